Context: an optimization exercise on an open-source flow, tuned for small area. The choices shown serve that exercise and are no tape-out recipe. RTL that was checked went through simulation tests only; none was proved equivalent to the original. The runs stand in the order in which they began. Some may have run side by side, so a run need not build on the results above it, and the first need not be the original design. The series may have gaps, and a smaller design here may also do less where the tests do not look. Only the layout flow was run in runs 4 to 6; the RTL was not checked for function there. Power and IR drop assume default switching activity.

[flow/config.mk]
export PLATFORM = sky130hd
export DESIGN_NAME = top
export DESIGN_NICKNAME = top
export VERILOG_FILES = /design/flow/design.v
export SDC_FILE = /design/flow/constraint.sdc
export NUM_CORES = 4
export LEC_CHECK = 0
export CAP_MARGIN = 20
export CORE_MARGIN = 2
export CORE_UTILIZATION = 40
export SLEW_MARGIN = 20
[flow/constraint.sdc]
create_clock -name core_clock -period 40.0 [get_ports {clk}]
set_input_delay 8.0000 -clock core_clock [delete_from_list [all_inputs] [get_ports {clk}]]
set_output_delay 8.0000 -clock core_clock [all_outputs]
set_load 0.01 [all_outputs]
[flow/design.v]
`timescale 1ns / 1ps
module baudgen_rx #(
		    parameter BAUD_DIV = 1250
		    )(
		      input wire  rst,
		      input wire  clk,
		      input wire  baud_clk_en,
		      output wire baud_clk
		      );
   localparam N = $clog2(BAUD_DIV);
   localparam M = $clog2(BAUD_DIV >> 1);
   reg [N-1:0] 			  divide_cnt;
   assign baud_clk = (divide_cnt == M) ? baud_clk_en : 0;
   always @(posedge clk) begin
      if (rst) divide_cnt <= 0;
      else begin
	 if (baud_clk_en) divide_cnt <= (divide_cnt == BAUD_DIV - 1) ? 0 : divide_cnt + 1;
	 else divide_cnt <= BAUD_DIV - 1;
      end
   end
endmodule
`timescale 1ns / 1ps
module baudgen_tx #(
		    parameter BAUD_DIV = 1250
		    )(
		      input wire  rst,
		      input wire  clk,
		      input wire  baud_clk_en,
		      output wire baud_clk
		      );
   localparam N = $clog2(BAUD_DIV);
   reg [N-1:0] 			  divide_cnt;
   assign baud_clk = (divide_cnt == 0) ? baud_clk_en : 0;
   always @(posedge clk) begin
      if (rst) divide_cnt <= 0;
      else begin
	 if (baud_clk_en) divide_cnt <= (divide_cnt == BAUD_DIV - 1) ? 0 : divide_cnt + 1;
	 else divide_cnt <= BAUD_DIV - 1;
      end
   end
endmodule
`timescale 1ns / 1ps
module uart_rx(
	input wire clk,
	input wire rst,
	input wire rx,
	output reg rx_done,
	output reg [7:0] rx_data
    );
	wire baud_clk;
	reg baud_clk_en, bit_counter_rst, load, rx_temp;
	reg [1:0] state, next_state;
	reg [3:0] bit_counter;
	reg [9:0] raw_rx_data;
	localparam IDLE = 2'b00;
	localparam RECEIVE = 2'b01;
	localparam LOAD = 2'b10;
	localparam DONE = 2'b11;
	baudgen_rx
	baudgen_rx_inst (
		.rst(rst),
		.clk(clk),
		.baud_clk_en(baud_clk_en),
		.baud_clk(baud_clk));
	always @(posedge clk) begin
		if (rst) begin
			state <= IDLE;
			bit_counter <= 4'd0;
			rx_data <= 8'd0;
			rx_temp <= 1'b1;
			raw_rx_data <= 10'd0;
			end 
		else begin
			rx_temp <= rx;
			state <= next_state;
			if (bit_counter_rst) bit_counter <= 4'd0;
			else if (baud_clk) bit_counter <= bit_counter + 4'd1;
			if (baud_clk) raw_rx_data <= {rx_temp, raw_rx_data[9:1]};
			if (load) rx_data <= raw_rx_data[8:1];
		end
	end
	always @(*) begin
		next_state = state;
		case (state)
			IDLE : begin
				baud_clk_en = 1'b0;
				bit_counter_rst = 1'b1;
				load = 1'b0;
				rx_done = 1'b0;
				if (rx_temp == 1'b0) next_state = RECEIVE;
			end
			RECEIVE : begin
				baud_clk_en = 1'b1;
				bit_counter_rst = 1'b0;
				load = 1'b0;
				rx_done = 1'b0;
				if (bit_counter == 4'd10) next_state = LOAD;
			end
			LOAD : begin
				baud_clk_en = 1'b0;
				bit_counter_rst = 1'b0;
				load = 1'b1;
				rx_done = 1'b0;
				next_state = DONE;
			end
			DONE : begin
				baud_clk_en = 1'b0;
				bit_counter_rst = 1'b0;
				load = 1'b0;
				rx_done = 1'b1;
				next_state = IDLE;
			end
			default : begin
				baud_clk_en = 1'b0;
				bit_counter_rst = 1'b0;
				load = 1'b0;
				rx_done = 1'b0;
			end
		endcase
	end
endmodule
`timescale 1ns / 1ps
module uart_tx(
	       input wire 	clk,
	       input wire 	rst,
	       input wire 	tx_start,
	       input wire [7:0] tx_data,
	       output reg 	tx,
	       output reg 	tx_ready
	       );
   wire 			baud_clk;
   reg [9:0] 			shifter;
   reg [3:0] 			bit_counter;
   reg [7:0] 			tx_data_reg;
   reg 				shifter_rst;
   reg 				baud_clk_en;
   reg [1:0] 			state, next_state;
   localparam IDLE = 2'b00;
   localparam START = 2'b01;
   localparam TRANS = 2'b10;
   baudgen_tx
     baudgen_tx_inst (
		      .rst(rst),
		      .clk(clk),
		      .baud_clk_en(baud_clk_en),
		      .baud_clk(baud_clk));
   always @(posedge clk) begin
      if (rst) tx_data_reg <= 8'd0;
      else begin
	 if (tx_start == 1'b1 && state == IDLE) tx_data_reg <= tx_data;
      end
   end
   always @(posedge clk) begin
      if (rst) begin
	 shifter <= 10'b11_1111_1111;
	 tx <= 1'b1;
	 bit_counter <= 4'd0;
      end
      else begin
	 if (shifter_rst == 1'b1) begin
	    shifter <= {tx_data_reg, 2'b01};
	    bit_counter <= 4'd0;
	 end
	 else if (shifter_rst == 1'b0 && baud_clk == 1'b1) begin
	    shifter <= {1'b1, shifter[9:1]};
	    bit_counter <= bit_counter + 4'd1;
	 end
	 tx <= shifter[0];
      end
   end
   always @(posedge clk) begin
      if (rst) state <= IDLE;
      else state <= next_state;
   end
   always @(*) begin
      next_state = state;
      baud_clk_en = 1'b0;
      case (state) 
	IDLE : begin
	   shifter_rst = 1'b0;
	   tx_ready = 1'b1;
	   if (tx_start == 1'b1) next_state = START;
	end
	START : begin
	   shifter_rst = 1'b1;
	   baud_clk_en = 1'b1;
	   tx_ready = 1'b0;
	   next_state = TRANS;
	end
	TRANS : begin
	   shifter_rst = 1'b0;
	   baud_clk_en = 1'b1;
	   tx_ready = 1'b0;
	   if (bit_counter == 4'd11) next_state = IDLE;
	end
	default : begin
	   shifter_rst = 1'b0;
	   tx_ready = 1'b0;
	end
      endcase
   end
endmodule
`timescale 1ns / 1ps
module bluetooth_parser(
    input  wire        clk,
    input  wire        rst,
    input  wire        rx_bluetooth,
    input  wire        req_husky_done,
    output reg         req_husky_arrow_en,
    output reg  [2:0]  man_motor_state,
    output reg  [3:0]  led
);
    localparam 
        MAN_STOP     = 3'b000,
        MAN_FORWARD  = 3'b001,
        MAN_BACKWARD = 3'b010,
        MAN_LEFT     = 3'b011,
        MAN_RIGHT    = 3'b100,
        AUTO         = 3'b110;
    localparam [22:0] TIMER_MAX = 23'd1_499_999;
    wire        rx_bluetooth_done;
    wire [7:0]  rx_bluetooth_data;
    reg  [7:0]  prev_rx_bluetooth_data;
    reg         periodic_mode;
    reg [22:0]  timer_cnt;
    uart_rx uart_rx_bluetooth_inst (
        .clk      (clk),
        .rst      (rst),
        .rx       (rx_bluetooth),
        .rx_done  (rx_bluetooth_done),
        .rx_data  (rx_bluetooth_data)
    );
    always @(posedge clk) begin
        if (rst) begin
            periodic_mode          <= 1'b0;
            man_motor_state        <= MAN_STOP;
            prev_rx_bluetooth_data <= 8'd0;
        end else begin
             if (rx_bluetooth_done) begin
                case (rx_bluetooth_data)
                    8'h46: man_motor_state <= MAN_FORWARD;
                    8'h52: man_motor_state <= MAN_RIGHT;
                    8'h42: man_motor_state <= MAN_BACKWARD;
                    8'h4C: man_motor_state <= MAN_LEFT;
                    8'h53: man_motor_state <= MAN_STOP;
                    8'h56: man_motor_state <= man_motor_state;
                    8'h41: 
                        if (!periodic_mode) begin
                            periodic_mode <= 1'b1;
                            man_motor_state <= AUTO;
                        end else begin
                            periodic_mode <= 1'b0;
                            man_motor_state <= MAN_STOP;
                        end 
                    default: if (!periodic_mode)
                                 man_motor_state <= MAN_STOP;
                endcase
                prev_rx_bluetooth_data <= rx_bluetooth_data;
            end
        end
    end
    always @(posedge clk) begin
        if (rst)
            timer_cnt <= 23'd0;
        else if (!periodic_mode)
            timer_cnt <= 23'd0;
        else if (timer_cnt == TIMER_MAX)
            timer_cnt <= 23'd0;
        else
            timer_cnt <= timer_cnt + 1;
    end
    always @(posedge clk) begin
        if (rst)
            req_husky_arrow_en <= 1'b0;
        else begin
            req_husky_arrow_en <= 1'b0;
            if (periodic_mode && (timer_cnt == TIMER_MAX))
                req_husky_arrow_en <= 1'b1;
            if (rx_bluetooth_done && rx_bluetooth_data == 8'h56 && prev_rx_bluetooth_data != 8'h56)
                req_husky_arrow_en <= 1'b1;
        end
    end
    always @(posedge clk) begin
        if (rst)
            led <= 4'd0;
        else begin
            if (periodic_mode)
                led <= 4'b0111;
            else 
                led <= 4'b0000;
            if (rx_bluetooth_done) begin
                case (rx_bluetooth_data)
                    8'h46: led <= 4'b1000;
                    8'h52: led <= 4'b0001;
                    8'h42: led <= 4'b0100;
                    8'h4C: led <= 4'b0010;
                    8'h53: led <= 4'b0000;
                    8'h56: led <= 4'b0011;
                    default: led <= 4'b0000;
                endcase
            end
        end
    end
endmodule
`timescale 1ns / 1ps
module bluetooth_request(
			 input wire 	  clk,
			 input wire 	  rst,
			 input wire 	  req_bluetooth_start,
			 input wire [7:0] req_bluetooth_data,
			 output reg 	  req_bluetooth_done,
			 output wire 	  tx_bluetooth
			 );
   localparam PACKET_LEN = 4'd10;
   wire 				  tx_bluetooth_ready;
   reg [3:0] 				  byte_index;
   wire [7:0] 				  tx_bluetooth_data;
   reg 					  tx_bluetooth_start;
   uart_tx
     uart_tx_bluetooth_inst (
			     .clk(clk),
			     .rst(rst),
			     .tx_start(tx_bluetooth_start),
			     .tx_data(tx_bluetooth_data),
			     .tx(tx_bluetooth),
			     .tx_ready(tx_bluetooth_ready));
   assign tx_bluetooth_data = req_bluetooth_data;
   localparam IDLE = 3'b000;
   localparam BUILD = 3'b001;
   localparam LOAD = 3'b010;
   localparam SEND = 3'b011;
   localparam WAIT = 3'b100;
   localparam DONE = 3'b101;
   reg [2:0] 				  state, next_state;
   always @(posedge clk) begin
      if (rst) begin
	 state <= IDLE;
      end
      else begin
	 state <= next_state;
      end
   end
   always @(*) begin
      next_state = state;
      tx_bluetooth_start = 1'b0;
      req_bluetooth_done = 1'b0;
      case (state)
	IDLE : begin
	   if (req_bluetooth_start) next_state = BUILD;
	end
	BUILD : begin
	   next_state = LOAD;
	end
	LOAD : begin
	   tx_bluetooth_start = 1'b1;
	   next_state = SEND;
	end
	SEND : begin
	   next_state = WAIT;
	end
	WAIT : begin
	   if (tx_bluetooth_ready) next_state = DONE;
	end
	DONE : begin
	   req_bluetooth_done = 1'b1;
	   next_state = IDLE;
	end
      endcase
   end
endmodule
`timescale 1ns / 1ps
module buzzer(
	      input wire 	clk,  
	      input wire 	rst,  
	      input wire [15:0] distance,  
	      input wire 	valid,  
	      output reg 	buzzer           
	      );
   reg [31:0] 			tone_cnt;
   localparam [31:0] tone_period = 15000;  
   reg [31:0] 			beep_cnt;
   reg [31:0] 			beep_period;
   reg 				tone_en;
   always @(posedge clk) begin
      if (rst) begin
         beep_period <= 0;
      end else if (valid) begin
         if (distance < 10)
           beep_period <= 100000;    
         else if (distance < 15)
           beep_period <= 300000;    
         else if (distance < 20)
           beep_period <= 600000;    
         else if (distance < 25)
           beep_period <= 1200000;   
         else if (distance < 30)
           beep_period <= 2400000;   
         else
           beep_period <= 32'hFFFFFFFF;  
      end
   end
   always @(posedge clk) begin
      if (rst) begin
         beep_cnt <= 0;
         tone_en <= 0;
      end else if (beep_period == 32'hFFFFFFFF) begin
         tone_en <= 0;                
         beep_cnt <= 0;
      end else begin
         beep_cnt <= beep_cnt + 1;
         if (beep_cnt >= beep_period) begin
            beep_cnt <= 0;
            tone_en <= ~tone_en;     
         end
      end
   end
   always @(posedge clk) begin
      if (rst) begin
         tone_cnt <= 0;
         buzzer <= 0;
      end else if (!tone_en) begin
         tone_cnt <= 0;
         buzzer <= 0;
      end else begin
         tone_cnt <= tone_cnt + 1;
         if (tone_cnt < tone_period / 2)
           buzzer <= 1;
         else if (tone_cnt < tone_period)
           buzzer <= 0;
         else
           tone_cnt <= 0;
      end
   end
endmodule
`timescale 1ns / 1ps
module driving_algorithm(
			 input wire 	   clk,
			 input wire 	   rst,
			 input wire [15:0] origin_x,
			 input wire [15:0] target_x,
			 input wire [15:0] origin_y,
			 input wire [15:0] target_y,
			 output reg [2:0]  auto_motor_state
			 );
   localparam [2:0]
     AUTO_STOP     = 3'b000,
     AUTO_FORWARD  = 3'b001,
     AUTO_BACKWARD = 3'b010,
     AUTO_LEFT     = 3'b011,
     AUTO_RIGHT    = 3'b100;
   localparam [22:0] TURN_CYCLES  = 23'd499_999;
   localparam [22:0] PAUSE_CYCLES = 23'd899_999;
   localparam [22:0] BACK_CYCLES  = 23'd1_999_999;
   wire signed [16:0] 			   dx = $signed(target_x) - $signed(origin_x);
   wire signed [16:0] 			   dy = $signed(target_y) - $signed(origin_y);
   wire 				   forward_enable  = (target_x > 16'd100 && target_x < 16'd200 && target_y <= 16'd130);
   wire 				   backward_enable = (target_x > 16'd100 && target_x < 16'd200 && target_y > 16'd130 && target_y < 16'd200);
   wire 				   left_enable     = (target_x < 16'd101);
   wire 				   right_enable    = (target_x > 16'd199 || suspicious_corner);
   wire 				   suspicious_corner = ((target_y > 16'd200 && target_y < 16'd240) || (dx > -30 && dx < 0 && dy > -30 && dy < 0));
   reg 					   turn_phase;
   reg [22:0] 				   cnt;
   always @(posedge clk) begin
      if (rst) begin
         turn_phase       <= 1'b1;
         cnt              <= 23'd0;
         auto_motor_state <= AUTO_STOP;
      end
      else if (forward_enable) begin
         turn_phase       <= 1'b1;
         cnt              <= 23'd0;
         auto_motor_state <= AUTO_FORWARD;
      end
      else if (backward_enable) begin
         if (cnt < BACK_CYCLES) begin
            cnt              <= cnt + 1;
            auto_motor_state <= AUTO_BACKWARD;
         end else begin
            cnt              <= 23'd0;
            auto_motor_state <= AUTO_STOP;
         end
      end
      else if (left_enable || right_enable) begin
         if (turn_phase) begin
            if (cnt < TURN_CYCLES) begin
               cnt              <= cnt + 1;
               auto_motor_state <= left_enable ? AUTO_LEFT : AUTO_RIGHT;
            end else begin
               turn_phase       <= 1'b0;
               cnt              <= 23'd0;
               auto_motor_state <= AUTO_STOP;
            end
         end else begin
            if (cnt < PAUSE_CYCLES) begin
               cnt              <= cnt + 1;
               auto_motor_state <= AUTO_STOP;
            end else begin
               turn_phase       <= 1'b1;
               cnt              <= 23'd0;
               auto_motor_state <= left_enable ? AUTO_LEFT : AUTO_RIGHT;
            end
         end
      end
      else begin
         turn_phase       <= 1'b1;
         cnt              <= 23'd0;
         auto_motor_state <= AUTO_STOP;
      end
   end
endmodule
`timescale 1ns / 1ps
module husky_cmd_set(
		     input wire       clk,
		     input wire       rst,
		     input wire       btn0,
		     input wire       req_husky_done,
		     input wire       req_husky_arrow_en,
		     output reg       req_husky_start,
		     output reg [7:0] req_husky_cmd,
		     output reg [7:0] req_husky_data_len
		     );
   reg 				      btn0_sync0, btn0_sync1, btn0_prev;
   always @(posedge clk) begin
      if (rst) begin
	 btn0_sync0 <= 1'b0;
	 btn0_sync1 <= 1'b0;
	 btn0_prev <= 1'b0;
      end
      else begin
	 btn0_sync0 <= btn0;
	 btn0_sync1 <= btn0_sync0;
	 btn0_prev <= btn0_sync1;
      end
   end
   wire 				      btn0_rise;
   assign btn0_rise = ~btn0_prev & btn0_sync1;
   localparam CMD_NONE = 8'h00;
   localparam CMD_REQUEST_KNOCK = 8'h2C;
   localparam CMD_REQUEST_ARROW_LEARNED = 8'h25;
   always @(posedge clk) begin
		if (rst) begin
			req_husky_start <= 1'b0;
			req_husky_cmd <= CMD_NONE;
			req_husky_data_len <= 8'h00;
      end
      else begin
            if (btn0_rise) begin
                req_husky_start <= 1'b1;
				req_husky_cmd <= CMD_REQUEST_KNOCK;
				req_husky_data_len <= 8'h00;
            end
			if (req_husky_arrow_en) begin  
				req_husky_start <= 1'b1;
				req_husky_cmd <= CMD_REQUEST_ARROW_LEARNED;
				req_husky_data_len <= 8'h00;
			end
			else if (req_husky_done) begin
				req_husky_start <= 1'b0;
				req_husky_cmd <= CMD_NONE;
				req_husky_data_len <= 8'h00;
			end
      end
	end
endmodule
`timescale 1ns / 1ps
module husky_parser(
		    input wire 	     clk,
		    input wire 	     rst,
		    input wire 	     rx_husky,
		    input wire 	     req_bluetooth_done,
		    output reg 	     req_bluetooth_start,
		    output reg [7:0] req_bluetooth_data,
		    output reg [15:0] origin_x,
            output reg [15:0] target_x,
            output reg [15:0] origin_y,
            output reg [15:0] target_y
		    );
   wire 			     rx_husky_done;
   wire [7:0] 			     rx_husky_data;
   uart_rx
     uart_rx_husky_inst (
			 .clk(clk),
			 .rst(rst),
			 .rx(rx_husky),
			 .rx_done(rx_husky_done),
			 .rx_data(rx_husky_data));
   localparam IDLE = 4'b0000;
   localparam HEADER1 = 4'b0001;
   localparam HEADER2 = 4'b0010;
   localparam ADDR = 4'b0011;
   localparam LEN = 4'b0100;
   localparam CMD = 4'b0101;
   localparam DATA_LOAD = 4'b0111;
   localparam DATA_WAIT = 4'b1000;
   localparam SEND = 4'b1001;
   localparam SEND_WAIT = 4'b1010;
   reg [3:0] 			     state, next_state;
   reg [3:0] 			     byte_count;
   reg [7:0] 			     buffer [0:9];
   reg [3:0] 			     send_index;
   always @(posedge clk) begin
      if (rst) begin
	 state <= IDLE;
	 next_state <= IDLE;
	 origin_x <= 16'd0;
	 origin_y <= 16'd0;
	 target_x <= 16'd0;
	 target_y <= 16'd0;
	 byte_count <= 4'd0;
	 send_index <= 4'd1;
	 req_bluetooth_start <= 1'b0;
	 req_bluetooth_data <= 8'd0;
      end 
      else begin
	 state <= next_state;
	 req_bluetooth_start <= 1'b0;
	 case (state)
	   IDLE : begin
	      if (rx_husky_done && rx_husky_data == 8'h55) next_state <= HEADER1;
	   end
	   HEADER1 : begin
              if (rx_husky_done && rx_husky_data == 8'hAA) next_state <= HEADER2;
	   end
	   HEADER2 : begin
              if (rx_husky_done && rx_husky_data == 8'h11) next_state <= ADDR;
	   end
	   ADDR : begin
              if (rx_husky_done) next_state <= LEN;
	   end
	   LEN : begin
              if (rx_husky_done) next_state <= CMD;
	   end
	   CMD : begin
              if (rx_husky_done && rx_husky_data == 8'h2B) begin
		 next_state <= DATA_LOAD;
		 byte_count <= 4'd0;
              end
	   end
	   DATA_LOAD : begin
	      buffer[byte_count] <= rx_husky_data;
	      next_state <= DATA_WAIT;
	   end
	   DATA_WAIT : begin
	      if (rx_husky_done) begin
		 if (byte_count == 4'd9) begin
		    next_state <= SEND;
		    byte_count <= 4'd0;
		    send_index <= 4'd1;
		 end
		 else begin
		    byte_count <= byte_count + 4'd1;
		    next_state <= DATA_LOAD;
		 end
	      end
	   end
	   SEND : begin
	      req_bluetooth_data <= buffer[send_index];
	      req_bluetooth_start <= 1'b1;
	      next_state <= SEND_WAIT;
	   end
	   SEND_WAIT : begin
	    if (req_bluetooth_done) begin
		 if (send_index == 4'd8) begin
		    origin_x <= {buffer[2], buffer[1]};
		    origin_y <= {buffer[4], buffer[3]};
		    target_x <= {buffer[6], buffer[5]};
		    target_y <= {buffer[8], buffer[7]};
		    send_index <= 4'd1;
		    next_state <= IDLE;
		 end
		 else begin
		    send_index <= send_index + 4'd1;
		    next_state <= SEND;
		 end
	    end
	   end
	 endcase
      end
   end
endmodule
`timescale 1ns / 1ps
module husky_request(
		     input wire       clk,
		     input wire       rst,
		     input wire       req_husky_start,
		     input wire [7:0] req_husky_cmd,
		     input wire [7:0] req_husky_data_len,
		     output reg       req_husky_done,
		     output wire      tx_husky
		     );
   localparam PACKET_LEN = 3'd6;
   wire 			      tx_husky_ready;
   reg [7:0] 			      tx_husky_packet [0:5];
   reg [2:0] 			      byte_index;
   reg [2:0] 			      state, next_state;
   wire [7:0] 			      tx_husky_data;
   reg 				      tx_husky_start;
   uart_tx
     uart_tx_husky_inst (
			 .clk(clk),
			 .rst(rst),
			 .tx_start(tx_husky_start),
			 .tx_data(tx_husky_data),
			 .tx(tx_husky),
			 .tx_ready(tx_husky_ready));
   always @(*) begin
      tx_husky_packet[0] = 8'h55;
      tx_husky_packet[1] = 8'hAA;
      tx_husky_packet[2] = 8'h11;
      tx_husky_packet[3] = req_husky_data_len;
      tx_husky_packet[4] = req_husky_cmd;
      tx_husky_packet[5] = tx_husky_packet[0] + tx_husky_packet[1] + tx_husky_packet[2] + tx_husky_packet[3] + tx_husky_packet[4];
   end
   assign tx_husky_data = tx_husky_packet[byte_index];
   localparam IDLE = 3'b000;
   localparam BUILD = 3'b001;
   localparam LOAD = 3'b010;
   localparam SEND = 3'b011;
   localparam WAIT = 3'b100;
   localparam DONE = 3'b101;
   always @(posedge clk) begin
      if (rst) begin
	 state <= IDLE;
	 byte_index <= 3'd0;
      end
      else begin
	 state <= next_state;
	 if (state == WAIT && tx_husky_ready && byte_index < PACKET_LEN - 3'd1) byte_index <= byte_index + 3'd1;
	 if (state == DONE) byte_index <= 3'd0;
      end
   end
   always @(*) begin
      next_state = state;
      tx_husky_start = 1'b0;
      req_husky_done = 1'b0;
      case (state)
	IDLE : begin
	   if (req_husky_start) next_state = BUILD;
	end
	BUILD : begin
	   next_state = LOAD;
	end
	LOAD : begin
	   tx_husky_start = 1'b1;
	   next_state = SEND;
	end
	SEND : begin
	   next_state = WAIT;
	end
	WAIT : begin
	   if (tx_husky_ready) next_state = (byte_index == PACKET_LEN - 3'd1) ? DONE : LOAD;
	end
	DONE : begin
	   req_husky_done = 1'b1;
	   next_state = IDLE;
	end
      endcase
   end
endmodule
`timescale 1ns / 1ps
module motor_controller(
			input wire 	 clk,
			input wire 	 rst,
			input wire [2:0] man_motor_state,
			input wire [2:0] auto_motor_state,
			input wire 	 obstacle_stop,
			output reg 	 A_1A,
			output reg 	 A_1B,
			output reg 	 B_1A,
			output reg 	 B_1B
			);
   localparam MAN_STOP    = 3'b000;
   localparam MAN_FORWARD = 3'b001;
   localparam MAN_BACKWARD= 3'b010;
   localparam MAN_LEFT    = 3'b011;
   localparam MAN_RIGHT   = 3'b100;
   localparam AUTO        = 3'b110;
   localparam AUTO_STOP    = 3'b000;
   localparam AUTO_FORWARD = 3'b001;
   localparam AUTO_BACKWARD= 3'b010;
   localparam AUTO_LEFT    = 3'b011;
   localparam AUTO_RIGHT   = 3'b100;
   reg [7:0] 				 counter;
   always @(posedge clk) begin
      if (rst)
        counter <= 8'd0;
      else
        counter <= (counter == 8'd255) ? 8'd0 : counter + 8'd1;
   end
   always @(*) begin
      case (man_motor_state)
        MAN_STOP : begin
           A_1A = 1'b0;
           A_1B = 1'b0;
           B_1A = 1'b0;
           B_1B = 1'b0;
        end
        MAN_FORWARD : begin
           A_1A = 1'b1;
           A_1B = 1'b0;
           B_1A = 1'b1;
           B_1B = 1'b0;
        end
        MAN_BACKWARD : begin
           A_1A = 1'b0;
           A_1B = 1'b1;
           B_1A = 1'b0;
           B_1B = 1'b1;
        end
        MAN_LEFT : begin
           A_1A = 1'b0;
           A_1B = 1'b1;
           B_1A = 1'b1;
           B_1B = 1'b0;
        end
        MAN_RIGHT : begin
           A_1A = 1'b1;
           A_1B = 1'b0;
           B_1A = 1'b0;
           B_1B = 1'b1;
        end
        AUTO : begin
	   if (obstacle_stop) begin
	      A_1A = 1'b0;
	      A_1B = 1'b0;
	      B_1A = 1'b0;
	      B_1B = 1'b0;
	   end
	   else begin
              case (auto_motor_state)
		AUTO_STOP : begin
                   A_1A = 1'b0;
                   A_1B = 1'b0;
                   B_1A = 1'b0;
                   B_1B = 1'b0;
		end
		AUTO_FORWARD : begin
                   A_1A = (counter < 8'd185) ? 1'b1 : 1'b0;
                   A_1B = 1'b0;
                   B_1A = (counter < 8'd185) ? 1'b1 : 1'b0;
                   B_1B = 1'b0;
		end
		AUTO_BACKWARD : begin
                   A_1A = 1'b0;
                   A_1B = (counter < 8'd180) ? 1'b1 : 1'b0;
                   B_1A = 1'b0;
                   B_1B = (counter < 8'd180) ? 1'b1 : 1'b0;
		end
		AUTO_LEFT : begin
                   A_1A = 1'b0;
                   A_1B = (counter < 8'd200) ? 1'b1 : 1'b0;
                   B_1A = (counter < 8'd200) ? 1'b1 : 1'b0;
                   B_1B = 1'b0;
		end
		AUTO_RIGHT : begin
                   A_1A = (counter < 8'd200) ? 1'b1 : 1'b0;
                   A_1B = 1'b0;
                   B_1A = 1'b0;
                   B_1B = (counter < 8'd200) ? 1'b1 : 1'b0;
		end
		default : begin
                   A_1A = 1'b0;
                   A_1B = 1'b0;
                   B_1A = 1'b0;
                   B_1B = 1'b0;
		end
              endcase
	   end
        end
        default : begin
           A_1A = 1'b0;
           A_1B = 1'b0;
           B_1A = 1'b0;
           B_1B = 1'b0;
        end
      endcase
   end
endmodule
`timescale 1ns / 1ps
module ultrasonic (
		   input wire 	     clk,  
		   input wire 	     rst,  
		   output reg 	     trig,  
		   input wire 	     echo,  
		   output reg [15:0] distance,  
		   output reg 	     valid,  
		   output reg 	     obstacle_stop  
		   );
   localparam CLK_FREQ = 12000000;
   localparam TRIG_PERIOD = CLK_FREQ / 10;   
   localparam TRIG_PULSE = 1200;             
   localparam STOP_THRESHOLD = 20;  
   reg [31:0] 			     trig_cnt;
   reg 				     echo_d, echo_start;
   reg [31:0] 			     echo_timer;
   always @(posedge clk) begin
      if (rst) begin
         trig_cnt <= 0;
         trig <= 0;
      end else begin
         trig_cnt <= trig_cnt + 1;
         if (trig_cnt < TRIG_PULSE)
           trig <= 1;
         else
           trig <= 0;
         if (trig_cnt >= TRIG_PERIOD)
           trig_cnt <= 0;
      end
   end
   always @(posedge clk) begin
      if (rst) begin
         echo_d <= 0;
         echo_start <= 0;
         echo_timer <= 0;
         distance <= 0;
         valid <= 0;
	 obstacle_stop <= 0;
      end else begin
         echo_d <= echo;
         echo_start <= echo & ~echo_d;   
         if (echo_start)
           echo_timer <= 0;
         else if (echo)
           echo_timer <= echo_timer + 1;
         else if (~echo & echo_d) begin  
            distance <= echo_timer / 696;  
            valid <= 1;
	    if ((echo_timer / 696) < STOP_THRESHOLD)
              obstacle_stop <= 1;
            else
              obstacle_stop <= 0;
         end else
           valid <= 0;
      end
   end
endmodule
`timescale 1ns / 1ps
module xadc_parser (
		    input wire clk,  
		    input wire rst,  
		    input wire [15:0] adc_data,  
		    input wire drdy,  
		    output reg den,  
		    output reg pwm_r,  
		    output reg pwm_g,  
		    output reg pwm_b              
		    );
   reg [15:0] 		       counter;
   always @(posedge clk) begin
      if (rst) begin
         den <= 1'd0;
         counter <= 16'd0;
      end else begin
         if (counter == 16'd0) begin
            den <= 1'd1;
            counter <= counter + 16'd1;
         end else if (counter == 16'd1) begin
            den <= 1'd0;
            counter <= counter + 16'd1;
         end else if (counter == 16'd60000) begin
            counter <= 16'd0;
         end else begin
            counter <= counter + 16'd1;
         end
      end
   end
   reg [7:0] duty;             
   wire [17:0] scaled_wire;
   assign scaled_wire = (adc_data[15:4] - 12'd880) * 12'd271;
   always @(posedge clk) begin
      if (rst)
        duty <= 8'd0;
      else if (drdy) begin
         if (adc_data[15:4] <= 12'd880)
           duty <= 8'd0;
         else if (adc_data[15:4] >= 12'd1360)
           duty <= 8'd255;
         else begin
	    duty <= scaled_wire >> 9;
         end
      end
   end
   reg [7:0] pwm_counter;
   always @(posedge clk) begin
      if (rst)
        pwm_counter <= 8'd0;
      else
        pwm_counter <= pwm_counter + 8'd1;
   end
   always @(posedge clk) begin
      if (rst) begin
         pwm_r <= 1'd0;
         pwm_g <= 1'd0;
         pwm_b <= 1'd0;
      end else begin
         pwm_r <= (pwm_counter < duty) ? 1'd1 : 1'd0;
         pwm_g <= (pwm_counter < duty) ? 1'd1 : 1'd0;
         pwm_b <= (pwm_counter < duty) ? 1'd1 : 1'd0;
      end
   end
endmodule
`timescale 1ns / 1ps
module top(
	   input wire 	     clk,
	   input wire 	     rst,
	   input wire 	     btn0,
	   input wire 	     rx_bluetooth,
	   input wire 	     rx_husky,
	   input wire [15:0] adc_data,
	   input wire 	     adc_drdy,
	   input wire 	     echo,
	   output wire 	     tx_bluetooth,
	   output wire 	     tx_husky,
	   output wire 	     tx_pc,
	   output wire 	     A_1A,
	   output wire 	     A_1B,
	   output wire 	     B_1A,
	   output wire 	     B_1B,
	   output wire [3:0] led,
	   output wire 	     right_pwm_r,
	   output wire 	     right_pwm_g,
	   output wire 	     right_pwm_b,
	   output wire 	     left_pwm_r,
	   output wire 	     left_pwm_g,
	   output wire 	     left_pwm_b,
	   output wire 	     trig,
	   output wire 	     buzzer,
	   output wire 	     adc_den
	   );
   wire 		     pwm_r, pwm_g, pwm_b;
   assign tx_pc = rx_husky;
   assign right_pwm_r = pwm_r;
   assign right_pwm_g = pwm_g;
   assign right_pwm_b = pwm_b;
   assign left_pwm_r = pwm_r;
   assign left_pwm_g = pwm_g;
   assign left_pwm_b = pwm_b;
   wire 		     req_husky_start;
   wire 		     req_husky_done;
   wire 		     req_husky_arrow_en;
   wire [7:0] 		     req_husky_cmd;
   wire [7:0] 		     req_husky_data_len;
   wire 		     req_bluetooth_done;
   wire 		     req_bluetooth_start;
   wire [7:0] 		     req_bluetooth_data;
   wire [2:0] 		     man_motor_state;
   wire [2:0] 		     auto_motor_state;
   wire [15:0] 		     origin_x;
   wire [15:0] 		     target_x;
   wire [15:0] 		     origin_y;
   wire [15:0] 		     target_y;
   wire [15:0] 		     distance;
   wire 		     valid;
   wire 		     obstacle_stop;
   husky_cmd_set 
     husky_cmd_set_inst (
			 .clk(clk),
			 .rst(rst),
			 .btn0(btn0),
			 .req_husky_done(req_husky_done),
			 .req_husky_arrow_en(req_husky_arrow_en),
			 .req_husky_start(req_husky_start),
			 .req_husky_cmd(req_husky_cmd),
			 .req_husky_data_len(req_husky_data_len));
   husky_request
     husky_request_inst (
			 .clk(clk),
			 .rst(rst),
			 .req_husky_start(req_husky_start),
			 .req_husky_cmd(req_husky_cmd),
			 .req_husky_data_len(req_husky_data_len),
			 .req_husky_done(req_husky_done),
			 .tx_husky(tx_husky));
   husky_parser
     husky_parser_inst (
			.clk(clk),
			.rst(rst),
			.rx_husky(rx_husky),
			.req_bluetooth_done(req_bluetooth_done),
			.req_bluetooth_start(req_bluetooth_start),
			.req_bluetooth_data(req_bluetooth_data),
			.origin_x(origin_x),
			.target_x(target_x),
			.origin_y(origin_y),
			.target_y(target_y));
   driving_algorithm
     driving_algo_inst (
			.clk(clk),
			.rst(rst),
			.origin_x(origin_x),
			.target_x(target_x),
			.origin_y(origin_y),
			.target_y(target_y),
			.auto_motor_state(auto_motor_state));
   bluetooth_request
     bluetooth_request_inst (
			     .clk(clk),
			     .rst(rst),
			     .req_bluetooth_start(req_bluetooth_start),
			     .req_bluetooth_data(req_bluetooth_data),
			     .req_bluetooth_done(req_bluetooth_done),
			     .tx_bluetooth(tx_bluetooth));
   bluetooth_parser
     bluetooth_parser_inst (
			    .clk(clk),
			    .rst(rst),
			    .rx_bluetooth(rx_bluetooth),
			    .req_husky_done(req_husky_done),
			    .req_husky_arrow_en(req_husky_arrow_en),
			    .man_motor_state(man_motor_state),
			    .led(led));
   motor_controller
     motor_controller_inst (
			    .clk(clk),
			    .rst(rst),
			    .man_motor_state(man_motor_state),
			    .auto_motor_state(auto_motor_state),
				 .obstacle_stop(obstacle_stop),
			    .A_1A(A_1A),
			    .A_1B(A_1B),
			    .B_1A(B_1A),
			    .B_1B(B_1B));
   buzzer
     buzzer_inst (
		  .clk(clk),
		  .rst(rst),
		  .distance(distance),
		  .valid(valid),
		  .buzzer(buzzer));
   ultrasonic
     ultrasonic_inst (
		      .clk(clk),
		      .rst(rst),
		      .trig(trig),
		      .echo(echo),
		      .distance(distance),
		      .valid(valid),
		      .obstacle_stop(obstacle_stop));
   xadc_parser
     xadc_parser (
		  .clk(clk),
		  .rst(rst),
		  .adc_data(adc_data),
		  .drdy(adc_drdy),
		  .den(adc_den),
		  .pwm_r(pwm_r),
		  .pwm_g(pwm_g),
		  .pwm_b(pwm_b));
endmodule
[flow/run.sh]
#!/bin/bash
# synth_recipe.tcl (not shown) runs the flow's synth.tcl, then flattens the netlist and writes it again
# the make line also repeats each setting of config.mk as NAME=value (left out here)
make -C /OpenROAD-flow-scripts/flow DESIGN_CONFIG=/design/flow/config.mk WORK_HOME=/design/flow/orfs CLKGATE_MAP_FILE= SYNTH_SCRIPT=/design/flow/synth_recipe.tcl finish
==> out/qor.yml, run 1 <==
outcome: "complete, no violations"
drtPass1Iterations: 4
largest-register: "husky_parser_inst.buffer"
critPathLaunchType: "register"
yosysMostFrequentCell: "dfxtp_1"
grt_pass1_wl_mm: 135.6
maxSlewViolCount: 0
p_switching_uw: 431.4
crit_fanout: 31
grt_use_met3_pct: 2.473
largest_register_ffs: 128
cts_tree: "built"
cts_buffers: 75
combinationalPowerShare_pct: 14.4
drtIter0Drc: 1831
synth_area_leaders: "dfxtp_1 (28%), edfxtp_1 (10%), ha_1 (5.8%), nor2_1 (5.1%), nand2_1 (4.2%)"
syn-cell-area_sq_um: 37640
design.core.area_sq_um: 93330
hpwlAfterDp_mm: 56.76
p_int_uw: 1233
post_cts_buffers: 0
max_cap_viol_count: 0
route.detailed.drc: 0
nets: 4464
synth_commonest_cells: "dfxtp_1 (520), nor2_1 (514), nand2_1 (421)"
synth.top_cell.area_share_pct: 27.66
routed_via_density: 5.302
htree_levels: 3
cts-resized-gates: 0
routed_wl_mm: 81.42
slowest_stage: "dfxtp_1"
cp.required_ns: 40.48
yosys.area.top_type: "dfxtp_1"
power_uw: 1664
synthCells: 4267
max_freq_mhz: 47.42
ios: 43
hp-class: "reg -> reg"
avgSynthCellArea_sq_um: 8.821
synth_cell_type_count: 139
synth_edf_count: 128
period_needed_ns: 21.09
use_met1_pct: 23.34
fin_crit_sh_pct: 52.72
tightestPinTransition_ns: 0.9668
critPathArrivalTime_ns: 21.57
rsz0062_at_grt: "false"
fillCellCount: 9101
post_drt_wl_per_cell_microns: 14.67
hold_viol: 0
syn_to_final_growth_pct: 10.60
yosys_warnings: 15
first_global_vias: 26920
grt_use_met2_pct: 26.03
slew_headroom_pct: 35.08
chipWidth_microns: 310.8
drive_gt1_share_pct: 7.800
vdd_drop_max_mv: 0.03471
cpPeakStageDelay_ns: 0.95
clock_skew_ns: 0.02212
rows: 112
power_density_nw_per_um2: 39.98
path_class: "reg -> reg"
antenna_found_initial: 0
n_antenna_cell: 0
start_util_pct: 40.33
dieArea_sq_um: 96570
yosysSeqAreaShare_pct: 37.87
switching_share_pct: 25.92
track_usage_pct: 16.43
clk_pin_slew_ns: 0.06
grt_max_degree: 171
p_leak_uw: 0.01459
port_buffers: 38
ctsHoldBuffers: 0
ys.flop_type: "dfxtp_1"
dr_total_vias: 29420
ys_seq_elements: 648
clock_sinks: 648
cts_buffer_depth: 3
die_h_microns: 310.8
place.gp.congestion: 0.8241
antenna_left: 0
overflow: 0
synthArstFlopShare_pct: 0
cp-end-kind: "register"
clock-root-buffer: "clkbuf_16"
finalSetupViolCount: 0
seq_power_share_pct: 42.9
grt-busiest-layer: "met2"
clkPwrFrac_pct: 42.7
clk_latency_ns: 0.64
finalSetupTns_ns: 0
## per-stage QoR
stage / setup WS [ns] / utilization [%] / cell area, sq um / instances / hold slack (ns)
finish: 18.91 / 44.61 / 41630 / 5549 / 0.4307
global route: 16.90 / 44.61 / 41630 / 5549 / 0.4363
CTS: 19.15 / 44.59 / 41620 / 5549 / 0.4282
detailed placement: 19.18 / 41.82 / 39030 / 5414 / 0.4289
global placement: 19.22 / 41.82 / 39030 / 5414 / 0.4124
floorplan: 23.88 / - / 37750 / 4297 / 0.3998
## cell type report
type	count	area, sq um	area share (%)
Tap cell	1254	1569	3.769
Inverter	223	837.1	2.011
Multi-Input combinational cell	3240	21900	52.60
Clock inverter	37	525.5	1.262
Timing Repair Buffer	49	480.5	1.154
Sequential cell	648	14250	34.24
Clock buffer	98	2066	4.962
## placed cells by master, fill, tap and decap left out, drive strengths merged, types with 19 or more instances in the layout
cell type / count
clkbuf: 98
nand3: 162
mux4: 40
mux2: 26
nor4: 47
nand2b: 50
o21a: 33
clkdlybuf4s50: 37
or3: 28
o211ai: 29
conb: 32
xnor2: 153
a21o: 28
and3: 58
ha: 175
xor2: 137
and2: 37
a21oi: 295
o21bai: 24
nand2: 422
inv: 223
dfxtp: 520
clkinv: 25
nor3: 132
mux2i: 93
o21ai: 149
nor2b: 53
nand4: 56
o31ai: 22
or2: 25
fa: 29
a211o: 19
a211oi: 43
edfxtp: 128
a31oi: 33
nor2: 518
## power by group through the flow
stage	Combinational, uW	Clock (uW)	Sequential [uW]
finish	240	711	713
global route	278	757	718
CTS	245	731	714
detailed placement	243	0	728
global placement	239	0	727
floorplan	199	0	719
## worst paths after layout
path	depth (start not counted)	to	slack [ns]	from
min reg2reg	1	ultrasonic_inst.echo_start	0.43	ultrasonic_inst.echo_d
max	64	ultrasonic_inst.distance[0]	18.91	ultrasonic_inst.echo_timer[31]
min	1	ultrasonic_inst.echo_start	0.43	ultrasonic_inst.echo_d
max reg2reg	64	ultrasonic_inst.distance[0]	18.91	ultrasonic_inst.echo_timer[31]
## cell families (layout without fill, tap and decap cells)
| group | Yosys count | in the layout | synth area share (%) |
|---|---|---|---|
| flops | 648 | 648 | 37.87 |
| compound gates | 883 | 883 | 16.42 |
| other cells | 2 | 32 | 0.01995 |
| buf+inv | 409 | 407 | 4.318 |
| simple gates | 1661 | 1661 | 21.11 |
| fa+ha+maj | 215 | 215 | 7.662 |
| xor+xnor | 290 | 290 | 6.898 |
| mux | 159 | 159 | 5.698 |
## routing by layer
layer  routed length, microns  part of all wire [%]
met5                        0                     0
met4                     1434                   1.8
met3                     2874                   3.5
met2                    36640                    45
met1                    40470                    50
## critical path: cells and delay by family (launching register included)
family          cells  cell delay, ns
mux                 4            1.62
buf+inv             1            0.09
compound gates     39           11.16
xor+xnor            2            1.37
flops               1            0.95
simple gates       18            5.73
==> inputs of run 2 (changes only) <==
==> flow/design.v (replaced) <==
module uart_rx(
    input  wire       clk,
    input  wire       rst,
    input  wire       rx,
    output wire       rx_done,
    output wire [7:0] rx_data
);
    reg        rx_temp;
    reg        active;     
    reg [3:0]  bc;
    reg [10:0] div;
    reg [7:0]  sh;
    wire baud = active && div == 11'd11;
    assign rx_done = active && bc == 4'd12;
    assign rx_data = sh;
    always @(posedge clk) begin
        rx_temp <= rst | rx;
        if (rst)
            active <= 1'b0;
        else if (!active)
            active <= !rx_temp;
        else if (bc == 4'd12)
            active <= 1'b0;
        if (!active)
            bc <= 4'd0;
        else if (bc >= 4'd10 || baud)
            bc <= bc + 4'd1;
        div <= (!active || div == 11'd1249) ? 11'd0 : div + 11'd1;
        if (baud && bc != 4'd9)
            sh <= {rx_temp, sh[7:1]};
    end
endmodule
module uart_tx(
    input  wire       clk,
    input  wire       rst,
    input  wire       start,    
    input  wire       last,     
    input  wire [7:0] data,     
    output wire       load,     
    output wire       next,     
    output wire       done,     
    output wire       tx
);
    localparam S_IDLE = 3'd0, S_BUILD = 3'd1, S_LOAD = 3'd2, S_SEND = 3'd3,
               S_TRANS = 3'd4, S_WAIT = 3'd5, S_DONE = 3'd6;
    reg [2:0]  state;
    reg [10:0] div;
    reg [3:0]  bc;
    wire trans = state == S_TRANS;
    wire tick  = div == 11'd1;
    assign load = state == S_LOAD;
    assign next = state == S_WAIT && !last;
    assign done = state == S_DONE;
    reg bit_out;
    always @(*) begin
        case (bc)
            4'd1: bit_out = 1'b0;
            4'd2: bit_out = data[0];
            4'd3: bit_out = data[1];
            4'd4: bit_out = data[2];
            4'd5: bit_out = data[3];
            4'd6: bit_out = data[4];
            4'd7: bit_out = data[5];
            4'd8: bit_out = data[6];
            4'd9: bit_out = data[7];
            default: bit_out = 1'b1;
        endcase
    end
    assign tx = !trans || bit_out;
    always @(posedge clk) begin
        if (rst)
            state <= S_IDLE;
        else case (state)
            S_IDLE:  if (start) state <= S_BUILD;
            S_BUILD: state <= S_LOAD;
            S_LOAD:  state <= S_SEND;
            S_SEND:  state <= S_TRANS;
            S_TRANS: if (bc == 4'd10 && tick) state <= S_WAIT;
            S_WAIT:  state <= last ? S_DONE : S_LOAD;
            default: state <= S_IDLE;
        endcase
        div <= (!trans || div == 11'd1249) ? 11'd0 : div + 11'd1;
        bc  <= !trans ? 4'd0 : bc + {3'd0, tick};
    end
endmodule
`timescale 1ns / 1ps
module top(
	   input wire 	     clk,
	   input wire 	     rst,
	   input wire 	     btn0,
	   input wire 	     rx_bluetooth,
	   input wire 	     rx_husky,
	   input wire [15:0] adc_data,
	   input wire 	     adc_drdy,
	   input wire 	     echo,
	   output wire 	     tx_bluetooth,
	   output wire 	     tx_husky,
	   output wire 	     tx_pc,
	   output wire 	     A_1A,
	   output wire 	     A_1B,
	   output wire 	     B_1A,
	   output wire 	     B_1B,
	   output wire [3:0] led,
	   output wire 	     right_pwm_r,
	   output wire 	     right_pwm_g,
	   output wire 	     right_pwm_b,
	   output wire 	     left_pwm_r,
	   output wire 	     left_pwm_g,
	   output wire 	     left_pwm_b,
	   output wire 	     trig,
	   output wire 	     buzzer,
	   output wire 	     adc_den
	   );
   assign tx_pc = rx_husky;
   reg [7:0] pwm_cnt;
   always @(posedge clk) pwm_cnt <= rst ? 8'd0 : pwm_cnt + 8'd1;
   wire       bt_done;
   wire [7:0] bt_data;
   uart_rx bt_rx(.clk(clk), .rst(rst), .rx(rx_bluetooth), .rx_done(bt_done), .rx_data(bt_data));
   localparam [2:0] MAN_STOP = 3'b000, MAN_AUTO = 3'b001, MAN_F = 3'b111,
                    MAN_B = 3'b100, MAN_L = 3'b101, MAN_R = 3'b110;
   reg        periodic;
   reg [2:0]  man;
   reg        prev_v;
   reg        arrow_en;
   reg        bt_pd;       
   reg [20:0] timer;
   wire timer_max = timer == 21'd1_499_999;
   always @(posedge clk) begin
      if (rst) begin
         periodic <= 1'b0;
         man      <= MAN_STOP;
         prev_v   <= 1'b0;
      end else if (bt_done) begin
         case (bt_data)
           8'h46: man <= MAN_F;
           8'h52: man <= MAN_R;
           8'h42: man <= MAN_B;
           8'h4C: man <= MAN_L;
           8'h53: man <= MAN_STOP;
           8'h56: ;
           8'h41: begin
              periodic <= !periodic;
              man      <= periodic ? MAN_STOP : MAN_AUTO;
           end
           default: if (!periodic) man <= MAN_STOP;
         endcase
         prev_v <= bt_data == 8'h56;
      end
      timer    <= (!periodic || timer_max) ? 21'd0 : timer + 21'd1;
      arrow_en <= !rst && ((periodic && timer_max) || (bt_done && bt_data == 8'h56 && !prev_v));
      bt_pd    <= !rst && bt_done;
   end
   reg [3:0] led_byte;
   always @(*) begin
      case (bt_data)
        8'h46: led_byte = 4'b1000;
        8'h52: led_byte = 4'b0001;
        8'h42: led_byte = 4'b0100;
        8'h4C: led_byte = 4'b0010;
        8'h56: led_byte = 4'b0011;
        default: led_byte = 4'b0000;
      endcase
   end
   assign led = bt_pd ? led_byte : {1'b0, periodic, periodic, periodic};
   reg btn_s0, btn_s1, btn_prev;
   reg [1:0] hcmd;       
   wire h_done;
   always @(posedge clk) begin
      btn_s0   <= !rst && btn0;
      btn_s1   <= !rst && btn_s0;
      btn_prev <= !rst && btn_s1;
      if (rst)                      hcmd <= 2'b00;
      else if (arrow_en)            hcmd <= 2'b10;
      else if (h_done)              hcmd <= 2'b00;
      else if (btn_s1 && !btn_prev) hcmd <= 2'b01;
   end
   reg [2:0] hidx;
   reg [1:0] hsnap;
   wire h_load, h_next;
   reg [7:0] h_byte;
   always @(*) begin
      case (hidx)
        3'd0: h_byte = 8'h55;
        3'd1: h_byte = 8'hAA;
        3'd2: h_byte = 8'h11;
        3'd3: h_byte = 8'h00;
        3'd4: h_byte = {2'b00, |hsnap, 1'b0, hsnap[0], |hsnap, 1'b0, hsnap[1]};
        default: h_byte = {2'b00, |hsnap, 1'b1, hsnap[0], |hsnap, 1'b0, hsnap[1]};
      endcase
   end
   uart_tx h_tx(.clk(clk), .rst(rst), .start(|hcmd), .last(hidx == 3'd5), .data(h_byte),
                .load(h_load), .next(h_next), .done(h_done), .tx(tx_husky));
   always @(posedge clk) begin
      if (rst || h_done) hidx <= 3'd0;
      else if (h_next)   hidx <= hidx + 3'd1;
      if (h_load) hsnap <= hcmd;
   end
   wire       hu_done;
   wire [7:0] hu_data;
   uart_rx hu_rx(.clk(clk), .rst(rst), .rx(rx_husky), .rx_done(hu_done), .rx_data(hu_data));
   localparam [3:0] P_IDLE = 4'd0, P_H1 = 4'd1, P_H2 = 4'd2, P_ADDR = 4'd3, P_LEN = 4'd4,
                    P_CMD = 4'd5, P_DL = 4'd7, P_DW = 4'd8, P_SEND = 4'd9, P_SW = 4'd10;
   reg [3:0] pst;
   reg       lag;
   reg [3:0] pcnt;       
   reg [7:0] buf0, buf1, buf2, buf3, buf4, buf5, buf6, buf7;
   reg       bt_start;
   localparam [2:0] D_NONE = 3'd0, D_F = 3'd1, D_B = 3'd2, D_L = 3'd3, D_R = 3'd4;
   reg [2:0] dmode;
   wire      bt_req_done;
   wire p_act   = !lag;
   wire p_shift = p_act && pst == P_DW && hu_done && !pcnt[3];
   wire p_rot   = p_act && pst == P_SW && bt_req_done;
   wire [15:0] ox = {buf2, buf1};
   wire [15:0] oy = {buf4, buf3};
   wire [15:0] tx_ = {buf6, buf5};
   wire [15:0] ty_ = {buf0, buf7};
   wire signed [16:0] dx = $signed(tx_) - $signed(ox);
   wire signed [16:0] dy = $signed(ty_) - $signed(oy);
   wire f_en = tx_ > 16'd100 && tx_ < 16'd200 && ty_ <= 16'd130;
   wire b_en = tx_ > 16'd100 && tx_ < 16'd200 && ty_ > 16'd130 && ty_ < 16'd200;
   wire l_en = tx_ < 16'd101;
   wire susp = (ty_ > 16'd200 && ty_ < 16'd240) || (dx > -30 && dx < 0 && dy > -30 && dy < 0);
   wire r_en = tx_ > 16'd199 || susp;
   wire [2:0] new_mode = f_en ? D_F : b_en ? D_B : l_en ? D_L : r_en ? D_R : D_NONE;
   always @(posedge clk) begin
      if (p_shift || p_rot) begin
         buf0 <= buf1; buf1 <= buf2; buf2 <= buf3; buf3 <= buf4;
         buf4 <= buf5; buf5 <= buf6; buf6 <= buf7;
         buf7 <= p_shift ? hu_data : buf0;
      end
   end
   always @(posedge clk) begin
      if (rst) begin
         pst      <= P_IDLE;
         lag      <= 1'b0;
         bt_start <= 1'b0;
         dmode    <= D_L;
      end else begin
         bt_start <= (p_act && pst == P_SEND) || (lag && pst == P_SW);
         lag      <= 1'b0;
         if (p_act) case (pst)
           P_IDLE: if (hu_done && hu_data == 8'h55) begin pst <= P_H1; lag <= 1'b1; end
           P_H1:   if (hu_done && hu_data == 8'hAA) begin pst <= P_H2; lag <= 1'b1; end
           P_H2:   if (hu_done && hu_data == 8'h11) begin pst <= P_ADDR; lag <= 1'b1; end
           P_ADDR: if (hu_done) begin pst <= P_LEN; lag <= 1'b1; end
           P_LEN:  if (hu_done) begin pst <= P_CMD; lag <= 1'b1; end
           P_CMD:  if (hu_done && hu_data == 8'h2B) begin pst <= P_DL; lag <= 1'b1; pcnt <= 4'd0; end
           P_DL:   begin pst <= P_DW; lag <= 1'b1; end
           P_DW:   if (hu_done) begin
              lag <= 1'b1;
              if (pcnt == 4'd9) begin pst <= P_SEND; pcnt <= 4'd1; end
              else begin pst <= P_DL; pcnt <= pcnt + 4'd1; end
           end
           P_SEND: begin pst <= P_SW; lag <= 1'b1; end
           P_SW:   if (bt_req_done) begin
              lag <= 1'b1;
              if (pcnt == 4'd8) begin pst <= P_IDLE; dmode <= new_mode; end
              else begin pst <= P_SEND; pcnt <= pcnt + 4'd1; end
           end
           default: ;
         endcase
      end
   end
   uart_tx bt_tx(.clk(clk), .rst(rst), .start(bt_start), .last(1'b1), .data(buf0),
                 .load(), .next(), .done(bt_req_done), .tx(tx_bluetooth));
   localparam [2:0] A_STOP = 3'b000, A_F = 3'b111, A_B = 3'b100, A_L = 3'b101, A_R = 3'b110;
   reg        turn_phase;
   reg [20:0] dcnt;
   reg [2:0]  auto_st;
   wire [2:0] a_dir = dmode == D_L ? A_L : A_R;
   always @(posedge clk) begin
      if (rst || dmode == D_F || dmode == D_NONE) begin
         turn_phase <= 1'b1;
         dcnt       <= 21'd0;
         auto_st    <= (!rst && dmode == D_F) ? A_F : A_STOP;
      end else if (dmode == D_B) begin
         if (dcnt < 21'd1_999_999) begin dcnt <= dcnt + 21'd1; auto_st <= A_B; end
         else begin dcnt <= 21'd0; auto_st <= A_STOP; end
      end else if (turn_phase) begin
         if (dcnt < 21'd499_999) begin dcnt <= dcnt + 21'd1; auto_st <= a_dir; end
         else begin turn_phase <= 1'b0; dcnt <= 21'd0; auto_st <= A_STOP; end
      end else begin
         if (dcnt < 21'd899_999) begin dcnt <= dcnt + 21'd1; auto_st <= A_STOP; end
         else begin turn_phase <= 1'b1; dcnt <= 21'd0; auto_st <= a_dir; end
      end
   end
   reg [20:0] tcnt;
   always @(posedge clk) tcnt <= (rst || tcnt == 21'd1_200_000) ? 21'd0 : tcnt + 21'd1;
   assign trig = tcnt != 21'd0 && tcnt <= 21'd1200;
   reg        echo_d, echo_start, fell, obstacle;
   reg [11:0] epre;      
   reg [2:0]  eunits;    
   wire       efall = !echo_start && !echo && echo_d;
   always @(posedge clk) begin
      echo_d     <= !rst && echo;
      echo_start <= !rst && echo && !echo_d;
      fell       <= !rst && efall;
      if (echo_start) begin
         epre   <= 12'd0;
         eunits <= 3'd0;
      end else if (echo) begin
         if (epre == 12'd3479) begin
            epre <= 12'd0;
            if (eunits != 3'd6) eunits <= eunits + 3'd1;
         end else
           epre <= epre + 12'd1;
      end
      if (rst) obstacle <= 1'b0;
      else if (efall) obstacle <= eunits < 3'd4;
   end
   reg [2:0]  bp;
   reg [16:0] bpre;      
   reg [4:0]  bq;        
   reg        tone_en;
   reg [13:0] tone_cnt;
   reg        beep_ge;
   always @(*) begin
      case (bp)
        3'd0: beep_ge = 1'b1;
        3'd1: beep_ge = bq >= 5'd1;
        3'd2: beep_ge = bq >= 5'd3;
        3'd3: beep_ge = bq >= 5'd6;
        3'd4: beep_ge = bq >= 5'd12;
        default: beep_ge = bq >= 5'd24;
      endcase
   end
   wire beep_off = bp[2] & bp[1];
   always @(posedge clk) begin
      if (rst) bp <= 3'd0;
      else if (fell) bp <= eunits[2:1] == 2'b00 ? 3'd1 : eunits;
      if (rst || beep_off || beep_ge) begin
         bpre <= 17'd0;
         bq   <= 5'd0;
      end else if (bpre == 17'd99_999) begin
         bpre <= 17'd0;
         bq   <= bq + 5'd1;
      end else
        bpre <= bpre + 17'd1;
      if (rst || beep_off) tone_en <= 1'b0;
      else if (beep_ge) tone_en <= !tone_en;
      tone_cnt <= (rst || !tone_en || tone_cnt == 14'd15000) ? 14'd0 : tone_cnt + 14'd1;
   end
   assign buzzer = tone_cnt != 14'd0 && tone_cnt <= 14'd7500;
   wire is_auto = man == MAN_AUTO;
   wire thr = auto_st[1] ? (auto_st[0] ? pwm_cnt < 8'd185 : pwm_cnt < 8'd200)
                         : (auto_st[0] ? pwm_cnt < 8'd200 : pwm_cnt < 8'd180);
   wire m_on = is_auto ? (auto_st[2] && !obstacle && thr) : man[2];
   wire m_u  = is_auto ? auto_st[1] : man[1];
   wire m_v  = is_auto ? auto_st[0] : man[0];
   assign A_1A = m_on & m_u;
   assign A_1B = m_on & !m_u;
   assign B_1A = m_on & m_v;
   assign B_1B = m_on & !m_v;
   reg [15:0] xcnt;
   always @(posedge clk) xcnt <= (rst || xcnt == 16'd60000) ? 16'd0 : xcnt + 16'd1;
   assign adc_den = xcnt == 16'd1;
   wire [11:0] av = adc_data[15:4];
   wire [17:0] scaled = ({6'd0, av} - 18'd880) * 18'd271;
   reg  [7:0]  duty;
   reg         pwm;
   always @(posedge clk) begin
      if (rst) duty <= 8'd0;
      else if (adc_drdy) duty <= av <= 12'd880 ? 8'd0 : av >= 12'd1360 ? 8'd255 : scaled[16:9];
      pwm <= !rst && pwm_cnt < duty;
   end
   assign right_pwm_r = pwm;
   assign right_pwm_g = pwm;
   assign right_pwm_b = pwm;
   assign left_pwm_r  = pwm;
   assign left_pwm_g  = pwm;
   assign left_pwm_b  = pwm;
endmodule
==> run 2 against run 1 <==
Effect of this change:
- setup slack improved by 4.1 ns
- sequential cell count shrank 309
- fmax rose by 24%
- synthesized area is 51% lower
- design area is 50% lower
- clock skew decreased by 0.0092 ns
- register-to-register slack better by 18 ns
- critical path depth fell by 62
- core utilization increased by 1.0 points
- combinational power down about 20%
- sequential power fell by 48%
- critical endpoint is now tx_pc
- highest routed layer unchanged
==> out/qor.yml, run 2 <==
drtPass1Iterations: 6  # +2
crit_path_start: "rx_husky"
crit_fanout: 2  # -94%
dr_total_vias: 13860  # -53%
clock-root-buffer: "clkbuf_16"
n_antenna_cell: 0  # unchanged
clock_skew_ns: 0.01292  # -0.009202 ns
cpPeakStageDelay_ns: 0.55  # -0.40 ns
slowest_stage: "clkdlybuf4s50_1"
clk_pin_slew_ns: 0.06  # about the same
hpwlAfterDp_mm: 26.79  # -53%
synth_cell_type_count: 77  # -45%
yosysMostFrequentCell: "nor2_1"
finalSetupViolCount: 0  # unchanged
place.gp.congestion: 0.9018  # +9.4%
critPathArrivalTime_ns: 9.03  # -12.54 ns
antenna_found_initial: 0  # unchanged
ys.flop_type: "dfxtp_1"
synthArstFlopShare_pct: 0  # unchanged
port_buffers: 38  # unchanged
cp.required_ns: 32.00  # -8.48 ns
path_class: "in -> out"
final_util_pct: 45.61  # +1.0 points
syn_to_final_growth_pct: 12.32
nets: 2274  # -49%
synth.top_cell.area_share_pct: 27.42  # -0.24 points
antenna_left: 0  # unchanged
avgSynthCellArea_sq_um: 9.005  # +2.1%
critPathLaunchType: "input pin"
critical_path_cell_count: 2  # -97%
hp-class: "reg -> reg"
r2r-end: "dmode[2]"
worstPathCellList: "clkdlybuf4s50_1, clkdlybuf4s50_1"
critPathTopFamily: "buffers and inverters"
finalSetupTns_ns: 0  # unchanged
die_h_microns: 218.9  # -30%
routed_wl_mm: 36.40  # -55%
cts-resized-gates: 0  # unchanged
grt_max_degree: 52  # -70%
synth_area_leaders: "dfxtp_1 (27%), edfxtp_1 (14%), ha_1 (9.1%), nor2_1 (6.0%), xor2_1 (5.0%)"
cts_tree: "built"
ctsHoldBuffers: 0  # unchanged
ios: 43  # unchanged
cts_buffer_depth: 3  # unchanged
critPathBufInv: 2  # +1
max_freq_mhz: 58.72  # +24%
overflow: 0  # unchanged
setup.worst_path.end: "tx_pc"
yosys_warnings: 3  # -12
synth_commonest_cells: "nor2_1 (294), dfxtp_1 (253), inv_1 (168)"
power_density_nw_per_um2: 44.05  # +10%
slew_headroom_pct: 40.14  # +5.1 points
crit-reg2reg-launch: "buf7[0]"
synthCells: 2051  # -52%
outcome: "complete, no violations"
syn-cell-area_sq_um: 18470  # -51%
route.detailed.drc: 0  # unchanged
maxSlewViolCount: 0  # unchanged
max_cap_viol_count: 0  # unchanged
dieArea_sq_um: 47910  # -50%
min_from: "echo_d"
drtIter0Drc: 723  # -61%
post_cts_buffers: 0  # unchanged
design.core.area_sq_um: 45480  # -51%
rows: 78  # -30%
chipWidth_microns: 218.9  # -30%
clock_sinks: 339  # -48%
first_global_vias: 13420  # -50%
cp-end-kind: "output port"
largestRegisters: "dcnt: 21 flops, tcnt: 21 flops, timer: 21 flops"
rsz0062_at_grt: "false"
tightestPinTransition_ns: 0.8944  # -0.07235 ns
post_drt_wl_per_cell_microns: 13.38  # -8.8%
period_needed_ns: 17.03  # -4.059 ns
cts_buffers: 38  # -49%
grt_pass1_wl_mm: 62.71  # -54%
ys_seq_elements: 339  # -48%
vdd_drop_max_mv: 0.02750  # -21%
htree_levels: 2  # -1
r2r_slack_ns: 36.94  # +18.03 ns
yosys.area.top_type: "dfxtp_1"
track_usage_pct: 15.52  # -0.91 points
final_common_cell: "nor2_1"
reg2regPathDepth: 12  # -81%
final_cell_mix: "nor2_1 (294), dfxtp_1 (253), inv_1 (168), nand2_1 (143), ha_1 (135)"
drive_gt1_share_pct: 4.950  # -2.8 points
yosysSeqAreaShare_pct: 41.40  # +3.5 points
start_util_pct: 40.61  # +0.28 points
fin_crit_sh_pct: 42.57  # -10 points
hold_viol: 0  # unchanged
cpMostUsedCell: "clkdlybuf4s50_1"
p_leak_uw: 0.007973  # -45%
routed_via_density: 5.093  # -3.9%
clk_latency_ns: 0.53  # -0.11 ns
synth_edf_count: 86  # -33%
## run 2: changes by cell type in the layout (fill, tap and decap cells not counted), sizes merged, moves of 70 or more
cell	delta
mux2i	-78
nand3	-70
nor2	-223
dfxtp	-267
nor3	-90
a21oi	-204
nand2	-279
## run 2: worst min path at each step
stage	end	slack, ns	depth (start not counted)
4_1_cts	echo_start	0.42	1
3_3_place_gp	echo_start	0.40	1
2_1_floorplan	echo_start	0.39	1
5_1_grt	echo_start	0.44	1
6_report	echo_start	0.42	1
3_5_place_dp	echo_start	0.41	1
## run 2: logic make-up (layout without fill, tap and decap cells)
group,Yosys count,in the layout,share of synthesized area [%]
AOI/OAI and AO/OA,300,300,10.15
muxes,25,25,1.423
DFF,339,339,41.40
and+or+nand+nor,815,815,21.33
xor gates and xnor gates,198,198,9.389
adders and majority gates,159,159,11.75
buffers and inverters,215,285,4.559
## run 2: power breakdown
| part | switching, uW | internal (uW) | total, uW |
|---|---|---|---|
| combinational | 103 | 90.6 | 193 |
| clock | 141 | 209 | 350 |
| sequential | 11.3 | 359 | 371 |
| total | 255 | 659 | 914 |
## run 2: cell type report
cell class                 instances  area [sq um]
fill                            4394         24730
multi-input combinational       1497         10010
sequential                       339          7647
clock buffer                      47          1057
tap                              600         750.7
inverter                         170         638.1
timing repair buffer              46         432.9
clock inverter                    22         212.7
## run 2: layer usage
| metal | up-vias | part of all wire (%) | global-route usage (%) | wire length, microns |
|---|---|---|---|---|
| met4 | 0 | 1.6 | 3.986 | 590 |
| li1 | 7141 | - | - | - |
| met1 | 6484 | 49 | 20.98 | 17730 |
| met5 | - | 0 | 0 | 0 |
| met3 | 46 | 3.6 | 2.342 | 1294 |
| met2 | 186 | 46 | 25.95 | 16790 |
## run 2: through the flow
| step | hold WS (ns) | instances | setup slack, ns | power [uW] | cell area, sq um |
|---|---|---|---|---|---|
| after floorplan | 0.3916 | 2051 | 23.88 | 535.2 | 18470 |
| after global placement | 0.4002 | 2651 | 22.99 | 570.4 | 19460 |
| after detailed placement | 0.4073 | 2652 | 22.96 | 572.7 | 19470 |
| after CTS | 0.4182 | 2721 | 22.96 | 928.1 | 20740 |
| after global routing | 0.4360 | 2721 | 22.93 | 973.5 | 20740 |
| final | 0.4157 | 2721 | 22.97 | 913.9 | 20740 |
==> inputs of run 3 (changes only) <==
--- a/flow/design.v
+++ b/flow/design.v
@@ -10,7 +10,8 @@
     reg [3:0]  bc;
     reg [10:0] div;
     reg [7:0]  sh;
-    wire baud = active && div == 11'd11;
+    wire tick = div == 11'h7fc;
+    wire baud = active && tick;
     assign rx_done = active && bc == 4'd12;
     assign rx_data = sh;
     always @(posedge clk) begin
@@ -25,7 +26,7 @@
             bc <= 4'd0;
         else if (bc >= 4'd10 || baud)
             bc <= bc + 4'd1;
-        div <= (!active || div == 11'd1249) ? 11'd0 : div + 11'd1;
+        div <= !active ? 11'd0 : tick ? 11'h439 : {div[9:0], ~(div[10] ^ div[8])};
         if (baud && bc != 4'd9)
             sh <= {rx_temp, sh[7:1]};
     end
@@ -47,7 +48,7 @@
     reg [10:0] div;
     reg [3:0]  bc;
     wire trans = state == S_TRANS;
-    wire tick  = div == 11'd1;
+    wire tick  = div == 11'h001;
     assign load = state == S_LOAD;
     assign next = state == S_WAIT && !last;
     assign done = state == S_DONE;
@@ -79,7 +80,7 @@
             S_WAIT:  state <= last ? S_DONE : S_LOAD;
             default: state <= S_IDLE;
         endcase
-        div <= (!trans || div == 11'd1249) ? 11'd0 : div + 11'd1;
+        div <= !trans ? 11'd0 : tick ? 11'h329 : {div[9:0], ~(div[10] ^ div[8])};
         bc  <= !trans ? 4'd0 : bc + {3'd0, tick};
     end
 endmodule
@@ -124,8 +125,8 @@
    reg        prev_v;
    reg        arrow_en;
    reg        bt_pd;       
-   reg [20:0] timer;
-   wire timer_max = timer == 21'd1_499_999;
+   reg [20:0] timer;     
+   wire timer_max = timer == 21'h1cc75c;    
    always @(posedge clk) begin
       if (rst) begin
          periodic <= 1'b0;
@@ -147,7 +148,7 @@
          endcase
          prev_v <= bt_data == 8'h56;
       end
-      timer    <= (!periodic || timer_max) ? 21'd0 : timer + 21'd1;
+      timer    <= (!periodic || timer_max) ? 21'd0 : {timer[19:0], ~(timer[20] ^ timer[18])};
       arrow_en <= !rst && ((periodic && timer_max) || (bt_done && bt_data == 8'h56 && !prev_v));
       bt_pd    <= !rst && bt_done;
    end
@@ -212,16 +213,25 @@
    wire p_act   = !lag;
    wire p_shift = p_act && pst == P_DW && hu_done && !pcnt[3];
    wire p_rot   = p_act && pst == P_SW && bt_req_done;
-   wire [15:0] ox = {buf2, buf1};
-   wire [15:0] oy = {buf4, buf3};
+   reg       d_bor, d_lo, near;
+   wire      d_hi = !pcnt[0];
+   wire [8:0] d_diff = {d_hi & buf0[7], buf0} - {d_hi & buf4[7], buf4} - {8'd0, d_hi & d_bor};
+   wire      d_lo_ok = d_diff[7:0] != 8'd0 && d_diff[7:0] < 8'd30;
+   always @(posedge clk) begin
+      if (p_rot && pcnt <= 4'd4) begin
+         if (!d_hi) begin
+            d_bor <= d_diff[8];
+            d_lo  <= d_lo_ok;
+         end else
+           near <= (pcnt[2] ? near : 1'b1) && d_lo && d_diff == 9'd0;
+      end
+   end
    wire [15:0] tx_ = {buf6, buf5};
    wire [15:0] ty_ = {buf0, buf7};
-   wire signed [16:0] dx = $signed(tx_) - $signed(ox);
-   wire signed [16:0] dy = $signed(ty_) - $signed(oy);
    wire f_en = tx_ > 16'd100 && tx_ < 16'd200 && ty_ <= 16'd130;
    wire b_en = tx_ > 16'd100 && tx_ < 16'd200 && ty_ > 16'd130 && ty_ < 16'd200;
    wire l_en = tx_ < 16'd101;
-   wire susp = (ty_ > 16'd200 && ty_ < 16'd240) || (dx > -30 && dx < 0 && dy > -30 && dy < 0);
+   wire susp = (ty_ > 16'd200 && ty_ < 16'd240) || near;
    wire r_en = tx_ > 16'd199 || susp;
    wire [2:0] new_mode = f_en ? D_F : b_en ? D_B : l_en ? D_L : r_en ? D_R : D_NONE;
    always @(posedge clk) begin
@@ -267,28 +277,54 @@
                  .load(), .next(), .done(bt_req_done), .tx(tx_bluetooth));
    localparam [2:0] A_STOP = 3'b000, A_F = 3'b111, A_B = 3'b100, A_L = 3'b101, A_R = 3'b110;
    reg        turn_phase;
-   reg [20:0] dcnt;
+   reg [16:0] dpre;
+   reg [4:0]  dq;
    reg [2:0]  auto_st;
+   reg        d_clr, d_inc;
    wire [2:0] a_dir = dmode == D_L ? A_L : A_R;
+   always @(*) begin
+      d_clr = 1'b1;
+      d_inc = 1'b0;
+      if (rst || dmode == D_F || dmode == D_NONE) ;
+      else if (dmode == D_B) begin
+         if (dq < 5'd20) begin d_clr = 1'b0; d_inc = 1'b1; end
+      end else if (turn_phase) begin
+         if (dq < 5'd5) begin d_clr = 1'b0; d_inc = 1'b1; end
+      end else begin
+         if (dq < 5'd9) begin d_clr = 1'b0; d_inc = 1'b1; end
+      end
+   end
+   wire dpre_wrap = dpre == 17'h12a35;
    always @(posedge clk) begin
+      if (d_clr) begin
+         dpre <= 17'd0;
+         dq   <= 5'd0;
+      end else if (dpre_wrap) begin
+         dpre <= 17'h10000;
+         dq   <= dq + 5'd1;
+      end else
+        dpre <= {dpre[15:0], ~(dpre[16] ^ dpre[13])};
       if (rst || dmode == D_F || dmode == D_NONE) begin
          turn_phase <= 1'b1;
-         dcnt       <= 21'd0;
          auto_st    <= (!rst && dmode == D_F) ? A_F : A_STOP;
-      end else if (dmode == D_B) begin
-         if (dcnt < 21'd1_999_999) begin dcnt <= dcnt + 21'd1; auto_st <= A_B; end
-         else begin dcnt <= 21'd0; auto_st <= A_STOP; end
-      end else if (turn_phase) begin
-         if (dcnt < 21'd499_999) begin dcnt <= dcnt + 21'd1; auto_st <= a_dir; end
-         else begin turn_phase <= 1'b0; dcnt <= 21'd0; auto_st <= A_STOP; end
+      end else if (dmode == D_B)
+        auto_st <= d_inc ? A_B : A_STOP;
+      else if (turn_phase) begin
+         auto_st <= d_inc ? a_dir : A_STOP;
+         if (!d_inc) turn_phase <= 1'b0;
       end else begin
-         if (dcnt < 21'd899_999) begin dcnt <= dcnt + 21'd1; auto_st <= A_STOP; end
-         else begin turn_phase <= 1'b1; dcnt <= 21'd0; auto_st <= a_dir; end
+         auto_st <= d_inc ? A_STOP : a_dir;
+         if (!d_inc) turn_phase <= 1'b1;
       end
    end
    reg [20:0] tcnt;
-   always @(posedge clk) tcnt <= (rst || tcnt == 21'd1_200_000) ? 21'd0 : tcnt + 21'd1;
-   assign trig = tcnt != 21'd0 && tcnt <= 21'd1200;
+   reg        trig_r;
+   wire       tcnt_0 = tcnt == 21'd0;
+   always @(posedge clk) begin
+      tcnt   <= (rst || tcnt == 21'h1a1d4b) ? 21'd0 : {tcnt[19:0], ~(tcnt[20] ^ tcnt[18])};
+      trig_r <= !rst && (tcnt_0 || (trig_r && tcnt != 21'h09ebaf));
+   end
+   assign trig = trig_r;
    reg        echo_d, echo_start, fell, obstacle;
    reg [11:0] epre;      
    reg [2:0]  eunits;    
@@ -301,11 +337,11 @@
          epre   <= 12'd0;
          eunits <= 3'd0;
       end else if (echo) begin
-         if (epre == 12'd3479) begin
+         if (epre == 12'h712) begin
             epre <= 12'd0;
             if (eunits != 3'd6) eunits <= eunits + 3'd1;
          end else
-           epre <= epre + 12'd1;
+           epre <= {epre[10:0], ~(epre[11] ^ epre[5] ^ epre[3] ^ epre[0])};
       end
       if (rst) obstacle <= 1'b0;
       else if (efall) obstacle <= eunits < 3'd4;
@@ -314,7 +350,8 @@
    reg [16:0] bpre;      
    reg [4:0]  bq;        
    reg        tone_en;
-   reg [13:0] tone_cnt;
+   reg [13:0] tone_cnt;  
+   reg        buzz;
    reg        beep_ge;
    always @(*) begin
       case (bp)
@@ -333,16 +370,18 @@
       if (rst || beep_off || beep_ge) begin
          bpre <= 17'd0;
          bq   <= 5'd0;
-      end else if (bpre == 17'd99_999) begin
+      end else if (bpre == 17'h0546b) begin
          bpre <= 17'd0;
          bq   <= bq + 5'd1;
       end else
-        bpre <= bpre + 17'd1;
+        bpre <= {bpre[15:0], ~(bpre[16] ^ bpre[13])};
       if (rst || beep_off) tone_en <= 1'b0;
       else if (beep_ge) tone_en <= !tone_en;
-      tone_cnt <= (rst || !tone_en || tone_cnt == 14'd15000) ? 14'd0 : tone_cnt + 14'd1;
+      tone_cnt <= (rst || !tone_en || tone_cnt == 14'h2751) ? 14'd0
+                  : {tone_cnt[12:0], ~(tone_cnt[13] ^ tone_cnt[4] ^ tone_cnt[2] ^ tone_cnt[0])};
+      buzz     <= !rst && tone_en && (tone_cnt == 14'd0 || (buzz && tone_cnt != 14'h11d7));
    end
-   assign buzzer = tone_cnt != 14'd0 && tone_cnt <= 14'd7500;
+   assign buzzer = buzz;
    wire is_auto = man == MAN_AUTO;
    wire thr = auto_st[1] ? (auto_st[0] ? pwm_cnt < 8'd185 : pwm_cnt < 8'd200)
                          : (auto_st[0] ? pwm_cnt < 8'd200 : pwm_cnt < 8'd180);
@@ -353,16 +392,19 @@
    assign A_1B = m_on & !m_u;
    assign B_1A = m_on & m_v;
    assign B_1B = m_on & !m_v;
-   reg [15:0] xcnt;
-   always @(posedge clk) xcnt <= (rst || xcnt == 16'd60000) ? 16'd0 : xcnt + 16'd1;
+   reg [15:0] xcnt;      
+   always @(posedge clk)
+     xcnt <= (rst || xcnt == 16'hadd6) ? 16'd0 : {xcnt[14:0], ~(xcnt[15] ^ xcnt[14] ^ xcnt[12] ^ xcnt[3])};
    assign adc_den = xcnt == 16'd1;
    wire [11:0] av = adc_data[15:4];
-   wire [17:0] scaled = ({6'd0, av} - 18'd880) * 18'd271;
+   wire [8:0]  ax = av[8:0] - 9'd368;
+   wire [12:0] ax15 = {ax, 4'd0} - {4'd0, ax};
+   wire [9:0]  ascaled = {1'b0, ax} + {5'd0, ax15[12:8]};
    reg  [7:0]  duty;
    reg         pwm;
    always @(posedge clk) begin
       if (rst) duty <= 8'd0;
-      else if (adc_drdy) duty <= av <= 12'd880 ? 8'd0 : av >= 12'd1360 ? 8'd255 : scaled[16:9];
+      else if (adc_drdy) duty <= av <= 12'd880 ? 8'd0 : av >= 12'd1360 ? 8'd255 : ascaled[8:1];
       pwm <= !rst && pwm_cnt < duty;
    end
    assign right_pwm_r = pwm;
==> run 3 against run 2 <==
Effect of this change:
- via count down 29%
- hold slack about the same
- fmax up 0.19%
- clock skew up 0.013 ns
- synthesized cell count down 30%
- clock power down 8.9%
- first-iteration DRC count down 38%
- sequential share of layout area up 10 points
- sequential power down 1%
- critical path type unchanged
- largest cell class is now registers
- still clean
- synthesized area down 21%
==> out/qor.yml, run 3 <==
outcome: "complete, no violations"
period_needed_ns: 17.00  # -0.03170 ns
dr_total_vias: 9867  # -29%
overflow: 0  # unchanged
p_switching_uw: 153.5  # -40%
ctsHoldBuffers: 0  # unchanged
cts-resized-gates: 0  # unchanged
post_drt_wl_per_cell_microns: 13.30  # -0.56%
clock_sinks: 345  # +1.8%
syn_to_final_growth_pct: 13.10
vdd_drop_max_mv: 0.03246  # +18%
antenna_left: 0  # unchanged
place_area_sq_um: 15360  # -21%
power_density_nw_per_um2: 43.91  # -0.33%
htree_levels: 2  # unchanged
seq_power_share_pct: 50.7  # +10 points
slew_headroom_pct: 31.71  # -8.4 points
critPathBufInv: 2  # unchanged
critPathLaunchType: "input pin"
cts_buffers: 37  # -2.6%
clock_skew_ns: 0.02560  # +0.01269 ns
max_freq_mhz: 58.83  # +0.19%
grt_use_met3_pct: 2.539  # +0.20 points
use_met1_pct: 18.88  # -2.1 points
drtIter0Drc: 446  # -38%
holdWs_ns: 0.4158  # +0.0001150 ns
synthArstFlopShare_pct: 0  # unchanged
crit_fanout: 2  # unchanged
drtPass1Iterations: 5  # -1
tightestPinTransition_ns: 1.011  # +0.1166 ns
yosysMostFrequentCell: "dfxtp_1"
yosys_warnings: 3  # unchanged
design.core.area_sq_um: 35740  # -21%
hpwlAfterDp_mm: 17.46  # -35%
cpPeakStageDelay_ns: 0.53  # -0.02 ns
hold_viol: 0  # unchanged
synth_edf_count: 89  # +3.5%
cts_buffer_depth: 3  # unchanged
route.detailed.drc: 0  # unchanged
critPathTopFamily: "buffers and inverters"
clk_latency_ns: 0.52  # about the same
port_buffers: 38  # unchanged
clkPwrFrac_pct: 44.0  # +5.7 points
final_cell_mix: "dfxtp_1 (256), nor2_1 (152), and2_1 (120), edfxtp_1 (89), nand2_1 (71)"
place.gp.congestion: 0.8142  # -9.7%
synthCells: 1427  # -30%
yosysSeqAreaShare_pct: 53.45  # +12 points
n_antenna_cell: 0  # unchanged
finalSetupTns_ns: 0  # unchanged
antenna_found_initial: 0  # unchanged
p_leak_uw: 0.006153  # -23%
syn-cell-area_sq_um: 14590  # -21%
synth.top_cell.area_share_pct: 35.13  # +7.7 points
routed_via_density: 5.068  # -0.49%
final_common_cell: "dfxtp_1"
post_cts_buffers: 0  # unchanged
slowest_stage: "clkdlybuf4s50_1"
critPathArrivalTime_ns: 9.00  # -0.03 ns
synth_cell_type_count: 74  # -3.9%
ios: 43  # unchanged
worstPathCellList: "clkdlybuf4s50_1, clkdlybuf4s50_1"
largestRegisters: "tcnt: 21 flops, timer: 21 flops"
first_global_vias: 9654  # -28%
path_class: "in -> out"
synth_commonest_cells: "dfxtp_1 (256), nor2_1 (152), and2_1 (120)"
finish.instance_area_sq_um: 16500  # -20%
rsz0062_at_grt: "false"
ys.flop_type: "dfxtp_1"
grt_pass1_wl_mm: 45.14  # -28%
max_cap_viol_count: 0  # unchanged
rows: 69  # -12%
die_h_microns: 195.0  # -11%
finalSetupViolCount: 0  # unchanged
cts_tree: "built"
p_int_uw: 571.0  # -13%
start_util_pct: 40.82  # +0.20 points
ys_seq_elements: 345  # +1.8%
nets: 1549  # -32%
switching_share_pct: 21.18  # -6.8 points
track_usage_pct: 13.81  # -1.7 points
grt-busiest-layer: "met2"
fin_crit_sh_pct: 42.49  # -0.079 points
drive_gt1_share_pct: 5.585  # +0.63 points
clock-root-buffer: "clkbuf_16"
dieArea_sq_um: 38020  # -21%
clk_pin_slew_ns: 0.06  # about the same
grt_use_met2_pct: 22.37  # -3.6 points
chipWidth_microns: 195.0  # -11%
cp.required_ns: 32.00  # about the same
synth_area_leaders: "dfxtp_1 (35%), edfxtp_1 (18%), ha_1 (5.3%), and2_1 (5.1%), nor2_1 (3.9%)"
cp-end-kind: "output port"
hp-class: "reg -> reg"
grt_max_degree: 65  # +25%
avgSynthCellArea_sq_um: 10.22  # +14%
routed_wl_mm: 25.90  # -29%
combinationalPowerShare_pct: 5.2  # -16 points
yosys.area.top_type: "dfxtp_1"
cpMostUsedCell: "clkdlybuf4s50_1"
maxSlewViolCount: 0  # unchanged
run 3: cell count changes after synthesis, moves of 58 or more:
cell,delta
nor2_1,-142
inv_1,-99
and2_1,+96
xor2_1,-77
ha_1,-73
nand2_1,-71
xnor2_1,-58
run 3: layout make-up:
type | count | area (sq um)
clock buffers | 61 | 1121
multi-input cells | 968 | 6336
fillers | 3398 | 19240
repair buffers | 40 | 390.4
inverters | 69 | 259.0
clock inverters | 3 | 18.77
flip-flops and latches | 345 | 7797
well taps | 461 | 576.8
run 3: logic make-up after synthesis:
family,synth area share (%)
DFF,53.45
muxes,2.290
and+or+nand+nor,22.37
xor gates and xnor gates,3.894
adders and majority gates,5.729
AOI/OAI and AO/OA,9.134
buffers and inverters,3.139
run 3: worst paths after layout:
kind	from	end	slack [ns]	cells past startpoint
setup / recovery	rx_husky	tx_pc	23.00	2
setup reg to reg	pcnt[0]	near	36.31	11
hold reg to reg	buf3[6]	buf2[6]	0.42	0
hold / removal	buf3[6]	buf2[6]	0.42	0
run 3: metal layers:
layer / wire length, microns / vias to the layer above
li1: - / 5076
met1: 13020 / 4620
met2: 11340 / 127
met3: 968 / 44
met4: 578 / 0
met5: 0 / -
run 3: per-stage QoR:
| stage | power, uW | instances | worst slack (ns) | util [%] |
|---|---|---|---|---|
| after CTS | 735.9 | 1947 | 23.00 | 46.16 |
| final | 724.5 | 1947 | 23.00 | 46.16 |
| after global routing | 755.7 | 1947 | 22.95 | 46.16 |
| after detailed placement | 412.9 | 1883 | 23.00 | 42.97 |
| after floorplan | 402.7 | 1427 | 23.88 | - |
| after global placement | 412.7 | 1883 | 23.00 | 42.97 |
run 3: power groups by stage:
stage                     Combinational [uW]  Sequential, uW  Clock, uW
after global placement                  37.9             375          0
after CTS                               38.4             367        330
after detailed placement                38.1             375          0
after floorplan                         29.3             373          0
after global routing                    43.4             368        344
final                                   38.0             367        319
==> inputs of run 4 (changes only) <==
--- a/flow/design.v
+++ b/flow/design.v
@@ -31,7 +31,9 @@
             sh <= {rx_temp, sh[7:1]};
     end
 endmodule
-module uart_tx(
+module uart_tx #(
+    parameter DLY = 0           
+)(
     input  wire       clk,
     input  wire       rst,
     input  wire       start,    
@@ -43,7 +45,7 @@
     output wire       tx
 );
     localparam S_IDLE = 3'd0, S_BUILD = 3'd1, S_LOAD = 3'd2, S_SEND = 3'd3,
-               S_TRANS = 3'd4, S_WAIT = 3'd5, S_DONE = 3'd6;
+               S_TRANS = 3'd4, S_WAIT = 3'd5, S_DONE = 3'd6, S_PRE = 3'd7;
     reg [2:0]  state;
     reg [10:0] div;
     reg [3:0]  bc;
@@ -72,13 +74,14 @@
         if (rst)
             state <= S_IDLE;
         else case (state)
-            S_IDLE:  if (start) state <= S_BUILD;
+            S_IDLE:  if (start) state <= DLY ? S_PRE : S_BUILD;
+            S_PRE:   state <= S_BUILD;
             S_BUILD: state <= S_LOAD;
             S_LOAD:  state <= S_SEND;
             S_SEND:  state <= S_TRANS;
             S_TRANS: if (bc == 4'd10 && tick) state <= S_WAIT;
             S_WAIT:  state <= last ? S_DONE : S_LOAD;
-            default: state <= S_IDLE;
+            default: state <= S_IDLE;    
         endcase
         div <= !trans ? 11'd0 : tick ? 11'h329 : {div[9:0], ~(div[10] ^ div[8])};
         bc  <= !trans ? 4'd0 : bc + {3'd0, tick};
@@ -206,7 +209,6 @@
    reg       lag;
    reg [3:0] pcnt;       
    reg [7:0] buf0, buf1, buf2, buf3, buf4, buf5, buf6, buf7;
-   reg       bt_start;
    localparam [2:0] D_NONE = 3'd0, D_F = 3'd1, D_B = 3'd2, D_L = 3'd3, D_R = 3'd4;
    reg [2:0] dmode;
    wire      bt_req_done;
@@ -245,10 +247,8 @@
       if (rst) begin
          pst      <= P_IDLE;
          lag      <= 1'b0;
-         bt_start <= 1'b0;
          dmode    <= D_L;
       end else begin
-         bt_start <= (p_act && pst == P_SEND) || (lag && pst == P_SW);
          lag      <= 1'b0;
          if (p_act) case (pst)
            P_IDLE: if (hu_done && hu_data == 8'h55) begin pst <= P_H1; lag <= 1'b1; end
@@ -273,7 +273,8 @@
          endcase
       end
    end
-   uart_tx bt_tx(.clk(clk), .rst(rst), .start(bt_start), .last(1'b1), .data(buf0),
+   wire bt_start = (p_act && pst == P_SEND) || (lag && pst == P_SW);
+   uart_tx #(.DLY(1)) bt_tx(.clk(clk), .rst(rst), .start(bt_start), .last(1'b1), .data(buf0),
                  .load(), .next(), .done(bt_req_done), .tx(tx_bluetooth));
    localparam [2:0] A_STOP = 3'b000, A_F = 3'b111, A_B = 3'b100, A_L = 3'b101, A_R = 3'b110;
    reg        turn_phase;
@@ -347,39 +348,44 @@
       else if (efall) obstacle <= eunits < 3'd4;
    end
    reg [2:0]  bp;
-   reg [16:0] bpre;      
-   reg [4:0]  bq;        
+   reg [13:0] tpos;
+   reg [7:0]  ba;
+   reg [2:0]  lvl;
    reg        tone_en;
-   reg [13:0] tone_cnt;  
    reg        buzz;
-   reg        beep_ge;
+   reg        lvl_hit;      
    always @(*) begin
-      case (bp)
-        3'd0: beep_ge = 1'b1;
-        3'd1: beep_ge = bq >= 5'd1;
-        3'd2: beep_ge = bq >= 5'd3;
-        3'd3: beep_ge = bq >= 5'd6;
-        3'd4: beep_ge = bq >= 5'd12;
-        default: beep_ge = bq >= 5'd24;
+      case (lvl)
+        3'd0: lvl_hit = ba == 8'h3d && tpos == 14'h34ff;    
+        3'd1: lvl_hit = ba == 8'hcb && tpos == 14'h0e4b;    
+        3'd2: lvl_hit = ba == 8'hed && tpos == 14'h3ccc;    
+        3'd3: lvl_hit = ba == 8'ha9 && tpos == 14'h3a93;    
+        3'd4: lvl_hit = ba == 8'h2d && tpos == 14'h0936;    
+        default: lvl_hit = 1'b0;
       endcase
    end
    wire beep_off = bp[2] & bp[1];
+   wire beep_ge  = lvl >= bp;
+   wire tpos_0   = tpos == 14'd0;
+   wire tpos_end = tpos == 14'h2751;
    always @(posedge clk) begin
       if (rst) bp <= 3'd0;
       else if (fell) bp <= eunits[2:1] == 2'b00 ? 3'd1 : eunits;
       if (rst || beep_off || beep_ge) begin
-         bpre <= 17'd0;
-         bq   <= 5'd0;
-      end else if (bpre == 17'h0546b) begin
-         bpre <= 17'd0;
-         bq   <= bq + 5'd1;
-      end else
-        bpre <= {bpre[15:0], ~(bpre[16] ^ bpre[13])};
+         tpos <= 14'd0;
+         ba   <= 8'd0;
+         lvl  <= 3'd0;
+      end else begin
+         if (tpos_end) begin
+            tpos <= 14'd0;
+            ba   <= {ba[6:0], ~(ba[7] ^ ba[5] ^ ba[4] ^ ba[3])};
+         end else
+           tpos <= {tpos[12:0], ~(tpos[13] ^ tpos[4] ^ tpos[2] ^ tpos[0])};
+         if (lvl_hit) lvl <= lvl + 3'd1;
+      end
       if (rst || beep_off) tone_en <= 1'b0;
       else if (beep_ge) tone_en <= !tone_en;
-      tone_cnt <= (rst || !tone_en || tone_cnt == 14'h2751) ? 14'd0
-                  : {tone_cnt[12:0], ~(tone_cnt[13] ^ tone_cnt[4] ^ tone_cnt[2] ^ tone_cnt[0])};
-      buzz     <= !rst && tone_en && (tone_cnt == 14'd0 || (buzz && tone_cnt != 14'h11d7));
+      buzz <= !rst && tone_en && (tpos_0 || (buzz && tpos != 14'h11d7));
    end
    assign buzzer = buzz;
    wire is_auto = man == MAN_AUTO;
--- a/flow/config.mk
+++ b/flow/config.mk
@@ -8,4 +8,7 @@
 export CAP_MARGIN = 20
 export CORE_MARGIN = 2
 export CORE_UTILIZATION = 40
+export CTS_BUF_LIST = sky130_fd_sc_hd__clkbuf_8
+export CTS_CLUSTER_DIAMETER = 60
+export CTS_CLUSTER_SIZE = 16
 export SLEW_MARGIN = 20
==> run 4 against run 3 <==
Effect of this change:
- cell count decreased by 0.46%
- first-iteration DRC count increased by 26%
- via count increased by 1.0%
- setup slack got worse by 0.0033 ns
- critical path type unchanged
- highest routed layer unchanged
==> out/qor.yml, run 4 <==
yosysSeqAreaShare_pct: 51.75  # -1.7 points
max_freq_mhz: 58.82  # about the same
chipWidth_microns: 195.1  # about the same
clock-root-buffer: "clkbuf_8"
place_area_sq_um: 15390  # +0.22%
slew_headroom_pct: 41.82  # +10 points
dieArea_sq_um: 38050  # +0.10%
power_density_nw_per_um2: 37.49  # -15%
cpMostUsedCell: "clkdlybuf4s50_1"
routed_via_density: 5.144  # +1.5%
synth_edf_count: 89  # unchanged
hold_viol: 0  # unchanged
path_class: "in -> out"
critPathBufInv: 2  # unchanged
fin_crit_sh_pct: 42.50  # about the same
ys_seq_elements: 333  # -3.5%
ys.flop_type: "dfxtp_1"
final_cell_mix: "dfxtp_1 (244), nor2_1 (148), and2_1 (106), edfxtp_1 (89), inv_1 (85)"
largestRegisters: "tcnt: 21 flops, timer: 21 flops, dpre: 17 flops"
port_buffers: 38  # unchanged
cts_tree: "built"
r2r_slack_ns: 36.77  # +0.46 ns
critPathTopFamily: "buffers and inverters"
syn-cell-area_sq_um: 14600  # +0.10%
clock_sinks: 333  # -3.5%
antenna_left: 0  # unchanged
route.detailed.drc: 0  # unchanged
cp.required_ns: 32.00  # about the same
period_needed_ns: 17.00  # +0.003300 ns
synth_commonest_cells: "dfxtp_1 (244), nor2_1 (148), and2_1 (106)"
ctsHoldBuffers: 0  # unchanged
slowest_stage: "clkdlybuf4s50_1"
yosys_warnings: 4  # +1
multi_input_area_sq_um: 6569  # +3.7%
die_h_microns: 195.1  # about the same
crit-reg2reg-launch: "pcnt[0]"
start_util_pct: 40.86  # +0.042 points
fillCellCount: 3439  # +1.2%
rsz0062_at_grt: "false"
syn_to_final_growth_pct: 9.767
synthCells: 1430  # +0.21%
vdd_drop_max_mv: 0.02172  # -33%
clock_skew_ns: 0.03066  # +0.005054 ns
worstPathCellList: "clkdlybuf4s50_1, clkdlybuf4s50_1"
post_cts_buffers: 0  # unchanged
design.core.area_sq_um: 35740  # unchanged
drtPass1Iterations: 5  # unchanged
critPathArrivalTime_ns: 9.00  # about the same
ios: 43  # unchanged
min_to: "echo_start"
routed_wl_mm: 26.77  # +3.4%
seq_area_sq_um: 7557  # -3.1%
first_global_vias: 9555  # -1.0%
avgSynthCellArea_sq_um: 10.21  # -0.11%
power_uw: 601.0  # -17%
min_from: "echo_d"
clk_pin_slew_ns: 0.09  # +0.03 ns
hpwlAfterDp_mm: 18.64  # +6.7%
grt_pass1_wl_mm: 45.75  # +1.3%
n_antenna_cell: 0  # unchanged
finalSetupViolCount: 0  # unchanged
reg2regPathDepth: 10  # -1
cp-end-kind: "output port"
yosys.area.top_type: "dfxtp_1"
nets: 1552  # +0.19%
cts_buffers: 30  # -19%
crit_fanout: 2  # unchanged
p_leak_uw: 0.005862  # -4.7%
synthArstFlopShare_pct: 0  # unchanged
dr_total_vias: 9970  # +1.0%
post-place-ws_ns: 22.99  # -0.01110 ns
hp-class: "reg -> reg"
cts_buffer_depth: 3  # unchanged
final_common_cell: "dfxtp_1"
drtIter0Drc: 560  # +26%
worst_slack_ns: 23.00  # -0.003300 ns
cpPeakStageDelay_ns: 0.53  # about the same
drive_gt1_share_pct: 5.619  # +0.034 points
tightestPinTransition_ns: 0.8687  # -0.1423 ns
overflow: 0  # unchanged
htree_levels: 1  # -1
post_drt_wl_per_cell_microns: 13.81  # +3.8%
antenna_found_initial: 0  # unchanged
finalSetupTns_ns: 0  # unchanged
rows: 69  # unchanged
place.gp.congestion: 0.8428  # +3.5%
synth_cell_type_count: 89  # +20%
critPathLaunchType: "input pin"
maxSlewViolCount: 0  # unchanged
synth.top_cell.area_share_pct: 33.45  # -1.7 points
clk_latency_ns: 0.62  # +0.10 ns
cts-resized-gates: 0  # unchanged
r2r-end: "near"
max_cap_viol_count: 0  # unchanged
track_usage_pct: 14.06  # +0.25 points
synth_area_leaders: "dfxtp_1 (33%), edfxtp_1 (18%), ha_1 (5.7%), and2_1 (4.5%), nor2_1 (3.8%)"
grt_max_degree: 65  # unchanged
yosysMostFrequentCell: "dfxtp_1"
hold_path_depth: 1  # +1
outcome: "complete, no violations"
finish.instance_area_sq_um: 16030  # -2.8%
-- run 4: cell types whose count changed after synthesis, sizes merged, moves of 7 or more --
cell    previous run  this run
xnor2             35        42
and2             120       106
inv               69        80
nor4bb             7        15
nor2b             39        31
a21oi             65        56
dfxtp            256       244
nor4              30        23
-- run 4: routing by layer --
metal / track usage (%) / share of wire [%]
met5: 0 / 0
met4: 4.156 / 1.8
met3: 1.986 / 3.5
met2: 23.04 / 45
met1: 19.34 / 50
-- run 4: how the worst max path moves through the flow --
stage,startpoint,end,slack [ns],cells past startpoint
final,rx_husky,tx_pc,23.00,2
after global routing,rx_husky,tx_pc,22.96,2
after CTS,rx_husky,tx_pc,22.99,2
after detailed placement,rx_husky,tx_pc,22.99,2
after global placement,rx_husky,tx_pc,23.00,2
after floorplan,rx_husky,tx_pc,23.88,1
-- run 4: cell families (layout without fill, tap and decap cells) --
kind of cell	Yosys count	count (layout)	synth area share (%)
simple gates	587	587	22.32
fa+ha+maj	70	70	6.151
mux	35	35	2.562
compound gates	214	214	9.861
flops	333	333	51.75
xor+xnor	67	67	4.018
buf+inv	124	171	3.341
-- run 4: stage by stage --
step                util [%]  std cells  hold slack [ns]
global route           44.85       1938           0.4320
detailed placement     43.07       1888           0.4045
global placement       43.07       1888           0.3992
floorplan                  -       1430           0.3916
finish                 44.85       1938           0.4220
CTS                    44.83       1938           0.4259
-- run 4: area by class of cell --
class	count	area share, %
inverter	80	1.873
sequential	333	47.14
clock buffer	31	2.662
tap	461	3.598
clock inverter	19	1.264
multi-input combinational	973	40.98
timing repair buffer	41	2.482
-- run 4: power breakdown --
part	internal (uW)	total, uW	switching [uW]
logic	17.5	36.2	18.7
clock network	89.8	211	121
registers	349	354	4.77
total	457	601	144
==> inputs of run 5 (changes only) <==
--- a/flow/design.v
+++ b/flow/design.v
@@ -3,7 +3,9 @@
     input  wire       rst,
     input  wire       rx,
     output wire       rx_done,
-    output wire [7:0] rx_data
+    output wire [7:0] rx_data,
+    output wire       rx_sample,   
+    output wire       rx_bit
 );
     reg        rx_temp;
     reg        active;     
@@ -14,6 +16,8 @@
     wire baud = active && tick;
     assign rx_done = active && bc == 4'd12;
     assign rx_data = sh;
+    assign rx_sample = baud && bc != 4'd0 && bc != 4'd9;
+    assign rx_bit = rx_temp;
     always @(posedge clk) begin
         rx_temp <= rst | rx;
         if (rst)
@@ -42,6 +46,8 @@
     output wire       load,     
     output wire       next,     
     output wire       done,     
+    output wire       bit_done,  
+    output wire [3:0] bit_idx,   
     output wire       tx
 );
     localparam S_IDLE = 3'd0, S_BUILD = 3'd1, S_LOAD = 3'd2, S_SEND = 3'd3,
@@ -54,6 +60,8 @@
     assign load = state == S_LOAD;
     assign next = state == S_WAIT && !last;
     assign done = state == S_DONE;
+    assign bit_idx = bc;
+    assign bit_done = trans && tick && bc >= 4'd2 && bc <= 4'd9;
     reg bit_out;
     always @(*) begin
         case (bc)
@@ -120,7 +128,8 @@
    always @(posedge clk) pwm_cnt <= rst ? 8'd0 : pwm_cnt + 8'd1;
    wire       bt_done;
    wire [7:0] bt_data;
-   uart_rx bt_rx(.clk(clk), .rst(rst), .rx(rx_bluetooth), .rx_done(bt_done), .rx_data(bt_data));
+   uart_rx bt_rx(.clk(clk), .rst(rst), .rx(rx_bluetooth), .rx_done(bt_done), .rx_data(bt_data),
+                 .rx_sample(), .rx_bit());
    localparam [2:0] MAN_STOP = 3'b000, MAN_AUTO = 3'b001, MAN_F = 3'b111,
                     MAN_B = 3'b100, MAN_L = 3'b101, MAN_R = 3'b110;
    reg        periodic;
@@ -194,7 +203,7 @@
       endcase
    end
    uart_tx h_tx(.clk(clk), .rst(rst), .start(|hcmd), .last(hidx == 3'd5), .data(h_byte),
-                .load(h_load), .next(h_next), .done(h_done), .tx(tx_husky));
+                .load(h_load), .next(h_next), .done(h_done), .bit_done(), .bit_idx(), .tx(tx_husky));
    always @(posedge clk) begin
       if (rst || h_done) hidx <= 3'd0;
       else if (h_next)   hidx <= hidx + 3'd1;
@@ -202,34 +211,48 @@
    end
    wire       hu_done;
    wire [7:0] hu_data;
-   uart_rx hu_rx(.clk(clk), .rst(rst), .rx(rx_husky), .rx_done(hu_done), .rx_data(hu_data));
+   wire       hu_sample, hu_bit;
+   uart_rx hu_rx(.clk(clk), .rst(rst), .rx(rx_husky), .rx_done(hu_done), .rx_data(hu_data),
+                 .rx_sample(hu_sample), .rx_bit(hu_bit));
    localparam [3:0] P_IDLE = 4'd0, P_H1 = 4'd1, P_H2 = 4'd2, P_ADDR = 4'd3, P_LEN = 4'd4,
                     P_CMD = 4'd5, P_DL = 4'd7, P_DW = 4'd8, P_SEND = 4'd9, P_SW = 4'd10;
    reg [3:0] pst;
    reg       lag;
    reg [3:0] pcnt;       
-   reg [7:0] buf0, buf1, buf2, buf3, buf4, buf5, buf6, buf7;
    localparam [2:0] D_NONE = 3'd0, D_F = 3'd1, D_B = 3'd2, D_L = 3'd3, D_R = 3'd4;
    reg [2:0] dmode;
    wire      bt_req_done;
-   wire p_act   = !lag;
-   wire p_shift = p_act && pst == P_DW && hu_done && !pcnt[3];
-   wire p_rot   = p_act && pst == P_SW && bt_req_done;
-   reg       d_bor, d_lo, near;
-   wire      d_hi = !pcnt[0];
-   wire [8:0] d_diff = {d_hi & buf0[7], buf0} - {d_hi & buf4[7], buf4} - {8'd0, d_hi & d_bor};
-   wire      d_lo_ok = d_diff[7:0] != 8'd0 && d_diff[7:0] < 8'd30;
+   wire      bt_bit_done;
+   wire p_act = !lag;
+   reg  [63:0] ring;
+   wire r_load = hu_sample && (pst == P_DL || pst == P_DW) && !pcnt[3];
+   wire r_rot  = bt_bit_done;
+   always @(posedge clk)
+     if (r_load || r_rot) ring <= {r_load ? hu_bit : ring[0], ring[63:1]};
+   reg       s_bor, s_nz, s_ones, s_hz, near;
+   wire [3:0] s_bc;
+   wire      s_on    = r_rot && pcnt <= 4'd4;
+   wire      s_first = pcnt[0] && s_bc == 4'd2;          
+   wire      s_low   = pcnt[0] && s_bc <= 4'd6;          
+   wire      s_last  = !pcnt[0] && s_bc == 4'd9;         
+   wire      s_a = ring[0], s_b = ring[32];
+   wire      s_bin  = !s_first && s_bor;
+   wire      s_d    = s_a ^ s_b ^ s_bin;
+   wire      s_bout = (!s_a && s_b) || (!(s_a ^ s_b) && s_bin);
+   wire      s_nz_n   = (!s_first && s_nz) || (s_low && s_d);
+   wire      s_ones_n = (s_first || s_ones) && (!s_low || s_first || s_d);
+   wire      s_hz_n   = (!s_first && s_hz) || (!s_low && s_d) || (s_last && (s_a ^ s_b ^ s_bout));
    always @(posedge clk) begin
-      if (p_rot && pcnt <= 4'd4) begin
-         if (!d_hi) begin
-            d_bor <= d_diff[8];
-            d_lo  <= d_lo_ok;
-         end else
-           near <= (pcnt[2] ? near : 1'b1) && d_lo && d_diff == 9'd0;
+      if (s_on) begin
+         s_bor  <= s_bout;
+         s_nz   <= s_nz_n;
+         s_ones <= s_ones_n;
+         s_hz   <= s_hz_n;
+         if (s_last) near <= (pcnt[2] ? near : 1'b1) && s_nz_n && !s_ones_n && !s_hz_n;
       end
    end
-   wire [15:0] tx_ = {buf6, buf5};
-   wire [15:0] ty_ = {buf0, buf7};
+   wire [15:0] tx_ = ring[47:32];
+   wire [15:0] ty_ = ring[63:48];
    wire f_en = tx_ > 16'd100 && tx_ < 16'd200 && ty_ <= 16'd130;
    wire b_en = tx_ > 16'd100 && tx_ < 16'd200 && ty_ > 16'd130 && ty_ < 16'd200;
    wire l_en = tx_ < 16'd101;
@@ -237,13 +260,6 @@
    wire r_en = tx_ > 16'd199 || susp;
    wire [2:0] new_mode = f_en ? D_F : b_en ? D_B : l_en ? D_L : r_en ? D_R : D_NONE;
    always @(posedge clk) begin
-      if (p_shift || p_rot) begin
-         buf0 <= buf1; buf1 <= buf2; buf2 <= buf3; buf3 <= buf4;
-         buf4 <= buf5; buf5 <= buf6; buf6 <= buf7;
-         buf7 <= p_shift ? hu_data : buf0;
-      end
-   end
-   always @(posedge clk) begin
       if (rst) begin
          pst      <= P_IDLE;
          lag      <= 1'b0;
@@ -274,8 +290,8 @@
       end
    end
    wire bt_start = (p_act && pst == P_SEND) || (lag && pst == P_SW);
-   uart_tx #(.DLY(1)) bt_tx(.clk(clk), .rst(rst), .start(bt_start), .last(1'b1), .data(buf0),
-                 .load(), .next(), .done(bt_req_done), .tx(tx_bluetooth));
+   uart_tx #(.DLY(1)) bt_tx(.clk(clk), .rst(rst), .start(bt_start), .last(1'b1), .data({8{ring[0]}}),
+                 .load(), .next(), .done(bt_req_done), .bit_done(bt_bit_done), .bit_idx(s_bc), .tx(tx_bluetooth));
    localparam [2:0] A_STOP = 3'b000, A_F = 3'b111, A_B = 3'b100, A_L = 3'b101, A_R = 3'b110;
    reg        turn_phase;
    reg [16:0] dpre;
==> flow/flow/run.sh (new file) <==
#!/bin/bash
# Standard layout (standard.sh) with two changes: ports are buffered with the
# smallest buffer (buf_1), and clock tree synthesis uses clkbuf_4 without
# dummy loads. All of ORFS's logs stay in orfs/logs; make's output is in standard.log.
set -euo pipefail
cat >> config.mk <<'EOC'
export BUFFER_PORTS_ARGS = -buffer_cell sky130_fd_sc_hd__buf_1
export CTS_ARGS = -sink_clustering_enable -repair_clock_nets -dont_use_dummy_load -buf_list sky130_fd_sc_hd__clkbuf_4 -sink_clustering_size 9 -sink_clustering_max_diameter 50
EOC
bash standard.sh > standard.log 2>&1
==> flow/standard.sh (new file) <==
#!/bin/bash
# synth_recipe.tcl (not shown) runs the flow's synth.tcl, then flattens the netlist and writes it again
# the make line also repeats each setting of config.mk as NAME=value (left out here)
make -C /OpenROAD-flow-scripts/flow DESIGN_CONFIG=/design/flow/config.mk WORK_HOME=/design/flow/orfs CLKGATE_MAP_FILE= SYNTH_SCRIPT=/design/flow/synth_recipe.tcl "${@:-finish}"
--- a/flow/config.mk
+++ b/flow/config.mk
@@ -8,7 +8,6 @@
 export CAP_MARGIN = 20
 export CORE_MARGIN = 2
 export CORE_UTILIZATION = 40
-export CTS_BUF_LIST = sky130_fd_sc_hd__clkbuf_8
-export CTS_CLUSTER_DIAMETER = 60
-export CTS_CLUSTER_SIZE = 16
 export SLEW_MARGIN = 20
+export BUFFER_PORTS_ARGS = -buffer_cell sky130_fd_sc_hd__buf_1
+export CTS_ARGS = -sink_clustering_enable -repair_clock_nets -dont_use_dummy_load -buf_list sky130_fd_sc_hd__clkbuf_4 -sink_clustering_size 9 -sink_clustering_max_diameter 50
removed: flow/run.sh
==> run 5 against run 4 <==
Effect of this change:
- still clean
- sequential share of layout area up 3.9 points
- cell count down 4.0%
- combinational power down 1%
- wire length down 9.1%
- via count down 5.9%
- design area down 7.0%
- highest routed layer unchanged
==> out/qor.yml, run 5 <==
outcome: "complete, no violations"
cp.required_ns: 32.00  # about the same
hp-class: "reg -> reg"
p_int_uw: 420.5  # -7.9%
drive_gt1_share_pct: 4.630  # -0.99 points
dieArea_sq_um: 36540  # -4.0%
die_h_microns: 191.2  # -2.0%
yosys.area.top_type: "dfxtp_1"
port_buffers: 38  # unchanged
tightestPinTransition_ns: 0.9609  # +0.09219 ns
clk_pin_slew_ns: 0.08  # about the same
rows: 68  # -1.4%
r2r_slack_ns: 36.94  # +0.17 ns
yosysMostFrequentCell: "dfxtp_1"
final_cell_mix: "dfxtp_1 (244), nor2_1 (158), and2_1 (112), edfxtp_1 (91), nand2_1 (69)"
worstPathCellList: "buf_1, buf_1"
synth_edf_count: 91  # +2.2%
ctsHoldBuffers: 0  # unchanged
htree_levels: 2  # +1
critPathBufInv: 2  # unchanged
synth_commonest_cells: "dfxtp_1 (244), nor2_1 (158), and2_1 (112)"
routed_wl_mm: 24.33  # -9.1%
ys.flop_type: "dfxtp_1"
largest-register: "ring"
chipWidth_microns: 191.2  # -2.0%
critPathTopFamily: "buffers and inverters"
rsz0062_at_grt: "false"
hold_path_depth: 1  # unchanged
cts_buffer_depth: 3  # unchanged
clock-root-buffer: "clkbuf_4"
clk_latency_ns: 0.66  # +0.04 ns
combinationalPowerShare_pct: 6.5  # +0.5 points
power_density_nw_per_um2: 36.96  # -1.4%
p_switching_uw: 130.6  # -9.4%
ys_seq_elements: 335  # +0.60%
synth_area_leaders: "dfxtp_1 (35%), edfxtp_1 (20%), and2_1 (5.0%), ha_1 (4.7%), nor2_1 (4.2%)"
place.gp.congestion: 0.8349  # -0.94%
clock_skew_ns: 0.06181  # +0.03116 ns
synth_cell_type_count: 77  # -13%
grt_pass1_wl_mm: 42.04  # -8.1%
overflow: 0  # unchanged
period_needed_ns: 16.24  # -0.7651 ns
reg2regPathDepth: 7  # -3
post_drt_wl_per_cell_microns: 13.08  # -5.3%
finalSetupTns_ns: 0  # unchanged
slowest_stage: "buf_1"
design.core.area_sq_um: 34540  # -3.4%
synthCells: 1361  # -4.8%
synth.top_cell.area_share_pct: 34.86  # +1.4 points
first_global_vias: 8893  # -6.9%
critical_path_cell_count: 2  # unchanged
max_cap_viol_count: 0  # unchanged
seq_power_share_pct: 65.1  # +6.2 points
antenna_found_initial: 1  # +1
critPathLaunchType: "input pin"
max_freq_mhz: 61.59  # +4.7%
largest_register_ffs: 64
post_cts_buffers: 0  # unchanged
cpPeakStageDelay_ns: 0.15  # -0.38 ns
syn-cell-area_sq_um: 14010  # -4.1%
drtPass1Iterations: 4  # -1
cpMostUsedCell: "buf_1"
holdWs_ns: 0.4179  # -0.004173 ns
slew_headroom_pct: 35.70  # -6.1 points
final_common_cell: "dfxtp_1"
dr_total_vias: 9381  # -5.9%
cts_buffers: 45  # +50%
fin_crit_sh_pct: 40.59  # -1.9 points
finalSetupViolCount: 0  # unchanged
yosysSeqAreaShare_pct: 54.37  # +2.6 points
crit_fanout: 2  # unchanged
p_leak_uw: 0.005076  # -13%
yosys_warnings: 4  # unchanged
cts_tree: "built"
antenna_left: 0  # unchanged
route.detailed.drc: 0  # unchanged
grt_max_degree: 65  # unchanged
routed_via_density: 5.044  # -2.0%
vdd_drop_max_mv: 0.02113  # -2.7%
cp-end-kind: "output port"
start_util_pct: 40.56  # -0.30 points
syn_to_final_growth_pct: 6.412
hold_viol: 0  # unchanged
nets: 1485  # -4.3%
drtIter0Drc: 389  # -31%
switching_share_pct: 23.70  # -0.30 points
avgSynthCellArea_sq_um: 10.29  # +0.80%
hpwlAfterDp_mm: 16.38  # -12%
synthArstFlopShare_pct: 0  # unchanged
track_usage_pct: 13.73  # -0.34 points
cts-resized-gates: 0  # unchanged
ios: 43  # unchanged
maxSlewViolCount: 0  # unchanged
critPathArrivalTime_ns: 8.24  # -0.76 ns
largestRegisters: "ring: 64 flops, tcnt: 21 flops, timer: 21 flops"
path_class: "in -> out"
clkPwrFrac_pct: 28.4  # -6.6 points
clock_sinks: 335  # +0.60%
[run 5: changes by cell type after synthesis, moves of 6 or more]
cell / before / now
and3_1: 23 / 14
and2_1: 106 / 112
nor2_1: 148 / 158
or2_2: 9 / 3
inv_1: 80 / 59
nor4bb_1: 15 / 6
nor4_1: 22 / 30
ha_1: 67 / 53
[run 5: through the flow]
step | total power [uW] | cells | worst slack (ns) | cell area, sq um | util [%]
after floorplan | 395.0 | 1361 | 23.88 | 14010 | -
after global placement | 402.1 | 1814 | 23.76 | 14560 | 42.15
after detailed placement | 402.7 | 1814 | 23.76 | 14560 | 42.15
after CTS | 562.0 | 1859 | 23.76 | 14900 | 43.13
after global routing | 581.5 | 1860 | 23.73 | 14910 | 43.16
final | 551.1 | 1860 | 23.76 | 14910 | 43.16
[run 5: worst reg2reg max path: stages (launching register included)]
cell,delay (ns)
dfxtp_1,0.38
nand3_1,0.09
nor3_1,0.23
nand2_1,0.11
a31oi_1,0.72
nand3_1,0.34
nand2_2,0.15
buf_4,0.63
[run 5: cell families after synthesis]
kind of cell / share of synthesized area (%)
multiplexers: 2.313
XOR/XNOR: 3.876
AND/OR/NAND/NOR: 23.42
buffers and inverters: 2.920
adder cells (fa/ha/maj): 5.162
AO/OA/AOI/OAI: 7.939
flip-flops: 54.37
[run 5: final timing paths]
check / from / endpoint
worst max register to register: hu_rx.div[8] / ring[10]
worst min register to register: timer[14] / timer[15]
worst min-delay path: timer[14] / timer[15]
worst max-delay path: rx_husky / tx_pc
[run 5: per-layer routing]
metal,global-route usage (%),share of wire (%)
met1,19.55,52
met2,20.61,42
met3,2.717,3.7
met4,5.030,2.8
met5,0,0
[run 5: area by class of cell]
type / count / area (sq um)
fill: 3388 / 19630
sequential: 335 / 7617
timing repair buffer: 41 / 166.4
multi-input combinational: 924 / 5995
clock buffer: 45 / 337.8
antenna: 1 / 2.502
inverter: 59 / 221.5
tap: 455 / 569.3
[run 5: power groups by stage]
| stage | clock network [uW] | registers (uW) | logic [uW] |
|---|---|---|---|
| 2_1_floorplan | 0 | 365 | 30.1 |
| 3_3_place_gp | 0 | 367 | 35.5 |
| 3_5_place_dp | 0 | 367 | 36.0 |
| 4_1_cts | 167 | 359 | 36.2 |
| 5_1_grt | 180 | 360 | 41.5 |
| 6_report | 156 | 359 | 35.8 |
==> inputs of run 6 (changes only) <==
==> flow/flow/run.sh (replaced) <==
#!/bin/bash
# Standard layout (standard.sh) with two changes: ports are buffered with the
# smallest buffer (buf_1), and clock tree synthesis uses clkbuf_8 without
# dummy loads. All of ORFS's logs stay in orfs/logs; make's output is in standard.log.
set -euo pipefail
cat >> config.mk <<'EOC'
export BUFFER_PORTS_ARGS = -buffer_cell sky130_fd_sc_hd__buf_1
export CTS_ARGS = -sink_clustering_enable -repair_clock_nets -dont_use_dummy_load -buf_list sky130_fd_sc_hd__clkbuf_8 -sink_clustering_size 18 -sink_clustering_max_diameter 80
EOC
bash standard.sh > standard.log 2>&1
--- a/flow/config.mk
+++ b/flow/config.mk
@@ -10,4 +10,4 @@
 export CORE_UTILIZATION = 40
 export SLEW_MARGIN = 20
 export BUFFER_PORTS_ARGS = -buffer_cell sky130_fd_sc_hd__buf_1
-export CTS_ARGS = -sink_clustering_enable -repair_clock_nets -dont_use_dummy_load -buf_list sky130_fd_sc_hd__clkbuf_4 -sink_clustering_size 9 -sink_clustering_max_diameter 50
+export CTS_ARGS = -sink_clustering_enable -repair_clock_nets -dont_use_dummy_load -buf_list sky130_fd_sc_hd__clkbuf_8 -sink_clustering_size 18 -sink_clustering_max_diameter 80
==> run 6 against run 5 <==
Effect of this change:
- still clean on timing, DRC and antenna
- non-clock buffer count unchanged
- sequential share of layout area up 0.082 points
- cell count down 1.2%
- global-route usage down 0.43 points
- design area down 0.16%
- clock skew down 0.019 ns
- core utilization down 0.069 points
- critical path type unchanged
- critical endpoint unchanged
- largest power group unchanged
==> out/qor.yml, run 6 <==
ys.flop_type: "dfxtp_1"
antenna_found_initial: 0  # -1
slew_headroom_pct: 35.38  # -0.33 points
synth.top_cell.area_share_pct: 34.86  # unchanged
yosys.area.top_type: "dfxtp_1"
syn-cell-area_sq_um: 14010  # unchanged
p_leak_uw: 0.005035  # -0.82%
cts-resized-gates: 0  # unchanged
synth_edf_count: 91  # unchanged
synthCells: 1361  # unchanged
cts_tree: "built"
clk_pin_slew_ns: 0.10  # +0.02 ns
design.core.area_sq_um: 34540  # unchanged
worstPathCellList: "buf_1, buf_1"
rsz0062_at_grt: "false"
max_cap_viol_count: 0  # unchanged
hold_viol: 0  # unchanged
avgSynthCellArea_sq_um: 10.29  # unchanged
final_util_pct: 43.09  # -0.069 points
max_freq_mhz: 61.59  # unchanged
critPathLaunchType: "input pin"
clock_sinks: 335  # unchanged
place.gp.congestion: 0.8349  # unchanged
cpPeakStageDelay_ns: 0.15  # about the same
critical_path_cell_count: 2  # unchanged
drive_gt1_share_pct: 3.111  # -1.5 points
critPathArrivalTime_ns: 8.24  # about the same
cp-end-kind: "output port"
power_density_nw_per_um2: 36.64  # -0.87%
htree_levels: 1  # -1
routed_wl_mm: 23.91  # -1.7%
r2r-end: "ring[10]"
crit_fanout: 2  # unchanged
cp.required_ns: 32.00  # about the same
first_global_vias: 8722  # -1.9%
min_from: "hu_rx.div[0]"
dr_total_vias: 9241  # -1.5%
yosysMostFrequentCell: "dfxtp_1"
reg2regPathDepth: 7  # unchanged
clock_skew_ns: 0.04258  # -0.01924 ns
r2r_slack_ns: 36.97  # +0.03 ns
synth_cell_type_count: 77  # unchanged
post_drt_wl_per_cell_microns: 13.01  # -0.51%
fin_crit_sh_pct: 40.59  # unchanged
tightestPinTransition_ns: 0.9658  # +0.004889 ns
crit-reg2reg-launch: "hu_rx.div[8]"
critPathBufInv: 2  # unchanged
crit_path_start: "rx_husky"
finalSetupViolCount: 0  # unchanged
ios: 43  # unchanged
power_uw: 545.5  # -1.0%
die_h_microns: 191.2  # unchanged
rows: 68  # unchanged
ys_seq_elements: 335  # unchanged
drtIter0Drc: 387  # -0.51%
final_common_cell: "dfxtp_1"
clk_latency_ns: 0.56  # -0.10 ns
cts_buffers: 23  # -49%
finalSetupTns_ns: 0  # unchanged
port_buffers: 38  # unchanged
nets: 1463  # -1.5%
start_util_pct: 40.56  # unchanged
yosysSeqAreaShare_pct: 54.37  # unchanged
period_needed_ns: 16.24  # unchanged
grt_max_degree: 65  # unchanged
synth_commonest_cells: "dfxtp_1 (244), nor2_1 (158), and2_1 (112)"
path_class: "in -> out"
final_cell_mix: "dfxtp_1 (244), nor2_1 (158), and2_1 (112), edfxtp_1 (91), nand2_1 (69)"
track_usage_pct: 13.30  # -0.43 points
maxSlewViolCount: 0  # unchanged
clock-root-buffer: "clkbuf_8"
chipWidth_microns: 191.2  # unchanged
largestRegisters: "ring: 64 flops, tcnt: 21 flops, timer: 21 flops"
largest_register_ffs: 64  # unchanged
ctsHoldBuffers: 0  # unchanged
n_antenna_cell: 0  # -1
largest-register: "ring"
hpwlAfterDp_mm: 16.38  # unchanged
synthArstFlopShare_pct: 0  # unchanged
yosys_warnings: 4  # unchanged
hp-class: "reg -> reg"
synth_area_leaders: "dfxtp_1 (35%), edfxtp_1 (20%), and2_1 (5.0%), ha_1 (4.7%), nor2_1 (4.2%)"
cts_buffer_depth: 3  # unchanged
antenna_left: 0  # unchanged
outcome: "complete, no violations"
drtPass1Iterations: 4  # unchanged
post_cts_buffers: 0  # unchanged
syn_to_final_growth_pct: 6.242
cpMostUsedCell: "buf_1"
slowest_stage: "buf_1"
route.detailed.drc: 0  # unchanged
vdd_drop_max_mv: 0.02158  # +2.1%
overflow: 0  # unchanged
dieArea_sq_um: 36540  # unchanged
grt_pass1_wl_mm: 41.30  # -1.8%
critPathTopFamily: "buffers and inverters"
routed_via_density: 5.030  # -0.26%
setup.worst_path.end: "tx_pc"
run 6: cell counts after synthesis:
Identical to the previous run, type by type.
run 6: logic make-up (layout without fill, tap and decap cells):
group / after synthesis / count (layout) / share of synthesized area [%]
and+or+nand+nor: 599 / 599 / 23.42
DFF: 335 / 335 / 54.37
AOI/OAI and AO/OA: 175 / 175 / 7.939
buffers and inverters: 102 / 123 / 2.920
xor gates and xnor gates: 62 / 62 / 3.876
adders and majority gates: 56 / 56 / 5.162
muxes: 32 / 32 / 2.313
run 6: layer usage:
| layer | routed length, microns | global-route usage [%] |
|---|---|---|
| met5 | 0 | 0 |
| met4 | 547 | 3.343 |
| met3 | 644 | 1.781 |
| met2 | 10250 | 20.78 |
| met1 | 12470 | 19.41 |
run 6: worst min path at each step:
| stage | cells after the start | endpoint | slack (ns) |
|---|---|---|---|
| after detailed placement | 0 | ring[29] | 0.41 |
| after global placement | 1 | echo_start | 0.40 |
| after global routing | 1 | hu_rx.div[1] | 0.42 |
| final | 1 | hu_rx.div[1] | 0.41 |
| after floorplan | 1 | echo_start | 0.39 |
| after CTS | 1 | hu_rx.div[1] | 0.41 |
run 6: cell type report:
| class | instances | area, sq um |
|---|---|---|
| Inverter | 59 | 221.5 |
| Tap cell | 455 | 569.3 |
| Multi-Input combinational cell | 924 | 5995 |
| Timing Repair Buffer | 41 | 166.4 |
| Clock buffer | 23 | 316.6 |
| Fill cell | 3377 | 19660 |
| Sequential cell | 335 | 7617 |
run 6: report_power, final:
part	leakage [uW]	switching (uW)	internal [uW]	total, uW
Clock	0.000165	98.8	51.9	151
Combinational	0.00226	19.9	16.0	35.9
Sequential	0.00260	6.06	353	359
run 6: through the flow:
| stage | hold WS [ns] | cells | setup slack (ns) | area, sq um |
|---|---|---|---|---|
| after global routing | 0.4248 | 1837 | 23.73 | 14890 |
| after CTS | 0.4069 | 1837 | 23.76 | 14880 |
| final | 0.4078 | 1837 | 23.76 | 14890 |
| after detailed placement | 0.4052 | 1814 | 23.76 | 14560 |
| after floorplan | 0.3916 | 1361 | 23.88 | 14010 |
| after global placement | 0.3993 | 1814 | 23.76 | 14560 |
==> inputs of run 7 (changes only) <==
--- a/flow/design.v
+++ b/flow/design.v
@@ -1,11 +1,14 @@
-module uart_rx(
+module uart_rx #(
+    parameter KEEP = 1           
+)(
     input  wire       clk,
     input  wire       rst,
     input  wire       rx,
     output wire       rx_done,
     output wire [7:0] rx_data,
     output wire       rx_sample,   
-    output wire       rx_bit
+    output wire       rx_bit,
+    output wire [2:0] rx_idx       
 );
     reg        rx_temp;
     reg        active;     
@@ -15,9 +18,10 @@
     wire tick = div == 11'h7fc;
     wire baud = active && tick;
     assign rx_done = active && bc == 4'd12;
-    assign rx_data = sh;
+    assign rx_data = KEEP ? sh : 8'd0;
     assign rx_sample = baud && bc != 4'd0 && bc != 4'd9;
     assign rx_bit = rx_temp;
+    assign rx_idx = bc[2:0] - 3'd1;
     always @(posedge clk) begin
         rx_temp <= rst | rx;
         if (rst)
@@ -31,7 +35,7 @@
         else if (bc >= 4'd10 || baud)
             bc <= bc + 4'd1;
         div <= !active ? 11'd0 : tick ? 11'h439 : {div[9:0], ~(div[10] ^ div[8])};
-        if (baud && bc != 4'd9)
+        if (KEEP && baud && bc != 4'd9)
             sh <= {rx_temp, sh[7:1]};
     end
 endmodule
@@ -129,7 +133,7 @@
    wire       bt_done;
    wire [7:0] bt_data;
    uart_rx bt_rx(.clk(clk), .rst(rst), .rx(rx_bluetooth), .rx_done(bt_done), .rx_data(bt_data),
-                 .rx_sample(), .rx_bit());
+                 .rx_sample(), .rx_bit(), .rx_idx());
    localparam [2:0] MAN_STOP = 3'b000, MAN_AUTO = 3'b001, MAN_F = 3'b111,
                     MAN_B = 3'b100, MAN_L = 3'b101, MAN_R = 3'b110;
    reg        periodic;
@@ -210,10 +214,10 @@
       if (h_load) hsnap <= hcmd;
    end
    wire       hu_done;
-   wire [7:0] hu_data;
    wire       hu_sample, hu_bit;
-   uart_rx hu_rx(.clk(clk), .rst(rst), .rx(rx_husky), .rx_done(hu_done), .rx_data(hu_data),
-                 .rx_sample(hu_sample), .rx_bit(hu_bit));
+   wire [2:0] hu_idx;
+   uart_rx #(.KEEP(0)) hu_rx(.clk(clk), .rst(rst), .rx(rx_husky), .rx_done(hu_done), .rx_data(),
+                 .rx_sample(hu_sample), .rx_bit(hu_bit), .rx_idx(hu_idx));
    localparam [3:0] P_IDLE = 4'd0, P_H1 = 4'd1, P_H2 = 4'd2, P_ADDR = 4'd3, P_LEN = 4'd4,
                     P_CMD = 4'd5, P_DL = 4'd7, P_DW = 4'd8, P_SEND = 4'd9, P_SW = 4'd10;
    reg [3:0] pst;
@@ -224,6 +228,19 @@
    wire      bt_req_done;
    wire      bt_bit_done;
    wire p_act = !lag;
+   reg        hu_match;
+   reg  [7:0] hu_want;
+   always @(*) begin
+      case (pst)
+        P_H1:    hu_want = 8'hAA;
+        P_H2:    hu_want = 8'h11;
+        P_CMD:   hu_want = 8'h2B;
+        default: hu_want = 8'h55;
+      endcase
+   end
+   wire hu_bit_ok = hu_bit == hu_want[hu_idx];
+   always @(posedge clk)
+     if (hu_sample) hu_match <= (hu_idx == 3'd0 || hu_match) && hu_bit_ok;
    reg  [63:0] ring;
    wire r_load = hu_sample && (pst == P_DL || pst == P_DW) && !pcnt[3];
    wire r_rot  = bt_bit_done;
@@ -267,12 +284,12 @@
       end else begin
          lag      <= 1'b0;
          if (p_act) case (pst)
-           P_IDLE: if (hu_done && hu_data == 8'h55) begin pst <= P_H1; lag <= 1'b1; end
-           P_H1:   if (hu_done && hu_data == 8'hAA) begin pst <= P_H2; lag <= 1'b1; end
-           P_H2:   if (hu_done && hu_data == 8'h11) begin pst <= P_ADDR; lag <= 1'b1; end
+           P_IDLE: if (hu_done && hu_match) begin pst <= P_H1; lag <= 1'b1; end
+           P_H1:   if (hu_done && hu_match) begin pst <= P_H2; lag <= 1'b1; end
+           P_H2:   if (hu_done && hu_match) begin pst <= P_ADDR; lag <= 1'b1; end
            P_ADDR: if (hu_done) begin pst <= P_LEN; lag <= 1'b1; end
            P_LEN:  if (hu_done) begin pst <= P_CMD; lag <= 1'b1; end
-           P_CMD:  if (hu_done && hu_data == 8'h2B) begin pst <= P_DL; lag <= 1'b1; pcnt <= 4'd0; end
+           P_CMD:  if (hu_done && hu_match) begin pst <= P_DL; lag <= 1'b1; pcnt <= 4'd0; end
            P_DL:   begin pst <= P_DW; lag <= 1'b1; end
            P_DW:   if (hu_done) begin
               lag <= 1'b1;
==> flow/run.sh (new file) <==
#!/bin/bash
# synth_recipe.tcl (not shown) runs the flow's synth.tcl, then flattens the netlist and writes it again
# the make line also repeats each setting of config.mk as NAME=value (left out here)
make -C /OpenROAD-flow-scripts/flow DESIGN_CONFIG=/design/flow/config.mk WORK_HOME=/design/flow/orfs CLKGATE_MAP_FILE= SYNTH_SCRIPT=/design/flow/synth_recipe.tcl finish
==> flow/config.mk (replaced) <==
export PLATFORM = sky130hd
export DESIGN_NAME = top
export DESIGN_NICKNAME = top
export VERILOG_FILES = /design/flow/design.v
export SDC_FILE = /design/flow/constraint.sdc
export NUM_CORES = 4
export LEC_CHECK = 0
export CAP_MARGIN = 20
export CORE_MARGIN = 2
export CORE_UTILIZATION = 40
export CTS_BUF_LIST = sky130_fd_sc_hd__clkbuf_8
export CTS_CLUSTER_DIAMETER = 60
export CTS_CLUSTER_SIZE = 16
export SLEW_MARGIN = 20
removed: flow/flow/run.sh
removed: flow/standard.sh
==> run 7 against run 6 <==
Effect of this change:
- still clean
- via count up 1.1%
- synthesized area down 0.79%
- die area down 0.78%
- hold slack better by 0.016 ns
- core utilization up 0.86 points
- largest cell class unchanged
==> out/qor.yml, run 7 <==
post_drt_wl_per_cell_microns: 13.13  # +0.90%
outcome: "complete, no violations"
clock_skew_ns: 0.02068  # -0.02190 ns
worstPathCellList: "clkdlybuf4s50_1, clkdlybuf4s50_1"
post_cts_buffers: 0  # unchanged
worst_slack_ns: 23.00  # -0.7690 ns
grt_max_degree: 65  # unchanged
max_cap_viol_count: 0  # unchanged
period_needed_ns: 17.00  # +0.7690 ns
cts_tree: "built"
tightestPinTransition_ns: 0.8738  # -0.09195 ns
overflow: 0  # unchanged
largest-register: "ring"
seq_power_share_pct: 61.3  # -4.5 points
power_density_nw_per_um2: 38.57  # +5.3%
p_int_uw: 438.3  # +4.2%
path_class: "in -> out"
p_switching_uw: 144.5  # +16%
min_from: "echo_d"
final_common_cell: "dfxtp_1"
synthArstFlopShare_pct: 0  # unchanged
rows: 68  # unchanged
cp-end-kind: "output port"
drtIter0Drc: 506  # +31%
hold_viol: 0  # unchanged
dr_wl_met2_mm: 10.94  # +6.8%
dieArea_sq_um: 36260  # -0.78%
critPathLaunchType: "input pin"
hpwlAfterDp_mm: 16.41  # +0.21%
cp.required_ns: 32.00  # about the same
critPathTopFamily: "buffers and inverters"
ctsHoldBuffers: 0  # unchanged
synthCells: 1362  # +0.073%
min_to: "echo_start"
first_global_vias: 8786  # +0.73%
nets: 1462  # -0.068%
place.gp.congestion: 0.8170  # -2.1%
yosys.area.top_type: "dfxtp_1"
hold_path_depth: 1  # unchanged
maxSlewViolCount: 0  # unchanged
max_freq_mhz: 58.81  # -4.5%
synth.top_cell.area_share_pct: 35.14  # +0.28 points
drive_gt1_share_pct: 4.435  # +1.3 points
drtPass1Iterations: 5  # +1
final_util_pct: 43.96  # +0.86 points
ys_seq_elements: 328  # -2.1%
die_h_microns: 190.4  # -0.39%
chipWidth_microns: 190.4  # -0.39%
fin_crit_sh_pct: 42.51  # +1.9 points
vdd_drop_max_mv: 0.01960  # -9.2%
slowest_stage: "clkdlybuf4s50_1"
finalSetupViolCount: 0  # unchanged
critPathBufInv: 2  # unchanged
dr_total_vias: 9339  # +1.1%
combinationalPowerShare_pct: 8.9  # +2.3 points
post-place-ws_ns: 22.99  # -0.7646 ns
cts_buffer_depth: 3  # unchanged
clock_sinks: 328  # -2.1%
routed_via_density: 5.040  # +0.19%
cpPeakStageDelay_ns: 0.54  # +0.39 ns
r2r-end: "ring[12]"
wl_met1_mm: 12.26  # -1.7%
synth_area_leaders: "dfxtp_1 (35%), edfxtp_1 (18%), ha_1 (5.0%), and2_1 (4.7%), nor2_1 (4.2%)"
switching_share_pct: 24.80  # +1.9 points
crit-reg2reg-launch: "pst[3]"
fillCellCount: 3248  # -3.8%
yosys_warnings: 5  # +1
r2r_slack_ns: 37.27  # +0.30 ns
largest_register_ffs: 64  # unchanged
clkPwrFrac_pct: 29.8  # +2.2 points
n_antenna_cell: 0  # unchanged
hp-class: "reg -> reg"
synth_commonest_cells: "dfxtp_1 (244), nor2_1 (154), and2_1 (104)"
design.core.area_sq_um: 34370  # -0.49%
routed_wl_mm: 24.33  # +1.8%
critPathArrivalTime_ns: 9.00  # +0.76 ns
avgSynthCellArea_sq_um: 10.21  # -0.87%
htree_levels: 1  # unchanged
route.detailed.drc: 0  # unchanged
clk_latency_ns: 0.57  # about the same
antenna_found_initial: 0  # unchanged
critical_path_cell_count: 2  # unchanged
synth_edf_count: 84  # -7.7%
crit_fanout: 2  # unchanged
synth_cell_type_count: 76  # -1.3%
rsz0062_at_grt: "false"
slew_headroom_pct: 41.47  # +6.1 points
reg2regPathDepth: 6  # -1
yosysSeqAreaShare_pct: 53.29  # -1.1 points
wl_met3_microns: 668  # +3.7%
cts_buffers: 25  # +8.7%
cpMostUsedCell: "clkdlybuf4s50_1"
track_usage_pct: 13.41  # +0.11 points
ios: 43  # unchanged
crit_path_start: "rx_husky"
ys.flop_type: "dfxtp_1"
syn_to_final_growth_pct: 8.705
clk_pin_slew_ns: 0.09  # about the same
holdWs_ns: 0.4234  # +0.01556 ns
finalSetupTns_ns: 0  # unchanged
yosysMostFrequentCell: "dfxtp_1"
clock-root-buffer: "clkbuf_8"
p_leak_uw: 0.005327  # +5.8%
final_cell_mix: "dfxtp_1 (244), nor2_1 (154), and2_1 (104), edfxtp_1 (84), nand2_1 (75)"
largestRegisters: "ring: 64 flops, tcnt: 21 flops, timer: 21 flops"
highest_layer: "met4"
antenna_left: 0  # unchanged
grt_pass1_wl_mm: 41.66  # +0.89%
start_util_pct: 40.44  # -0.12 points
port_buffers: 38  # unchanged
cts-resized-gates: 0  # unchanged
syn-cell-area_sq_um: 13900  # -0.79%
[run 7: cell count changes in the layout (fill, tap and decap cells not counted), moves of 5 or more]
cell,change
buf_1,-37
clkdlybuf4s50_1,+37
inv_1,+15
and2_1,-8
and3_1,+8
edfxtp_1,-7
nand2_1,+6
o21ai_0,-5
[run 7: kinds of logic after synthesis]
logic type      after synthesis  share of synthesized area, %
simple gates                589                         23.07
xor+xnor                     59                         3.718
flops                       328                         53.29
mux                          33                         2.394
fa+ha+maj                    59                         5.455
compound gates              184                         8.786
buf+inv                     110                         3.286
[run 7: stage by stage]
| stage | cell area (sq um) | power (uW) | cells |
|---|---|---|---|
| finish | 15110 | 582.8 | 1853 |
| global route | 15110 | 613.6 | 1853 |
| CTS | 15100 | 592.9 | 1853 |
| detailed placement | 14640 | 417.2 | 1809 |
| global placement | 14640 | 416.4 | 1809 |
| floorplan | 13900 | 404.3 | 1362 |
[run 7: worst max-delay path by stage]
stage / to / slack [ns]
3_5_place_dp: tx_pc / 22.99
5_1_grt: tx_pc / 22.96
3_3_place_gp: tx_pc / 23.00
2_1_floorplan: tx_pc / 23.88
4_1_cts: tx_pc / 22.99
6_report: tx_pc / 23.00
[run 7: power groups by stage]
stage          clock (uW)  combinational (uW)  sequential (uW)
6_report              174                52.1              357
3_3_place_gp            0                51.8              365
2_1_floorplan           0                46.9              357
5_1_grt               195                59.7              359
3_5_place_dp            0                52.3              365
4_1_cts               183                52.7              357
[run 7: cell type report]
cell class / count / area (sq um) / share of cell area, %
sequential: 328 / 7407 / 49.02
multi-input combinational: 924 / 6046 / 40.01
tap: 455 / 569.3 / 3.768
timing repair buffer: 41 / 397.9 / 2.633
clock buffer: 26 / 357.8 / 2.368
inverter: 61 / 229.0 / 1.515
clock inverter: 18 / 102.6 / 0.6790
[run 7: per-layer routing]
| metal | track usage [%] | vias up |
|---|---|---|
| met5 | 0 | - |
| met4 | 3.071 | 0 |
| met3 | 1.951 | 32 |
| met2 | 21.59 | 111 |
| met1 | 19.05 | 4379 |
| li1 | - | 4817 |

afterwards: timing with drivers on the ports:
The flow's constraints put no driver on any port. The routed layouts listed below were extracted and timed again, unchanged, in two steps. Step 1 (the two cells are an assumption about what drives the block):
set clk [get_ports {clk}]
set_driving_cell -lib_cell sky130_fd_sc_hd__clkbuf_16 $clk
set_driving_cell -lib_cell sky130_fd_sc_hd__buf_2 [delete_from_list [all_inputs] $clk]
Step 2 times the ports against the registers' clock, not the clock port: input delays grow and output delays shrink by t, the midpoint of the rising clock arrivals with the driver on. a / b / c = ideal / step 1 / step 2; a / b = the first two.
| run | t (ns) | slack for setup (ns) | pins driven straight from the clock port |
|---|---|---|---|
| run 1 | 0.686 | 18.913 / 18.913 / 18.913 | 1 |
| run 2 | 0.573 | 22.971 / 22.950 / 22.950 | 1 |
| run 3 | 0.557 | 23.003 / 22.982 / 22.982 | 1 |
| run 4 | 0.659 | 23.000 / 22.977 / 22.977 | 1 |
| run 5 | 0.688 | 23.765 / 23.743 / 23.743 | 1 |
| run 6 | 0.585 | 23.765 / 23.743 / 23.743 | 1 |
| run 7 | 0.601 | 22.996 / 22.974 / 22.974 | 1 |
After both steps setup and hold are still met in every run listed. The setup slack of run 4, which loses most, moves by -0.023 ns with the drivers and by -0.023 ns with both steps.
